This is an optimization exercise on Yosys and OpenROAD, whose aim is small area, not a production implementation.
Where RTL was checked, it was by simulation tests only, not by an equivalence proof against the original.
The runs stand in the order in which they began. Some may have run side by side, so a run need not build on the results above it, and the first need not be the original design.
The series may have gaps, and a smaller design here may also do less where the tests do not look.
Function not checked in runs 1 and 2: the RTL went through the layout flow alone.
No driver is modelled on the clock port, so clocking that relies on it looks cheaper here than on a real chip.
Power figures rest on the tool's default switching activity, not on a simulated workload.

$ cat config.mk
export PLATFORM = sky130hd
export DESIGN_NAME = spi_flash_top
export DESIGN_NICKNAME = spi_flash_top
export VERILOG_FILES = /design/flow/design.v
export SDC_FILE = /design/flow/constraint.sdc
export NUM_CORES = 4
export LEC_CHECK = 0
export CAP_MARGIN = 20
export CORE_MARGIN = 2
export CORE_UTILIZATION = 40
export SLEW_MARGIN = 20
$ cat constraint.sdc
create_clock -name core_clock -period 10.0 [get_ports {clk}]
set_input_delay 2.0000 -clock core_clock [delete_from_list [all_inputs] [get_ports {clk}]]
set_output_delay 2.0000 -clock core_clock [all_outputs]
set_load 0.01 [all_outputs]
$ cat design.v
module spi_flash_top(
    input               clk     ,
    input               rst_n   ,
    input               miso    ,
    output              mosi    ,
    output              sclk    ,
    output              cs_n    ,
    input       [2:0]   key_in  ,
    output      [5:0]   seg_sel ,
    output      [7:0]   seg_dig
    );
    reg  [2:0]  kr0, kr1, kf;
    reg  [9:0]  dq;
    wire [2:0]  nedge = ~kr0 & kr1;
    wire        dz    = ~|dq[8:0];
    wire        dend  = dz & dq[9];
    wire        dfb   = dz ? |nedge : (dq[9] ^ dq[0] ^ dq[5] ^ (dq[3] & dq[7]));
    always @(posedge clk or negedge rst_n) begin
        if (!rst_n) begin
            kr0 <= 3'b111;
            kr1 <= 3'b111;
            kf  <= 3'b000;
            dq  <= 10'd0;
        end else begin
            kr0 <= key_in;
            kr1 <= kr0;
            kf  <= dend ? ~kr1 : 3'b000;
            dq  <= {dq[8:0], dfb};
        end
    end
    wire k_id = kf[0];
    wire k_rd = kf[1];
    wire k_wr = kf[2];
    reg         k2d;
    reg  [7:0]  wrl;
    wire [7:0]  wr_cur = wrl + {7'd0, k2d};
    always @(posedge clk or negedge rst_n) begin
        if (!rst_n) begin
            k2d <= 1'b0;
            wrl <= 8'd0;
        end else begin
            k2d <= k_wr;
            wrl <= wr_cur;
        end
    end
    wire        wreq, rreq;
    wire        req   = wreq | rreq;
    reg  [6:0]  sc;
    wire        tdone = req & (&sc);
    reg  [23:0] rx;
    reg         pre, mosi_r;
    wire        pre_d;
    always @(posedge clk or negedge rst_n) begin
        if (!rst_n) begin
            sc     <= 7'd0;
            mosi_r <= 1'b0;
        end else begin
            sc <= sc + {6'd0, req};
            if (sc[3:0] == 4'd3)
                mosi_r <= pre;
        end
    end
    always @(posedge clk) begin
        pre <= pre_d;
        if (sc[3:0] == 4'd11)
            rx <= {rx[22:0], miso};
    end
    assign sclk = ~(sc[3] ^ sc[2]);
    assign mosi = mosi_r;
    assign cs_n = ~req;
    localparam R_IDLE = 2'd0, R_ID = 2'd1, R_DA = 2'd2, R_DONE = 2'd3;
    reg  [1:0]  rs;
    reg         rflag, rvld;
    reg  [2:0]  rcnt;
    wire        ridle = (rs == R_IDLE);
    wire        rbusy = (rs == R_ID) | (rs == R_DA);
    wire        rend  = tdone & rbusy & (rcnt == 3'd7 || (rs == R_ID && rcnt == 3'd3));
    assign rreq = rbusy;
    always @(posedge clk or negedge rst_n) begin
        if (!rst_n) begin
            rs    <= R_IDLE;
            rflag <= 1'b0;
            rvld  <= 1'b0;
            rcnt  <= 3'd0;
        end else begin
            rvld <= (rs == R_DONE);
            case (rs)
                R_IDLE: rs <= k_id ? R_ID : k_rd ? R_DA : R_IDLE;
                R_ID, R_DA: if (rend) rs <= R_DONE;
                default: rs <= R_IDLE;
            endcase
            if (ridle & k_rd)
                rflag <= 1'b1;
            else if (ridle & k_id)
                rflag <= 1'b0;
            if (rbusy & tdone)
                rcnt <= rend ? 3'd0 : rcnt + 3'd1;
        end
    end
    reg  [7:0]  rtx;
    always @(*) begin
        rtx = 8'h00;
        if (rs == R_ID && rcnt == 3'd0)
            rtx = 8'h9F;
        else if (rs == R_DA)
            case (rcnt)
                3'd0: rtx = 8'h03;
                3'd1: rtx = 8'h0F;
                3'd2: rtx = 8'h91;
                3'd3: rtx = 8'h03;
                default: rtx = 8'h00;
            endcase
    end
    wire rreq_n = rbusy | (ridle & (k_id | k_rd));
    localparam M_IDLE = 3'd0, M_DONE = 3'd1, M_WREN1 = 3'd2, M_WREN2 = 3'd3,
               M_SE = 3'd4, M_PP = 3'd5, M_RDSR1 = 3'd6, M_RDSR2 = 3'd7;
    localparam S_IDLE = 3'd0, S_CMD = 3'd1, S_ADDR = 3'd2, S_DATA = 3'd3, S_DELA = 3'd4;
    reg  [2:0]  m, s;
    reg  [3:0]  cnt0;
    reg  [14:0] cnt1;
    reg         wip, wel;
    wire m_idle = (m == M_IDLE) | (m == M_DONE);
    wire m_wren = (m == M_WREN1) | (m == M_WREN2);
    wire m_se   = (m == M_SE);
    wire m_pp   = (m == M_PP);
    wire m_rdsr = (m == M_RDSR1) | (m == M_RDSR2);
    wire s_idle = (s == S_IDLE);
    wire s_cmd  = (s == S_CMD);
    wire s_addr = (s == S_ADDR);
    wire s_data = (s == S_DATA);
    wire s_dela = (s == S_DELA);
    assign wreq = s_cmd | s_addr | s_data;
    wire add0 = ~m_rdsr & tdone;
    wire end0 = add0 & (s_cmd ? (cnt0 == 4'd0) : s_addr ? (cnt0 == 4'd2) : (cnt0 == 4'd3));
    wire rdsr_data = m_rdsr & s_data;
    wire ctx1 = s_dela | rdsr_data;
    wire add1 = s_dela | (rdsr_data & tdone);
    wire hit1 = s_dela ? ((m_wren | m_rdsr) ? (&cnt1[3:0]) :
                          m_se ? (cnt1[14] & (&cnt1[11:9]) & (&cnt1[4:0])) :
                                 ((&cnt1[9:5]) & (&cnt1[2:0])))
                       : ((&cnt1[10:6]) & (&cnt1[3:0]));
    wire end1 = add1 & (hit1 | (tdone & ~wip));
    wire dela_end = s_dela & end1;
    always @(posedge clk or negedge rst_n) begin
        if (!rst_n) begin
            m    <= M_IDLE;
            s    <= S_IDLE;
            cnt0 <= 4'd0;
            wip  <= 1'b0;
            wel  <= 1'b0;
        end else begin
            case (m)
                M_IDLE, M_DONE: m <= k_wr ? M_WREN1 : M_IDLE;
                M_WREN1: if (dela_end) m <= M_SE;
                M_WREN2: if (dela_end) m <= M_PP;
                M_SE:    if (dela_end) m <= M_RDSR1;
                M_PP:    if (dela_end) m <= M_RDSR2;
                M_RDSR1: if (dela_end & ~wip) m <= wel ? M_PP : M_WREN2;
                M_RDSR2: if (dela_end) m <= M_DONE;
            endcase
            case (s)
                S_IDLE: if (~m_idle) s <= S_CMD;
                S_CMD:  if (tdone) s <= (m_se | m_pp) ? S_ADDR : m_rdsr ? S_DATA : S_DELA;
                S_ADDR: if (end0) s <= m_se ? S_DELA : S_DATA;
                S_DATA: if ((end0 & m_pp) | (rdsr_data & end1)) s <= S_DELA;
                S_DELA: if (end1) s <= S_IDLE;
                default: s <= S_IDLE;
            endcase
            if (add0)
                cnt0 <= end0 ? 4'd0 : cnt0 + 4'd1;
            if (rdsr_data & tdone) begin
                wel <= rx[1];
                wip <= rx[0];
            end
        end
    end
    always @(posedge clk)
        cnt1 <= (ctx1 & ~end1) ? cnt1 + {14'd0, add1} : 15'd0;
    reg  [7:0]  wtx;
    wire [7:0]  asel = (cnt0 == 4'd0) ? 8'h0F : (cnt0 == 4'd1) ? 8'h91 :
                       (cnt0 == 4'd2) ? 8'h03 : 8'h00;
    always @(*) begin
        wtx = 8'h00;
        if (m_wren)
            wtx = 8'h06;
        else if (m_rdsr)
            wtx = 8'h05;
        else if (m_se | m_pp) begin
            if (s_cmd)
                wtx = m_se ? 8'hD8 : 8'h02;
            else if (s_addr)
                wtx = asel;
            else if (s_data & m_pp)
                wtx = wr_cur + {6'd0, cnt0[1:0]};
        end
    end
    wire wreq_n = wreq | (s_idle & ~m_idle);
    wire [7:0] tx_n = ({8{wreq_n}} & wtx) | ({8{rreq_n}} & rtx);
    assign pre_d = tx_n[~sc[6:4]];
    localparam C_BLANK = 5'h10, C_P = 5'h11;
    wire        wv = (m == M_DONE);
    wire        ld = rvld | wv;
    reg  [15:0] rid;
    reg  [7:0]  lo;
    reg         f_id, f_rd, f_w, f_e;
    always @(posedge clk)
        if (rvld)
            rid <= rx[23:8];
    always @(posedge clk or negedge rst_n) begin
        if (!rst_n) begin
            lo   <= 8'd0;
            f_id <= 1'b0;
            f_rd <= 1'b0;
            f_w  <= 1'b0;
            f_e  <= 1'b0;
        end else if (ld) begin
            lo   <= ({8{rvld}} & rx[7:0]) | ({8{wv}} & (wip ? 8'h22 : wrl));
            f_id <= rvld & ~rflag;
            f_rd <= rvld & rflag;
            f_w  <= wv;
            f_e  <= wv & wip;
        end
    end
    reg  [7:0]  sq;
    wire        sq_end = ~sq[0] & sq[2] & sq[3] & sq[6] & sq[7];
    wire        sq_fb  = sq[7] ^ sq[1] ^ sq[3] ^ sq[4] ^ (~sq[0] & ~sq[2]);
    reg  [2:0]  jd;
    always @(posedge clk or negedge rst_n) begin
        if (!rst_n) begin
            sq <= 8'd188;
            jd <= 3'd0;
        end else begin
            sq <= {sq[6:0], sq_fb};
            if (sq_end)
                jd <= {jd[1:0], ~jd[2]};
        end
    end
    wire d0 = ~jd[2] & ~jd[0];
    wire d1 =  jd[0] & ~jd[1];
    wire d2 =  jd[1] & ~jd[2];
    wire d3 =  jd[2] &  jd[0];
    wire d4 =  jd[1] & ~jd[0];
    wire d5 =  jd[2] & ~jd[1];
    assign seg_sel = ~{d5, d4, d3, d2, d1, d0};
    function [4:0] cls5;
        input [3:0] v;
        cls5 = (v == 4'd0) ? C_P : (v == 4'd2) ? 5'h0A : (v == 4'd3) ? 5'h05 : C_BLANK;
    endfunction
    wire [3:0] x5 = f_id ? rid[15:12] : 4'd0;
    wire [3:0] x4 = f_id ? rid[11:8]  : 4'd0;
    wire [3:0] x3 = f_id ? rid[7:4]   : 4'd0;
    wire [3:0] x2 = f_id ? rid[3:0]   : 4'd0;
    reg  [4:0] code;
    always @(*) begin
        code = C_BLANK;
        if (d0)
            code = (f_rd | f_w) ? cls5(x5 | {2'b00, f_rd, 1'b0}) : {1'b0, x5};
        else if (d1)
            code = f_w ? cls5(x4 | {1'b0, f_rd, 2'b00}) : f_rd ? 5'h0D : {1'b0, x4};
        else if (d2)
            code = (f_rd | (f_w & ~f_e)) ? C_BLANK : {1'b0, x3};
        else if (d3)
            code = (f_rd | f_w) ? C_BLANK : {1'b0, x2};
        else if (d4)
            code = f_e ? cls5(lo[7:4]) : {1'b0, lo[7:4]};
        else
            code = f_e ? cls5(lo[3:0]) : {1'b0, lo[3:0]};
    end
    reg  [4:0] s1, s2;
    always @(posedge clk or negedge rst_n) begin
        if (!rst_n) begin
            s1 <= 5'h00;
            s2 <= C_BLANK;
        end else begin
            s1 <= code;
            s2 <= s1;
        end
    end
    reg [6:0] glyph;
    always @(*) begin
        case (s2)
            5'h00: glyph = 7'b100_0000;
            5'h01: glyph = 7'b111_1001;
            5'h02: glyph = 7'b010_0100;
            5'h03: glyph = 7'b011_0000;
            5'h04: glyph = 7'b001_1001;
            5'h05: glyph = 7'b001_0010;
            5'h06: glyph = 7'b000_0010;
            5'h07: glyph = 7'b111_1000;
            5'h08: glyph = 7'b000_0000;
            5'h09: glyph = 7'b001_0000;
            5'h0A: glyph = 7'b000_1000;
            5'h0B: glyph = 7'b000_0011;
            5'h0C: glyph = 7'b100_0110;
            5'h0D: glyph = 7'b010_0001;
            5'h0E: glyph = 7'b000_0110;
            5'h0F: glyph = 7'b000_1110;
            5'h11: glyph = 7'b000_1100;
            default: glyph = 7'b111_1111;
        endcase
    end
    assign seg_dig = {1'b1, glyph};
endmodule
$ cat run.sh
#!/bin/bash
# synth_recipe.tcl (not shown) runs the flow's synth.tcl, then flattens the netlist and writes it again
# the make line also repeats each setting of config.mk as NAME=value (left out here)
make -C /OpenROAD-flow-scripts/flow DESIGN_CONFIG=/design/flow/config.mk WORK_HOME=/design/flow/orfs CLKGATE_MAP_FILE= SYNTH_SCRIPT=/design/flow/synth_recipe.tcl finish
==> results of run 1 <==
cell usage after synthesis (all sizes together), types with 7 or more instances:
| library cell | count | area (um^2) |
|---|---|---|
| dfxtp | 16 | 320 |
| dfrtp | 76 | 1900 |
| nand3 | 26 | 135 |
| nor2 | 68 | 255 |
| nand2 | 61 | 231 |
| or3b | 9 | 78.8 |
| buf | 10 | 57.6 |
| ha | 37 | 463 |
| nand2b | 14 | 87.6 |
| dfstp | 12 | 315 |
| o21ai | 46 | 234 |
| mux2 | 7 | 82.6 |
| nor3 | 15 | 85.1 |
| nor2b | 17 | 106 |
| xnor2 | 27 | 244 |
| xor2 | 13 | 114 |
| a31oi | 8 | 50.1 |
| nand4 | 8 | 50.1 |
| o22ai | 11 | 75.1 |
| clkbuf | 16 | 60.1 |
| edfxtp | 40 | 1200 |
| a21oi | 31 | 159 |
| inv | 45 | 169 |
| and3 | 7 | 43.8 |
where the power goes:
part / switching, uW / internal, uW / total, uW
combinational: 128 / 111 / 239
clock: 268 / 427 / 695
sequential: 63.0 / 679 / 742
flip-flops by register name (all words and copies together) (netlist names), 4 cells and up:
signal	flops
rx	24
rid	16
cnt1	15
dq	10
lo	8
sq	8
wrl	8
sc	7
s1	5
s2	5
cnt0	4
cells by family (layout without fill, tap and decap cells):
group                      count (synthesis)  count (layout)  synth area share, %
AOI/OAI and AO/OA                        167             167                 15.5
xor gates and xnor gates                  40              40                 4.85
adders and majority gates                 38              38                 6.55
buffers and inverters                     71             100                 3.89
DFF                                      144             144                 50.7
muxes                                      9               9                 1.39
other                                      1               1               0.0509
and+or+nand+nor                          251             251                 17.1
metrics by stage:
stage	instance area [um^2]	utilization (%)	setup WS, ns	std cells	hold slack, ns
2_1_floorplan	7370	-	6.78	721	0.331
3_3_place_gp	7770	43.1	6.25	947	0.332
3_5_place_dp	7770	43.1	6.19	947	0.337
4_1_cts	8410	46.7	5.72	979	0.352
5_1_grt	8420	46.7	5.60	979	0.357
6_report	8420	46.7	5.72	979	0.348
final cells by class:
cell class	count	area, um^2	area share, %
clock inverters	15	223	2.65
flip-flops and latches	144	3740	44.4
inverters	45	169	2.01
repair buffers	23	223	2.65
well taps	229	287	3.40
multi-input cells	506	3350	39.8
clock buffers	17	425	5.06
worst max-delay path by stage:
stage / startpoint / endpoint / slack (ns)
final: s2[1] / seg_dig[0] / 5.72
after global routing: s2[1] / seg_dig[5] / 5.60
after CTS: s2[1] / seg_dig[0] / 5.72
after detailed placement: s2[1] / seg_dig[0] / 6.19
after global placement: s2[1] / seg_dig[0] / 6.25
after floorplan: s2[1] / seg_dig[0] / 6.78
layer usage:
metal / vias to the layer above / track usage, % / wire [um]
li1: 2620 / - / -
met1: 2551 / 21.5 / 6980
met2: 140 / 25.8 / 6990
met3: 37 / 3.72 / 772
met4: 0 / 7.74 / 392
met5: - / 0 / 0
==> flow_metrics.tcl, run 1 <==
set metrics [dict create \
    synth_area_per_cell_um2 10.2 \
    fillers 1669 \
    whs_endpoint "s2[1]" \
    drive_above_1_share_pct 9.87 \
    pin_count 23 \
    cp.arrival_ns 2.28 \
    power.total_uw 1680 \
    final.setup.tns_ns 0 \
    rsz0062_at_grt "no" \
    synth_edf_count 40 \
    die_area_mm2 0.0195 \
    slew_viol_final 0 \
    grt_max_degree 69 \
    ys_warn_count 1 \
    overflow 0 \
    place_congestion 0.886 \
    clock.fmax_mhz 234 \
    synthFlopType "dfrtp_1" \
    cpPeakStageDelay_ns 0.53 \
    worstMarginPinSlew_ns 0.864 \
    num_rows 49 \
    cts_setup_buffers 0 \
    wl_per_cell_um 15.5 \
    area_growth_pct 14.1 \
    critical_path_depth 7 \
    ys_seq_area_share_pct 50.7 \
    crit_buf_inv 2 \
    cp_top_family "buffers and inverters" \
    cts-resized-gates 0 \
    cts.sinks 144 \
    final_cell_mix "dfrtp_1 (76), nor2_1 (68), nand2_1 (60)" \
    grt_pass1_vias 5292 \
    holdPathStages 0 \
    clockRootBuffer "clkbuf_16" \
    power-per-cell-area_mw_per_mm2 199 \
    drt_iter0_drc 476 \
    cp_common_cell "nor2_1" \
    ys_seq_elements 144 \
    cts_tree "built" \
    reg2reg_to "cnt1[12]" \
    hpwl_um 10600 \
    worstHoldStart "s1[1]" \
    async_reset_ff_share_pct 61.1 \
    nNetsFinal 781 \
    drt_wl_total_um 15100 \
    dr.pass1.iters 5 \
    slew_headroom_pct 42.4 \
    p_leak_uw 0.00342 \
    port_buffers 21 \
    layout_commonest_cell "dfrtp_1" \
    dieHeight_um 140 \
    min_path_type "register to register" \
    core_mm2 0.0180 \
    path_clk_slew_ns 0.07 \
    path_cells "inv_1, ha_1, nor2_1, nor3_1, a211oi_1, nor2_1, clkdlybuf4s50_1" \
    cts_hold_buffers 0 \
    ff2ff_path_depth 13 \
    critical_path.endpoint_type "primary output" \
    min_period_ns 4.28 \
    cp_slowest_cell "clkdlybuf4s50_1" \
    setup_viol_count_final 0 \
    drc 0 \
    r2r_slack_ns 6.68 \
    path_max_fanout 6 \
    cts_buffers 17 \
    die_w_um 140 \
    path_class "register to primary output" \
    insertion_delay_ns 0.43 \
    ir_worst_vdd_v 0.000142 \
    synth_nets 765 \
    finalHoldViolCount 0 \
    cp_data_required_time_ns 8.00 \
    clock_path_buffers 2 \
    h-tree-depth 4 \
    drt-vias-per-instance 5.46 \
    r2r-start "sc[4]" \
    run_status "finished clean" \
    fin_crit_sh_pct 42.8 \
    antenna_found_initial 0 \
    antenna_left 0 \
    synth_cell_types 78 \
    diodes 0 \
    start_util_pct 40.9 \
    grt_pass1_wl_um 25800 \
    syn_area_mm2 0.00737 \
    drv_cap 0 \
    finClkSkew_ns 0.00948 \
    synthCells 721 \
    startpoint_type "register" \
    vias 5348 \
    grt_use_total_pct 16.4 \
]
==> inputs of run 2 (changes only) <==
--- a/config.mk
+++ b/config.mk
@@ -6,6 +6,8 @@
 export NUM_CORES = 4
 export LEC_CHECK = 0
+export ABC_AREA = 1
 export CAP_MARGIN = 20
 export CORE_MARGIN = 2
-export CORE_UTILIZATION = 40
+export CORE_UTILIZATION = 70
+export CTS_BUF_LIST = sky130_fd_sc_hd__clkbuf_4
 export SLEW_MARGIN = 20
==> run 2 against run 1 <==
  * Final area is 5.3% lower
  * Highest routed layer unchanged
  * Non-clock buffer count unchanged
  * Sequential cell count did not move
  * Synthesized cell count rose by 15%
  * Count of clock-buffer cells in the layout increased by 4
  * Register-to-register slack worse by 0.23 ns
  * Total power up 3.0%
  * Sequential power increased by 9.6%
  * Wire length is 6.2% lower
  * Fmax down 2.7%
  * Clock power down 45%
  * Area after synthesis shrank 0.63%
==> flow_metrics.tcl, run 2 <==
set metrics [dict create \
    path_max_fanout 6 \
    synth_most_common_cell "nand2_1" \
    async_reset_ff_share_pct 61.1 \
    synth_top_family_by_area "simple AND/OR/NAND/NOR gates" \
    r2r-start "m[2]" \
    synth_edf_count 40 \
    vias 5634 \
    die_area_mm2 0.0113 \
    min_path_type "register to register" \
    clock_path_buffers 2 \
    fin_area_mm2 0.00797 \
    cts-resized-gates 0 \
    cts_tree "built" \
    fin_crit_sh_pct 44.0 \
    hpwl_um 10500 \
    top_register "rx" \
    largest_reg_flops 24 \
    grt_use_total_pct 27.2 \
    cp_slowest_cell "clkdlybuf4s50_1" \
    cp.arrival_ns 2.40 \
    cts_hold_buffers 0 \
    drc 0 \
    muxShareOfSynthArea_pct 0.154 \
    drt_iter0_drc 395 \
    worst_slack_ns 5.60 \
    synthCells 831 \
    drt-vias-per-instance 5.56 \
    antenna_left 0 \
    antenna_found_initial 0 \
    run_status "finished clean" \
    yosys-top-cells-count "nand2_1 (194), inv_1 (119), dfrtp_1 (76)" \
    crit_buf_inv 3 \
    synthFlopType "dfrtp_1" \
    start_util_pct 71.6 \
    overflow 0 \
    ir_worst_vdd_v 0.000174 \
    die_w_um 106 \
    path_clk_slew_ns 0.12 \
    cts_setup_buffers 0 \
    nNetsFinal 908 \
    h-tree-depth 4 \
    insertion_delay_ns 0.55 \
    largestRegisters "rx (24), rid (16), cnt1 (15)" \
    synth_nets 875 \
    cp-startpoint "s2[1]" \
    yosys.area_share.simple_pct 22.0 \
    core_mm2 0.0102 \
    fin_cells 1013 \
    path_cells "inv_1, ha_1, inv_1, nor2_1, nand2_1, nand2_1, a21oi_1, nor2_1, clkdlybuf4s50_1" \
    grt_pass1_wl_um 23900 \
    place_congestion 0.938 \
    syn_area_mm2 0.00733 \
    worstMarginPinSlew_ns 0.938 \
    synth_fa_ha_area_share_pct 6.59 \
    clockRootBuffer "clkbuf_4" \
    clock.fmax_mhz 227 \
    yosys.area.top_type "dfrtp_1" \
    ys_seq_area_share_pct 51.0 \
    finalHoldViolCount 0 \
    synth_area_per_cell_um2 8.82 \
    timing.hold.ws_ns 0.351 \
    grt_pass1_vias 5288 \
    grt_max_degree 76 \
    critical_path.endpoint_type "primary output" \
    seqCellArea_mm2 0.00374 \
    slew_headroom_pct 37.4 \
    multi_input_area_mm2 0.00307 \
    wl_per_cell_um 14.0 \
    diodes 0 \
    num_rows 37 \
    startpoint_type "register" \
    cp_top_family "buffers and inverters" \
    netlist.area_leader.share_pct 26.0 \
    dr.pass1.iters 6 \
    setup_viol_count_final 0 \
    cp_data_required_time_ns 8.00 \
    cpPeakStageDelay_ns 0.53 \
    slew_viol_final 0 \
    final_cell_mix "nand2_1 (194), inv_1 (119), dfrtp_1 (76)" \
    ys_seq_elements 144 \
    cts_buffers 17 \
    drv_cap 0 \
    cts.sinks 144 \
    fillers 702 \
    yosys.area_share.xor_xnor_pct 1.91 \
    synth_cell_types 55 \
    min_period_ns 4.40 \
    finClkSkew_ns 0.0155 \
    dp.cells 981 \
    ys_warn_count 1 \
    placed_area_mm2 0.00767 \
    synth_area_leaders "dfrtp_1 (26%), edfxtp_1 (16%), nand2_1 (9.9%)" \
    area_growth_pct 8.71 \
    synth_compound_area_share_pct 11.2 \
    place_ws_ns 6.24 \
    final.setup.tns_ns 0 \
    pin_count 23 \
    layout_commonest_cell "nand2_1" \
    drive_above_1_share_pct 9.58 \
    path_class "register to primary output" \
    power-per-cell-area_mw_per_mm2 217 \
    drt_wl_total_um 14200 \
    dieHeight_um 106 \
    worstHoldStart "s1[1]" \
    port_buffers 21 \
    p_leak_uw 0.00364 \
    rsz0062_at_grt "no" \
]
run 2: cell type report:
cell class              count  area share (%)
clock inverters            11            1.73
inverters                 124            5.84
multi-input cells         554            38.6
flip-flops and latches    144            46.9
well taps                 136            2.14
repair buffers             23            2.80
clock buffers              21            1.98
run 2: worst reg2reg max path, stage by stage, from the launching register on:
cell     delay, ns
dfrtp_1       0.50
ha_1          0.51
inv_1         0.16
nor2_1        0.29
nand2_1       0.18
nand2_1       0.15
ha_1          0.20
ha_1          0.17
nand2_1       0.08
nor2_2        0.12
nand3_1       0.15
nor2_1        0.16
nand4_1       0.13
nor2_1        0.15
nand2_1       0.09
nor2_2        0.10
nand2_1       0.07
xnor2_1       0.12
inv_1         0.06
nor2_2        0.03
run 2: worst paths after layout:
check	to	slack [ns]	cells after the start
max	seg_dig[0]	5.60	9
min	s2[1]	0.35	0
max reg2reg	cnt1[14]	6.45	19
min reg2reg	s2[1]	0.35	0
max in group asynchronous	mosi_r	7.56	2
min in group asynchronous	jd[2]	1.26	1
run 2: cell families (layout without fill, tap and decap cells):
| logic type | Yosys count | after routing |
|---|---|---|
| xor+xnor | 16 | 16 |
| simple gates | 364 | 364 |
| buf+inv | 133 | 179 |
| mux | 1 | 1 |
| fa+ha+maj | 38 | 38 |
| other cells | 1 | 1 |
| flops | 144 | 144 |
| compound gates | 134 | 134 |
run 2: per-layer routing:
metal / GRT usage (%) / vias up / part of all wire (%)
met5: 0 / - / 0
met4: 13.0 / 0 / 2.7
met3: 5.52 / 37 / 4.1
met2: 45.6 / 160 / 49
met1: 33.8 / 2633 / 44
li1: - / 2804 / -
run 2: power breakdown:
group / switching (uW) / internal, uW / total, uW
Clock: 199 / 183 / 382
Sequential: 88.4 / 724 / 813
Combinational: 329 / 203 / 532
run 2: per-stage QoR:
| step | power [uW] | util [%] |
|---|---|---|
| 5_1_grt | 1840 | 77.9 |
| 3_3_place_gp | 1320 | 74.9 |
| 3_5_place_dp | 1350 | 75.0 |
| 4_1_cts | 1740 | 77.9 |
| 2_1_floorplan | 1170 | - |
| 6_report | 1730 | 77.9 |
==> inputs of run 3 (changes only) <==
==> design.v (replaced) <==
module key_debounce(
    input               clk     ,
    input               rst_n   ,
    input       [2:0]   key_in  ,
    output reg  [2:0]   key_out
);
    reg  [2:0]  kr0, kr1;
    reg  [9:0]  dq;
    wire [2:0]  nedge = ~kr0 & kr1;
    wire        dz    = ~|dq[8:0];
    wire        dend  = dz & dq[9];
    wire        dfb   = dz ? |nedge : (dq[9] ^ dq[0] ^ dq[5] ^ (dq[3] & dq[7]));
    always @(posedge clk or negedge rst_n) begin
        if (!rst_n) begin
            kr0     <= 3'b111;
            kr1     <= 3'b111;
            key_out <= 3'b000;
            dq      <= 10'd0;
        end else begin
            kr0     <= key_in;
            kr1     <= kr0;
            key_out <= dend ? ~kr1 : 3'b000;
            dq      <= {dq[8:0], dfb};
        end
    end
endmodule
module spi_master(
    input               clk     ,
    input               rst_n   ,
    input               req     ,
    input               pre_d   ,
    input               miso    ,
    output reg  [6:0]   sc      ,
    output              tdone   ,
    output reg  [23:0]  rx      ,
    output              mosi    ,
    output              sclk    ,
    output              cs_n
);
    reg         pre, mosi_r;
    reg  [6:0]  sc_n;
    reg         c;
    integer     i;
    always @(*) begin
        c = req;
        for (i = 0; i < 7; i = i + 1) begin
            sc_n[i] = sc[i] ^ c;
            c = c & sc[i];
        end
    end
    always @(posedge clk or negedge rst_n) begin
        if (!rst_n) begin
            sc     <= 7'd0;
            mosi_r <= 1'b0;
        end else begin
            sc <= sc_n;
            if (sc[3:0] == 4'd3)
                mosi_r <= pre;
        end
    end
    always @(posedge clk) begin
        pre <= pre_d;
        if (sc[3:0] == 4'd11)
            rx <= {rx[22:0], miso};
    end
    assign tdone = req & (&sc);
    assign sclk  = ~(sc[3] ^ sc[2]);
    assign mosi  = mosi_r;
    assign cs_n  = ~req;
endmodule
module flash_read(
    input               clk     ,
    input               rst_n   ,
    input               rd_id   ,
    input               rd_data ,
    input               tdone   ,
    output              req     ,
    output              req_n   ,
    output reg  [7:0]   tx      ,
    output              vld     ,
    output              flag
);
    reg  [4:0]  r;
    wire        busy  = r[4];
    wire        ready = ~r[4] & ~r[3];
    wire        last  = r[3] ? (&r[2:0]) : (&r[1:0]);
    always @(posedge clk or negedge rst_n) begin
        if (!rst_n)
            r <= 5'd0;
        else if (ready)
            r <= rd_id ? {2'b10, rd_data, 2'b00} : rd_data ? 5'b11000 : 5'b00000;
        else if (~busy)
            r <= {2'b00, r[2], 2'b10};
        else if (tdone)
            r <= last ? {2'b01, r[3] | r[2], 2'b00}
                      : {r[4:3], r[2] ^ (r[3] & r[1] & r[0]), r[1] ^ r[0], ~r[0]};
    end
    always @(*) begin
        tx = 8'h00;
        if (busy & ~r[3] & (r[1:0] == 2'd0))
            tx = 8'h9F;
        else if (busy & r[3])
            case (r[2:0])
                3'd0: tx = 8'h03;
                3'd1: tx = 8'h0F;
                3'd2: tx = 8'h91;
                3'd3: tx = 8'h03;
                default: tx = 8'h00;
            endcase
    end
    assign req   = busy;
    assign req_n = busy | (ready & (rd_id | rd_data));
    assign vld   = ~r[4] & r[1];
    assign flag  = r[2];
endmodule
module flash_write(
    input               clk     ,
    input               rst_n   ,
    input               write   ,
    input       [7:0]   wr_cur  ,    
    input       [1:0]   rx_lo   ,    
    input               tdone   ,
    output              req     ,
    output              req_n   ,
    output reg  [7:0]   tx      ,
    output              vld     ,
    output reg          wip
);
    localparam M_IDLE = 3'd0, M_DONE = 3'd1, M_WREN1 = 3'd2, M_WREN2 = 3'd3,
               M_SE = 3'd4, M_PP = 3'd5, M_RDSR1 = 3'd6, M_RDSR2 = 3'd7;
    localparam S_IDLE = 3'd0, S_CMD = 3'd1, S_ADDR = 3'd2, S_DATA = 3'd3, S_DELA = 3'd4;
    reg  [2:0]  m, s;
    reg  [3:0]  cnt0;
    reg  [14:0] cnt1;
    reg         wel;
    wire m_idle = (m == M_IDLE) | (m == M_DONE);
    wire m_wren = (m == M_WREN1) | (m == M_WREN2);
    wire m_se   = (m == M_SE);
    wire m_pp   = (m == M_PP);
    wire m_rdsr = (m == M_RDSR1) | (m == M_RDSR2);
    wire s_idle = (s == S_IDLE);
    wire s_cmd  = (s == S_CMD);
    wire s_addr = (s == S_ADDR);
    wire s_data = (s == S_DATA);
    wire s_dela = (s == S_DELA);
    wire add0 = ~m_rdsr & tdone;
    wire end0 = add0 & (s_cmd ? (cnt0 == 4'd0) : s_addr ? (cnt0 == 4'd2) : (cnt0 == 4'd3));
    wire rdsr_data = m_rdsr & s_data;
    wire ctx1 = s_dela | rdsr_data;
    wire add1 = s_dela | (rdsr_data & tdone);
    wire hit1 = s_dela ? ((m_wren | m_rdsr) ? (&cnt1[3:0]) :                           
                          m_se ? (cnt1[14] & (&cnt1[11:9]) & (&cnt1[4:0])) :           
                                 ((&cnt1[9:5]) & (&cnt1[2:0])))                        
                       : ((&cnt1[10:6]) & (&cnt1[3:0]));                               
    wire end1 = add1 & (hit1 | (tdone & ~wip));
    wire dela_end = s_dela & end1;
    reg  [14:0] cnt1_n;
    reg         c;
    integer     i;
    always @(*) begin
        c = add1;
        for (i = 0; i < 15; i = i + 1) begin
            cnt1_n[i] = cnt1[i] ^ c;
            c = c & cnt1[i];
        end
    end
    always @(posedge clk)
        cnt1 <= (ctx1 & ~end1) ? cnt1_n : 15'd0;
    always @(posedge clk or negedge rst_n) begin
        if (!rst_n) begin
            m    <= M_IDLE;
            s    <= S_IDLE;
            cnt0 <= 4'd0;
            wip  <= 1'b0;
            wel  <= 1'b0;
        end else begin
            case (m)
                M_IDLE, M_DONE: m <= write ? M_WREN1 : M_IDLE;
                M_WREN1: if (dela_end) m <= M_SE;
                M_WREN2: if (dela_end) m <= M_PP;
                M_SE:    if (dela_end) m <= M_RDSR1;
                M_PP:    if (dela_end) m <= M_RDSR2;
                M_RDSR1: if (dela_end & ~wip) m <= wel ? M_PP : M_WREN2;
                M_RDSR2: if (dela_end) m <= M_DONE;
            endcase
            case (s)
                S_IDLE: if (~m_idle) s <= S_CMD;
                S_CMD:  if (tdone) s <= (m_se | m_pp) ? S_ADDR : m_rdsr ? S_DATA : S_DELA;
                S_ADDR: if (end0) s <= m_se ? S_DELA : S_DATA;
                S_DATA: if ((end0 & m_pp) | (rdsr_data & end1)) s <= S_DELA;
                S_DELA: if (end1) s <= S_IDLE;
                default: s <= S_IDLE;
            endcase
            if (add0)
                cnt0 <= end0 ? 4'd0 : {cnt0[3] ^ (&cnt0[2:0]), cnt0[2] ^ (&cnt0[1:0]),
                                       cnt0[1] ^ cnt0[0], ~cnt0[0]};
            if (rdsr_data & tdone) begin
                wel <= rx_lo[1];
                wip <= rx_lo[0];
            end
        end
    end
    wire [7:0]  asel = (cnt0 == 4'd0) ? 8'h0F : (cnt0 == 4'd1) ? 8'h91 :
                       (cnt0 == 4'd2) ? 8'h03 : 8'h00;
    wire [7:0]  ppc;
    assign ppc[0]   = 1'b0;
    assign ppc[1]   = wr_cur[0] & cnt0[0];
    assign ppc[2]   = (wr_cur[1] & cnt0[1]) | ((wr_cur[1] ^ cnt0[1]) & ppc[1]);
    assign ppc[3]   = ppc[2] & wr_cur[2];
    assign ppc[4]   = ppc[3] & wr_cur[3];
    assign ppc[5]   = ppc[4] & wr_cur[4];
    assign ppc[6]   = ppc[5] & wr_cur[5];
    assign ppc[7]   = ppc[6] & wr_cur[6];
    wire [7:0]  pp_byte = wr_cur ^ {6'd0, cnt0[1:0]} ^ ppc;
    always @(*) begin
        tx = 8'h00;
        if (m_wren)
            tx = 8'h06;
        else if (m_rdsr)
            tx = 8'h05;
        else if (s_cmd)
            tx = m_se ? 8'hD8 : 8'h02;
        else if (s_addr)
            tx = asel;
        else if (s_data)
            tx = pp_byte;
    end
    assign req   = s_cmd | s_addr | s_data;
    assign req_n = req | (s_idle & ~m_idle);
    assign vld   = (m == M_DONE);
endmodule
module flash_ctrl(
    input       [2:0]   bit_idx ,
    input               wr_req_n,
    input       [7:0]   wr_tx   ,
    input               rd_req_n,
    input       [7:0]   rd_tx   ,
    output              pre_d
);
    wire [7:0] tx = ({8{wr_req_n}} & wr_tx) | ({8{rd_req_n}} & rd_tx);
    assign pre_d = tx[~bit_idx];
endmodule
module seg_driver(
    input               clk     ,
    input               rst_n   ,
    input       [23:0]  rx      ,
    input               rd_vld  ,
    input               rd_flag ,
    input               wr_vld  ,
    input               wr_err  ,
    input       [7:0]   wr_val  ,
    output      [5:0]   sel     ,
    output      [7:0]   dig
);
    localparam C_BLANK = 5'h10, C_P = 5'h11;
    reg  [15:0] rid;
    reg  [7:0]  lo;
    reg         f_id, f_rd, f_w, f_e;
    always @(posedge clk)
        if (rd_vld)
            rid <= rx[23:8];
    always @(posedge clk or negedge rst_n) begin
        if (!rst_n) begin
            lo   <= 8'd0;
            f_id <= 1'b0;
            f_rd <= 1'b0;
            f_w  <= 1'b0;
            f_e  <= 1'b0;
        end else if (rd_vld | wr_vld) begin
            lo   <= ({8{rd_vld}} & rx[7:0]) | ({8{wr_vld}} & (wr_err ? 8'h22 : wr_val));
            f_id <= rd_vld & ~rd_flag;
            f_rd <= rd_vld & rd_flag;
            f_w  <= wr_vld;
            f_e  <= wr_vld & wr_err;
        end
    end
    reg  [7:0]  sq;
    wire        sq_end = ~sq[0] & sq[2] & sq[3] & sq[6] & sq[7];
    wire        sq_fb  = sq[7] ^ sq[1] ^ sq[3] ^ sq[4] ^ (~sq[0] & ~sq[2]);
    reg  [2:0]  jd;
    always @(posedge clk or negedge rst_n) begin
        if (!rst_n) begin
            sq <= 8'd188;
            jd <= 3'd0;
        end else begin
            sq <= {sq[6:0], sq_fb};
            if (sq_end)
                jd <= {jd[1:0], ~jd[2]};
        end
    end
    wire d0 = ~jd[2] & ~jd[0];
    wire d1 =  jd[0] & ~jd[1];
    wire d2 =  jd[1] & ~jd[2];
    wire d3 =  jd[2] &  jd[0];
    wire d4 =  jd[1] & ~jd[0];
    wire d5 =  jd[2] & ~jd[1];
    assign sel = ~{d5, d4, d3, d2, d1, d0};
    wire [3:0] nib = ({4{d0}} & rid[15:12]) | ({4{d1}} & rid[11:8]) |
                     ({4{d2}} & rid[7:4])   | ({4{d3}} & rid[3:0])   |
                     ({4{d4}} & lo[7:4])    | ({4{d5}} & lo[3:0]);
    wire       hi  = ~jd[0] & jd[1] | jd[2] & ~jd[1];        
    wire [3:0] v   = ((hi | f_id) ? nib : 4'd0) | {1'b0, d1 & f_rd, d0 & f_rd, 1'b0};
    wire       letter = d0 ? (f_rd | f_w) : d1 ? f_w : hi & f_e;
    wire       blank  = d2 & (f_rd | (f_w & ~f_e)) | d3 & (f_rd | f_w);
    wire       dchar  = d1 & f_rd & ~f_w;
    reg  [4:0] code;
    always @(*) begin
        if (blank)
            code = C_BLANK;
        else if (dchar)
            code = 5'h0D;
        else if (letter)
            code = (v == 4'd0) ? C_P : (v == 4'd2) ? 5'h0A : (v == 4'd3) ? 5'h05 : C_BLANK;
        else
            code = {1'b0, v};
    end
    reg  [4:0] s1, s2;
    always @(posedge clk or negedge rst_n) begin
        if (!rst_n) begin
            s1 <= 5'h00;
            s2 <= C_BLANK;
        end else begin
            s1 <= code;
            s2 <= s1;
        end
    end
    reg [6:0] glyph;
    always @(*) begin
        case (s2)
            5'h00: glyph = 7'b100_0000;
            5'h01: glyph = 7'b111_1001;
            5'h02: glyph = 7'b010_0100;
            5'h03: glyph = 7'b011_0000;
            5'h04: glyph = 7'b001_1001;
            5'h05: glyph = 7'b001_0010;
            5'h06: glyph = 7'b000_0010;
            5'h07: glyph = 7'b111_1000;
            5'h08: glyph = 7'b000_0000;
            5'h09: glyph = 7'b001_0000;
            5'h0A: glyph = 7'b000_1000;
            5'h0B: glyph = 7'b000_0011;
            5'h0C: glyph = 7'b100_0110;
            5'h0D: glyph = 7'b010_0001;
            5'h0E: glyph = 7'b000_0110;
            5'h0F: glyph = 7'b000_1110;
            C_P:   glyph = 7'b000_1100;
            default: glyph = 7'b111_1111;
        endcase
    end
    assign dig = {1'b1, glyph};
endmodule
module spi_flash_top(
    input               clk     ,
    input               rst_n   ,
    input               miso    ,
    output              mosi    ,
    output              sclk    ,
    output              cs_n    ,
    input       [2:0]   key_in  ,
    output      [5:0]   seg_sel ,
    output      [7:0]   seg_dig
    );
    wire [2:0]  key_out;
    wire [6:0]  sc;
    wire [23:0] rx;
    wire        tdone, pre_d;
    wire        rd_req, rd_req_n, rd_vld, rd_flag;
    wire [7:0]  rd_tx;
    wire        wr_req, wr_req_n, wr_vld, wr_err;
    wire [7:0]  wr_tx;
    key_debounce u_key(
        .clk(clk), .rst_n(rst_n), .key_in(key_in), .key_out(key_out));
    reg         k2d;
    reg  [7:0]  wr_prev;
    reg  [7:0]  wr_cur;
    reg         c;
    integer     i;
    always @(*) begin
        c = k2d;
        for (i = 0; i < 8; i = i + 1) begin
            wr_cur[i] = wr_prev[i] ^ c;
            c = c & wr_prev[i];
        end
    end
    always @(posedge clk or negedge rst_n) begin
        if (!rst_n) begin
            k2d     <= 1'b0;
            wr_prev <= 8'd0;
        end else begin
            k2d     <= key_out[2];
            wr_prev <= wr_cur;
        end
    end
    spi_master u_spi(
        .clk(clk), .rst_n(rst_n), .req(rd_req | wr_req), .pre_d(pre_d),
        .miso(miso), .sc(sc), .tdone(tdone), .rx(rx),
        .mosi(mosi), .sclk(sclk), .cs_n(cs_n));
    flash_read u_read(
        .clk(clk), .rst_n(rst_n), .rd_id(key_out[0]), .rd_data(key_out[1]),
        .tdone(tdone), .req(rd_req), .req_n(rd_req_n), .tx(rd_tx),
        .vld(rd_vld), .flag(rd_flag));
    flash_write u_write(
        .clk(clk), .rst_n(rst_n), .write(key_out[2]), .wr_cur(wr_cur),
        .rx_lo(rx[1:0]), .tdone(tdone), .req(wr_req), .req_n(wr_req_n),
        .tx(wr_tx), .vld(wr_vld), .wip(wr_err));
    flash_ctrl u_ctrl(
        .bit_idx(sc[6:4]), .wr_req_n(wr_req_n), .wr_tx(wr_tx),
        .rd_req_n(rd_req_n), .rd_tx(rd_tx), .pre_d(pre_d));
    seg_driver u_seg(
        .clk(clk), .rst_n(rst_n), .rx(rx), .rd_vld(rd_vld), .rd_flag(rd_flag),
        .wr_vld(wr_vld), .wr_err(wr_err), .wr_val(wr_prev),
        .sel(seg_sel), .dig(seg_dig));
endmodule
==> flow/run.sh (new file) <==
#!/bin/bash
# Own layout flow: the standard synthesis, then the combinational logic
# is mapped again by ABC for area (registers, tie cells and their names are
# kept as the standard synthesis made them), then the standard layout.
set -euo pipefail
W=$(pwd)
R=$W/orfs/results/$FLOW_PLATFORM/spi_flash_top/base
LIB=$FLOW_HOME/platforms/$FLOW_PLATFORM/lib/sky130_fd_sc_hd__tt_025C_1v80.lib

bash standard.sh synth > $W/flow_synth.log 2>&1

cp $R/1_2_yosys.v $W/std_netlist.v
DU=$(awk '/DONT_USE_CELLS/,/^$/' $FLOW_HOME/platforms/$FLOW_PLATFORM/config.mk \
     | tr ' \\' '\n\n' | grep '^sky130' | sort -u | sed 's/^/-dont_use /' | tr '\n' ' ')
cat > $W/remap.ys <<EOY
read_liberty -ignore_miss_func $LIB
read_verilog $W/std_netlist.v
hierarchy -top $FLOW_TOP
blackbox sky130_fd_sc_hd__df* sky130_fd_sc_hd__edf* sky130_fd_sc_hd__sdf* sky130_fd_sc_hd__dl* sky130_fd_sc_hd__conb_1
flatten
opt_clean
abc -liberty $LIB $DU
opt_clean -purge
hilomap -singleton -hicell sky130_fd_sc_hd__conb_1 HI -locell sky130_fd_sc_hd__conb_1 LO
insbuf -buf sky130_fd_sc_hd__buf_4 A X
splitnets
opt_clean -purge
hierarchy -top $FLOW_TOP
tee -o $W/remap_stat.txt stat -liberty $LIB
write_verilog -noattr -nohex -nodec $W/remap_netlist.v
EOY
yosys -s $W/remap.ys > $W/flow_remap.log 2>&1
cp $W/remap_netlist.v $R/1_2_yosys.v
touch $R/1_2_yosys.v

bash standard.sh finish > $W/flow_layout.log 2>&1
==> standard.sh (new file) <==
#!/bin/bash
# synth_recipe.tcl (not shown) runs the flow's synth.tcl, then flattens the netlist and writes it again
# the make line also repeats each setting of config.mk as NAME=value (left out here)
make -C /OpenROAD-flow-scripts/flow DESIGN_CONFIG=/design/flow/config.mk WORK_HOME=/design/flow/orfs CLKGATE_MAP_FILE= SYNTH_SCRIPT=/design/flow/synth_recipe.tcl "${@:-finish}"
--- a/config.mk
+++ b/config.mk
@@ -6,8 +6,7 @@
 export NUM_CORES = 4
 export LEC_CHECK = 0
-export ABC_AREA = 1
 export CAP_MARGIN = 20
 export CORE_MARGIN = 2
 export CORE_UTILIZATION = 70
-export CTS_BUF_LIST = sky130_fd_sc_hd__clkbuf_4
+export CTS_BUF_LIST = sky130_fd_sc_hd__clkbuf_4 sky130_fd_sc_hd__clkbuf_8
 export SLEW_MARGIN = 20
removed: run.sh
==> run 3 against run 2 <==
  * Via count fell by 18%
  * Highest routed layer unchanged
  * Die area fell by 16%
  * Combinational power fell by 33%
  * Clock skew rose by 0.00063 ns
  * Worst setup slack got worse by 0.026 ns
  * Fmax fell by 0.58%
  * Critical endpoint is now seg_dig[3]
  * Final cell count fell by 29%
==> flow_metrics.tcl, run 3 <==
set metrics [dict create \
    cts-resized-gates 0 \
    clock_path_buffers 2 \
    cp.arrival_ns 2.42 \
    h-tree-depth 4 \
    startpoint_type "register" \
    pin_count 23 \
    finalHoldViolCount 0 \
    path_class "register to primary output" \
    grt.met2_usage_pct 45.6 \
    largest_reg_flops 24 \
    cts_buffers 17 \
    antenna_found_initial 0 \
    fin_area_mm2 0.00685 \
    rsz0062_at_grt "no" \
    placed_area_mm2 0.00643 \
    die_area_mm2 0.00944 \
    syn_area_mm2 0.00608 \
    path_cells "o21ai_0, a21oi_1, nor3_1, or4_1, clkdlybuf4s50_1" \
    drt_wl_total_um 12700 \
    wl_per_cell_um 17.7 \
    overflow 0 \
    vias 4624 \
    synth_area_per_cell_um2 10.8 \
    port_buffers 21 \
    path_max_fanout 15 \
    ys_warn_count 6 \
    clock.fmax_mhz 226 \
    synthCells 561 \
    layout_commonest_cell "dfrtp_1" \
    grt_pass1_vias 4371 \
    place_congestion 0.947 \
    start_util_pct 73.2 \
    min_period_ns 4.42 \
    drt_iter0_drc 425 \
    cpPeakStageDelay_ns 0.58 \
    num_rows 33 \
    dieHeight_um 97.2 \
    clockRootBuffer "clkbuf_8" \
    dr.pass1.iters 5 \
    dp.cells 688 \
    critical_path.endpoint_type "primary output" \
    grtUsageMet1_pct 37.5 \
    cts_setup_buffers 0 \
    diodes 0 \
    core_mm2 0.00830 \
    cts.sinks 142 \
    power-per-cell-area_mw_per_mm2 242 \
    busiest_layer "met2" \
    slew_viol_final 0 \
    clkPwrFrac_pct 28.6 \
    cts_hold_buffers 0 \
    drc 0 \
    drive_above_1_share_pct 7.80 \
    fillers 474 \
    cts_tree "built" \
    drv_cap 0 \
    nNetsFinal 608 \
    slew_headroom_pct 43.5 \
    grtUsageMet3_pct 6.33 \
    antenna_left 0 \
    grt_pass1_wl_um 21100 \
    synth_nets 567 \
    hpwl_um 8210 \
    ir_worst_vdd_v 0.000205 \
    final_cell_mix "dfrtp_1 (74), nand2_1 (62), nor2_1 (52)" \
    fin_cells 720 \
    cp_slowest_cell "dfrtp_1" \
    die_w_um 97.2 \
    seqPwrFrac_pct 50.0 \
    p_int_uw 1100 \
    insertion_delay_ns 0.44 \
    cp_data_required_time_ns 8.00 \
    setup_viol_count_final 0 \
    drt-vias-per-instance 6.42 \
    worstMarginPinSlew_ns 0.843 \
    min_path_type "register to register" \
    combinationalPowerShare_pct 21.4 \
    fin_crit_sh_pct 44.2 \
    grt_use_total_pct 28.2 \
    largestRegisters "u_spi.rx (24), u_seg.rid (16), u_write.cnt1 (15)" \
    final.setup.tns_ns 0 \
    path_clk_slew_ns 0.08 \
    top_register "u_spi.rx" \
    area_growth_pct 12.7 \
    grt_max_degree 87 \
    p_leak_uw 0.00273 \
    finClkSkew_ns 0.0161 \
    sw_frac_of_total_pct 33.4 \
    run_status "finished clean" \
    p_sw_uw 553 \
]
## run 3: cell count changes in the layout (fill, tap and decap cells not counted), sizes merged, moves of 12 or more
cell,change
nand2,-137
inv,-118
ha,-37
nand3,-33
o21ai,-31
nor2,-27
clkinv,+18
a21oi,+12
nor3,+12
## run 3: layout make-up
type	count	area, um^2	area share (%)
clock buffer	18	248	3.62
multi-input combinational	400	2320	33.9
sequential	142	3690	53.9
tap	105	131	1.92
clock inverter	14	166	2.43
inverter	18	67.6	0.987
timing repair buffer	23	226	3.31
## run 3: stage by stage
step	worst slack, ns	util [%]	hold WS [ns]	power [uW]
floorplan	6.59	-	0.331	1040
global placement	6.11	77.5	0.332	1160
detailed placement	6.03	77.5	0.335	1190
CTS	5.56	82.5	0.354	1660
global route	5.32	82.5	0.356	1740
finish	5.58	82.5	0.353	1650
## run 3: final timing paths
kind	startpoint	end	slack, ns	depth (start not counted)
max	u_seg.s2[2]	seg_dig[3]	5.58	5
min	u_seg.s1[0]	u_seg.s2[0]	0.35	0
max reg2reg	u_write.s[0]	u_write.cnt1[13]	6.34	9
min reg2reg	u_seg.s1[0]	u_seg.s2[0]	0.35	0
max in group asynchronous	rst_n	u_write.m[2]	7.88	1
min in group asynchronous	rst_n	u_seg.s2[3]	1.60	1
## run 3: power groups by stage
stage          Clock, uW  Combinational (uW)  Sequential, uW
3_3_place_gp           0                 336             827
3_5_place_dp           0                 352             834
6_report             473                 354             828
4_1_cts              476                 354             826
5_1_grt              507                 391             841
2_1_floorplan          0                 236             800
## run 3: per-layer routing
metal  part of all wire [%]  wire length [um]
met5                      0                 0
met4                    2.7               342
met3                    5.7               720
met2                     49              6190
met1                     43              5490
## run 3: critical path, delay by kind of cell (launching register included)
| kind | cells | cell delay (ns) |
|---|---|---|
| flops | 1 | 0.58 |
| buf+inv | 1 | 0.49 |
| simple gates | 2 | 0.55 |
| compound gates | 2 | 0.38 |
==> inputs of run 4 (changes only) <==
==> run.sh (new file) <==
#!/bin/bash
# synth_recipe.tcl (not shown) runs the flow's synth.tcl, then flattens the netlist and writes it again
# the make line also repeats each setting of config.mk as NAME=value (left out here)
make -C /OpenROAD-flow-scripts/flow DESIGN_CONFIG=/design/flow/config.mk WORK_HOME=/design/flow/orfs CLKGATE_MAP_FILE= SYNTH_SCRIPT=/design/flow/synth_recipe.tcl finish
removed: flow/run.sh
removed: standard.sh
==> run 4 against run 3 <==
  * First-iteration DRC count decreased by 44%
  * Area after synthesis grew 9.3%
  * Final area increased by 6.8%
  * Hold slack gained 0.0025 ns
  * Worst setup slack worse by 0.091 ns
  * Total power down 0.76%
  * Critical path type is now register to register
==> flow_metrics.tcl, run 4 <==
set metrics [dict create \
    final_cell_mix "dfrtp_1 (74), ha_1 (51), nand2_1 (50)" \
    synth_cell_types 69 \
    async_reset_ff_share_pct 60.6 \
    synthFlopType "dfrtp_1" \
    cp_data_required_time_ns 10.35 \
    start_util_pct 71.9 \
    drt_iter0_drc 239 \
    largestRegisters "u_spi.rx (24), u_seg.rid (16), u_write.cnt1 (15)" \
    synth_edf_count 40 \
    overflow 0 \
    finClkSkew_ns 0.0124 \
    netlist.area_leader.share_pct 27.9 \
    cts_setup_buffers 0 \
    core_mm2 0.00924 \
    path_max_fanout 22 \
    dieHeight_um 101 \
    diodes 0 \
    critical_path.endpoint_type "register" \
    top_register "u_spi.rx" \
    path_cells "or3b_1, o21ai_0, ha_1, ha_1, ha_1, ha_1, ha_1, ha_1, ha_1, ha_1, ha_1, ha_1, ha_1, ha_1, ha_1, ha_1, xor2_1, and2_1" \
    grt_pass1_vias 4538 \
    layout_commonest_cell "dfrtp_1" \
    rsz0062_at_grt "no" \
    clock_path_buffers 2 \
    path_clk_slew_ns 0.08 \
    ir_worst_vdd_v 0.000155 \
    die_area_mm2 0.0103 \
    worstMarginPinSlew_ns 0.889 \
    syn_area_mm2 0.00664 \
    min_path_type "register to register" \
    die_w_um 101 \
    synthCells 589 \
    power.total_uw 1640 \
    setup_viol_count_final 0 \
    drive_above_1_share_pct 9.84 \
    fin_crit_sh_pct 45.1 \
    slew_headroom_pct 40.7 \
    hpwl_um 9220 \
    pin_count 23 \
    cpPeakStageDelay_ns 0.74 \
    drt-vias-per-instance 6.05 \
    ys_warn_count 6 \
    min_period_ns 4.51 \
    cts_hold_buffers 0 \
    grt_pass1_wl_um 21700 \
    nNetsFinal 665 \
    yosys.area.top_type "dfrtp_1" \
    drt_wl_total_um 13100 \
    antenna_left 0 \
    final.setup.tns_ns 0 \
    synth_area_per_cell_um2 11.3 \
    clockRootBuffer "clkbuf_8" \
    startpoint_type "register" \
    finalHoldViolCount 0 \
    crit_buf_inv 0 \
    synth_nets 647 \
    clock.fmax_mhz 222 \
    dr.pass1.iters 5 \
    fillers 588 \
    cp.arrival_ns 4.86 \
    ys_seq_area_share_pct 55.5 \
    wl_per_cell_um 17.5 \
    drc 0 \
    ys_seq_elements 142 \
    area_growth_pct 10.0 \
    grt_max_degree 67 \
    drv_cap 0 \
    num_rows 35 \
    power-per-cell-area_mw_per_mm2 225 \
    cts_buffers 17 \
    h-tree-depth 4 \
    slew_viol_final 0 \
    insertion_delay_ns 0.45 \
    cp_slowest_cell "dfrtp_1" \
    path_class "register to register" \
    port_buffers 21 \
    grt_use_total_pct 27.9 \
    yosys-top-cells-count "dfrtp_1 (74), ha_1 (51), nand2_1 (50)" \
    cts.sinks 142 \
    cts-resized-gates 0 \
    cp_top_family "adder cells" \
    synth_area_leaders "dfrtp_1 (28%), edfxtp_1 (18%), ha_1 (9.6%)" \
    cts_tree "built" \
    largest_reg_flops 24 \
    antenna_found_initial 0 \
    place_congestion 0.870 \
    p_leak_uw 0.00320 \
    vias 4528 \
    synth_most_common_cell "dfrtp_1" \
    run_status "finished clean" \
    cp_common_cell "ha_1" \
]
run 4: changes by cell type in the layout (fill, tap and decap cells not counted), moves of 6 or more:
| cell | before | now |
|---|---|---|
| nand2_1 | 62 | 50 |
| nor3_1 | 26 | 7 |
| and2_1 | 0 | 18 |
| o21ai_0 | 34 | 27 |
| xnor2_1 | 16 | 7 |
| ha_1 | 0 | 51 |
| clkinv_1 | 18 | 0 |
| inv_1 | 0 | 34 |
| inv_8 | 6 | 0 |
| and3_1 | 9 | 2 |
| a21oi_1 | 39 | 24 |
| and2_0 | 7 | 1 |
run 4: final cells by class:
class	count	area, um^2	share of cell area (%)
flip-flops and latches	142	3690	50.5
multi-input cells	390	2710	37.1
clock buffers	18	248	3.39
repair buffers	22	215	2.94
well taps	129	161	2.21
clock inverters	14	156	2.14
inverters	34	128	1.75
run 4: final timing paths:
path,start,to,slack [ns],cells after the start
worst max-delay path,u_write.s[1],u_write.cnt1[14],5.49,18
worst min-delay path,u_seg.s1[3],u_seg.s2[3],0.36,0
worst max register to register,u_write.s[1],u_write.cnt1[14],5.49,18
worst min register to register,u_seg.s1[3],u_seg.s2[3],0.36,0
max in group asynchronous,rst_n,u_seg.sq[6],7.46,2
min in group asynchronous,rst_n,u_seg.jd[1],1.45,1
run 4: per-stage QoR:
step	instances	setup slack [ns]	hold WS, ns	instance area [um^2]	utilization, %
after floorplan	589	5.92	0.331	6640	-
after global placement	717	5.59	0.332	6900	74.7
after detailed placement	717	5.51	0.335	6900	74.7
after CTS	749	5.48	0.353	7310	79.1
after global routing	749	5.25	0.361	7310	79.1
final	749	5.49	0.355	7310	79.1
run 4: kinds of logic (layout without fill, tap and decap cells):
family	Yosys count	count (layout)	synth area share [%]
other	1	1	0.0564
buffers and inverters	57	88	3.67
xor gates and xnor gates	11	11	1.45
adders and majority gates	52	52	9.91
and+or+nand+nor	186	186	14.0
DFF	142	142	55.5
AOI/OAI and AO/OA	131	131	14.0
muxes	9	9	1.43
run 4: power by group:
| part | switching [uW] | leakage [uW] | internal [uW] |
|---|---|---|---|
| clock network | 228 | 0.000201 | 232 |
| registers | 95.7 | 0.00159 | 709 |
| logic | 201 | 0.00141 | 176 |
run 4: routing by layer:
metal	up-vias	part of all wire, %	wire (um)	global-route usage (%)
met3	30	5.1	669	7.94
met2	153	50	6530	45.9
met1	2184	42	5580	34.8
met4	0	2.8	365	12.1
met5	-	0	0	0
li1	2161	-	-	-
run 4: worst reg2reg max path: stages (launching register included):
cell	delay, ns
dfrtp_1	0.74
or3b_1	0.46
o21ai_0	0.17
ha_1	0.23
ha_1	0.19
ha_1	0.19
ha_1	0.20
ha_1	0.20
ha_1	0.20
ha_1	0.20
ha_1	0.19
ha_1	0.20
ha_1	0.19
ha_1	0.19
ha_1	0.19
ha_1	0.20
ha_1	0.20
xor2_1	0.13
and2_1	0.15
==> inputs of run 5 (changes only) <==
==> flow/run.sh (new file) <==
#!/bin/bash
# Own layout flow: the standard synthesis, then the combinational logic
# is mapped again by ABC for area (registers, tie cells and their names are
# kept as the standard synthesis made them), then the standard layout.
set -euo pipefail
W=$(pwd)
R=$W/orfs/results/$FLOW_PLATFORM/spi_flash_top/base
LIB=$FLOW_HOME/platforms/$FLOW_PLATFORM/lib/sky130_fd_sc_hd__tt_025C_1v80.lib

bash standard.sh synth > $W/flow_synth.log 2>&1

cp $R/1_2_yosys.v $W/std_netlist.v
DU=$(awk '/DONT_USE_CELLS/,/^$/' $FLOW_HOME/platforms/$FLOW_PLATFORM/config.mk \
     | tr ' \\' '\n\n' | grep '^sky130' | sort -u | sed 's/^/-dont_use /' | tr '\n' ' ')
cat > $W/remap.ys <<EOY
read_liberty -ignore_miss_func $LIB
read_verilog $W/std_netlist.v
hierarchy -top $FLOW_TOP
blackbox sky130_fd_sc_hd__df* sky130_fd_sc_hd__edf* sky130_fd_sc_hd__sdf* sky130_fd_sc_hd__dl* sky130_fd_sc_hd__conb_1
flatten
opt_clean
abc -liberty $LIB $DU
opt_clean -purge
hilomap -singleton -hicell sky130_fd_sc_hd__conb_1 HI -locell sky130_fd_sc_hd__conb_1 LO
insbuf -buf sky130_fd_sc_hd__buf_4 A X
splitnets
opt_clean -purge
hierarchy -top $FLOW_TOP
tee -o $W/remap_stat.txt stat -liberty $LIB
write_verilog -noattr -nohex -nodec $W/remap_netlist.v
EOY
yosys -s $W/remap.ys > $W/flow_remap.log 2>&1
cp $W/remap_netlist.v $R/1_2_yosys.v
touch $R/1_2_yosys.v

export CTS_ARGS="-sink_clustering_enable -repair_clock_nets -buf_list sky130_fd_sc_hd__clkbuf_8 -dont_use_dummy_load"
bash standard.sh finish > $W/flow_layout.log 2>&1
==> standard.sh (new file) <==
#!/bin/bash
# synth_recipe.tcl (not shown) runs the flow's synth.tcl, then flattens the netlist and writes it again
# the make line also repeats each setting of config.mk as NAME=value (left out here)
make -C /OpenROAD-flow-scripts/flow DESIGN_CONFIG=/design/flow/config.mk WORK_HOME=/design/flow/orfs CLKGATE_MAP_FILE= SYNTH_SCRIPT=/design/flow/synth_recipe.tcl "${@:-finish}"
--- a/config.mk
+++ b/config.mk
@@ -9,4 +9,3 @@
 export CORE_MARGIN = 2
 export CORE_UTILIZATION = 70
-export CTS_BUF_LIST = sky130_fd_sc_hd__clkbuf_4 sky130_fd_sc_hd__clkbuf_8
 export SLEW_MARGIN = 20
removed: run.sh
==> run 5 against run 4 <==
  * Count of clock-buffer cells in the layout down 1
  * Final area shrank 8.8%
  * Total power shrank 8.1%
==> flow_metrics.tcl, run 5 <==
set metrics [dict create \
    run_status "finished clean" \
    setup_viol_count_final 0 \
    port_buffers 21 \
    cts-resized-gates 0 \
    syn_area_mm2 0.00608 \
    pin_count 23 \
    core_mm2 0.00830 \
    cts_buffers 17 \
    crit_buf_inv 1 \
    cp_top_family "flip-flops" \
    cts_setup_buffers 0 \
    cp.arrival_ns 2.41 \
    ir_worst_vdd_v 0.000176 \
    diodes 0 \
    slew_viol_final 0 \
    drt-vias-per-instance 6.44 \
    r2r_slack_ns 6.51 \
    cpPeakStageDelay_ns 0.57 \
    cp_slowest_cell "dfrtp_1" \
    nNetsFinal 608 \
    final.setup.tns_ns 0 \
    seqCellArea_mm2 0.00369 \
    holdPathStages 0 \
    finalHoldViolCount 0 \
    synth_nets 567 \
    drt_wl_total_um 12000 \
    drc 0 \
    synthCells 561 \
    finClkSkew_ns 0.0412 \
    die_w_um 97.2 \
    die_area_mm2 0.00944 \
    fin_crit_sh_pct 44.1 \
    path_max_fanout 15 \
    min_period_ns 4.41 \
    drive_above_1_share_pct 5.50 \
    slew_headroom_pct 43.9 \
    power-per-cell-area_mw_per_mm2 226 \
    drv_cap 0 \
    ff2ff_path_depth 9 \
    cts_hold_buffers 0 \
    busiest_layer "met2" \
    ys_warn_count 6 \
    start_util_pct 73.2 \
    startpoint_type "register" \
    final_cell_mix "dfrtp_1 (74), nand2_1 (62), nor2_1 (52)" \
    grt.met2_usage_pct 42.5 \
    p_leak_uw 0.00264 \
    critical_path.endpoint_type "primary output" \
    overflow 0 \
    r2r-start "u_write.s[0]" \
    dieHeight_um 97.2 \
    antenna_left 0 \
    largest_reg_flops 24 \
    grtUsageMet3_pct 4.82 \
    worstMarginPinSlew_ns 0.836 \
    path_class "register to primary output" \
    num_rows 33 \
    clock_path_buffers 2 \
    reg2reg_to "u_write.cnt1[13]" \
    synth_area_per_cell_um2 10.8 \
    clock.fmax_mhz 227 \
    hpwl_um 8210 \
    multi_input_area_mm2 0.00232 \
    fillers 512 \
    grtUsageMet1_pct 37.2 \
    grt_max_degree 87 \
    wl_per_cell_um 17.0 \
    power.total_uw 1510 \
    whs_endpoint "u_seg.s2[0]" \
    grt_pass1_wl_um 20200 \
    worstHoldStart "u_seg.s1[0]" \
    vias 4538 \
    h-tree-depth 4 \
    path_cells "o21ai_0, a21oi_1, nor3_1, or4_1, clkdlybuf4s50_1" \
    min_path_type "register to register" \
    cts.sinks 142 \
    clockRootBuffer "clkbuf_8" \
    dr.pass1.iters 5 \
    cp_data_required_time_ns 8.00 \
    layout_commonest_cell "dfrtp_1" \
    place_congestion 0.947 \
    largestRegisters "u_spi.rx (24), u_seg.rid (16), u_write.cnt1 (15)" \
    top_register "u_spi.rx" \
    antenna_found_initial 0 \
    path_clk_slew_ns 0.06 \
    cts_tree "built" \
    area_growth_pct 9.70 \
    rsz0062_at_grt "no" \
    insertion_delay_ns 0.45 \
    drt_iter0_drc 343 \
    grt_use_total_pct 26.9 \
    grt_pass1_vias 4288 \
]
-- run 5: cell count changes in the layout (fill, tap and decap cells not counted), sizes merged, moves of 6 or more --
cell    previous run  this run
and3               3         9
clkinv             5        18
o21ai             28        34
a221oi             8         2
ha                51         0
and2              19         7
xnor2              7        16
nand2             50        62
nor3               7        26
inv               39         0
a21oi             27        39
-- run 5: final cells by class --
cell class | count | area share, %
clock buffer | 17 | 3.51
inverter | 18 | 1.01
sequential | 142 | 55.3
multi-input combinational | 400 | 34.8
timing repair buffer | 23 | 3.40
tap | 105 | 1.97
-- run 5: worst max path at each step --
| stage | start | endpoint | slack [ns] | depth (start not counted) |
|---|---|---|---|---|
| after global placement | u_seg.s2[2] | seg_dig[3] | 6.11 | 5 |
| after floorplan | u_seg.s2[2] | seg_dig[3] | 6.59 | 4 |
| after detailed placement | u_seg.s2[2] | seg_dig[3] | 6.03 | 5 |
| final | u_seg.s2[2] | seg_dig[3] | 5.59 | 5 |
| after CTS | u_seg.s2[2] | seg_dig[3] | 5.58 | 5 |
| after global routing | u_seg.s2[2] | seg_dig[3] | 5.35 | 5 |
-- run 5: through the flow --
step / area [um^2] / cells / utilization [%] / setup WS (ns) / hold slack, ns
after floorplan: 6080 / 561 / - / 6.59 / 0.331
after global placement: 6430 / 688 / 77.5 / 6.11 / 0.332
after detailed placement: 6430 / 688 / 77.5 / 6.03 / 0.335
after CTS: 6660 / 705 / 80.3 / 5.58 / 0.349
after global routing: 6670 / 705 / 80.3 / 5.35 / 0.352
final: 6670 / 705 / 80.3 / 5.59 / 0.348
-- run 5: metal layers --
metal / wire length, um / vias to the layer above
met1: 5250 / 2199
met2: 5850 / 153
met4: 283 / 0
met3: 625 / 27
met5: 0 / -
li1: - / 2159
-- run 5: power by group --
part | total [uW] | internal [uW] | switching [uW]
logic | 351 | 164 | 186
clock network | 332 | 149 | 183
registers | 826 | 720 | 107
==> inputs of run 6 (changes only) <==
--- a/flow/run.sh
+++ b/flow/run.sh
@@ -1,6 +1,10 @@
 #!/bin/bash
-# Own layout flow: the standard synthesis, then the combinational logic
-# is mapped again by ABC for area (registers, tie cells and their names are
-# kept as the standard synthesis made them), then the standard layout.
+# Own layout flow:
+#  1. the standard synthesis (standard.sh synth), unchanged;
+#  2. its combinational logic mapped again by ABC for area; the registers,
+#     their names and cell types, and the tie cells are kept as they are;
+#  3. the standard layout (standard.sh finish) on that netlist, with
+#     small port buffers and a clock tree without dummy loads.
+# Each tool's output goes to a log file of its own in this folder.
 set -euo pipefail
 W=$(pwd)
@@ -13,4 +17,5 @@
 DU=$(awk '/DONT_USE_CELLS/,/^$/' $FLOW_HOME/platforms/$FLOW_PLATFORM/config.mk \
      | tr ' \\' '\n\n' | grep '^sky130' | sort -u | sed 's/^/-dont_use /' | tr '\n' ' ')
+ABCS='+strash;&get,-n;&deepsyn,-T,30;&put;&get,-n;&dch,-f;&nf,-R,1000;&put'
 cat > $W/remap.ys <<EOY
 read_liberty -ignore_miss_func $LIB
@@ -20,5 +25,5 @@
 flatten
 opt_clean
-abc -liberty $LIB $DU
+abc -liberty $LIB $DU -script $ABCS
 opt_clean -purge
 hilomap -singleton -hicell sky130_fd_sc_hd__conb_1 HI -locell sky130_fd_sc_hd__conb_1 LO
@@ -35,3 +40,4 @@
 
 export CTS_ARGS="-sink_clustering_enable -repair_clock_nets -buf_list sky130_fd_sc_hd__clkbuf_8 -dont_use_dummy_load"
+export BUFFER_PORTS_ARGS="-buffer_cell sky130_fd_sc_hd__buf_1"
 bash standard.sh finish > $W/flow_layout.log 2>&1
==> run 6 against run 5 <==
  * Still clean on timing, DRC and antenna
  * Clock power is 2% lower
  * Global-route usage is 0.63 points higher
  * Clock skew is 0.016 ns lower
  * Worst setup slack worse by 0.46 ns
  * Non-clock buffer count is 1 higher
  * Sequential share of layout area is 3.3 points higher
  * Via count is 8.0% lower
  * Synthesized cell count is 8.0% lower
  * Area after synthesis is 4.3% lower
  * Count of clock-buffer cells in the layout stayed put
  * Sequential power is 6.7% lower
  * Wire length is 2.7% lower
  * Critical path type unchanged
  * Largest power group unchanged
==> flow_metrics.tcl, run 6 <==
set metrics [dict create \
    wl_met1_um 4880 \
    multi_input_area_mm2 0.00206 \
    clock.fmax_mhz 205 \
    cts-resized-gates 0 \
    drv_cap 0 \
    dr_wl_met3_um 628 \
    final.setup.tns_ns 0 \
    slew_viol_final 0 \
    fin_area_mm2 0.00629 \
    nNetsFinal 564 \
    holdPathStages 0 \
    drt_iter0_drc 322 \
    placed_area_mm2 0.00605 \
    dr.pass1.iters 5 \
    worstMarginPinSlew_ns 0.884 \
    cp_common_cell "nor2_1" \
    ir_worst_vdd_v 0.000145 \
    final_cell_mix "dfrtp_1 (74), nand2_1 (52), nor2_1 (49)" \
    min_period_ns 4.87 \
    num_rows 33 \
    core_mm2 0.00813 \
    route.met2.wl_um 5840 \
    power-per-cell-area_mw_per_mm2 213 \
    cp.arrival_ns 2.87 \
    synth_nets 522 \
    ys_warn_count 6 \
    cpPeakStageDelay_ns 0.49 \
    die_w_um 95.2 \
    power.total_uw 1340 \
    fillers 496 \
    ff2ff_path_depth 10 \
    path_class "register to primary output" \
    diodes 0 \
    synth_area_per_cell_um2 11.3 \
    antenna_found_initial 0 \
    layout_commonest_cell "dfrtp_1" \
    run_status "finished clean" \
    path_clk_slew_ns 0.08 \
    path_cells "nor2b_1, nor2_1, and3_1, or2_0, a31oi_1, o31a_1, nor2_1, nor3_1, o21ai_0, nand2b_1, buf_1" \
    clock_path_buffers 2 \
    fin_crit_sh_pct 48.7 \
    place_congestion 0.919 \
    critical_path.endpoint_type "primary output" \
    top_layer_used "met4" \
    finClkSkew_ns 0.0253 \
    cp_data_required_time_ns 8.00 \
    overflow 0 \
    cp_slowest_cell "dfrtp_1" \
    h-tree-depth 4 \
    drc 0 \
    startpoint_type "register" \
    grt_pass1_wl_um 18500 \
    slew_headroom_pct 41.1 \
    synthCells 516 \
    drt_wl_total_um 11700 \
    largestRegisters "u_spi.rx (24), u_seg.rid (16), u_write.cnt1 (15)" \
    die_area_mm2 0.00905 \
    seqCellArea_mm2 0.00369 \
    insertion_delay_ns 0.44 \
    setup_viol_count_final 0 \
    top_register "u_spi.rx" \
    port_buffers 21 \
    path_max_fanout 8 \
    drt-vias-per-instance 6.31 \
    wl_per_cell_um 17.7 \
    hpwl_um 7750 \
    pin_count 23 \
    cts_hold_buffers 0 \
    min_path_type "register to register" \
    start_util_pct 71.5 \
    p_leak_uw 0.00257 \
    largest_reg_flops 24 \
    cts_tree "built" \
    area_growth_pct 8.11 \
    vias 4174 \
    clockRootBuffer "clkbuf_8" \
    finalHoldViolCount 0 \
    grt_use_total_pct 27.5 \
    syn_area_mm2 0.00582 \
    cts_setup_buffers 0 \
    grt_pass1_vias 3833 \
    dieHeight_um 95.2 \
    antenna_left 0 \
    cts_buffers 17 \
    cts.sinks 142 \
    grt_max_degree 87 \
    drive_above_1_share_pct 6.12 \
    rsz0062_at_grt "no" \
]
-- run 6: cell type report --
class | instances | share of cell area (%)
Inverter | 16 | 0.955
Clock buffer | 17 | 3.72
Timing Repair Buffer | 24 | 1.73
Multi-Input combinational cell | 357 | 32.8
Tap cell | 105 | 2.09
Sequential cell | 142 | 58.7
-- run 6: report_power, final --
| part | internal, uW | leakage (uW) | switching, uW |
|---|---|---|---|
| Combinational | 96.0 | 0.000848 | 145 |
| Clock | 149 | 0.000122 | 177 |
| Sequential | 692 | 0.00159 | 79.2 |
-- run 6: final timing paths --
check	from	slack, ns	to
hold / removal	u_seg.s1[3]	0.34	u_seg.s2[3]
setup reg to reg	u_spi.sc[4]	6.56	u_write.s[2]
setup / recovery	u_seg.s2[1]	5.13	seg_dig[2]
hold reg to reg	u_seg.s1[3]	0.34	u_seg.s2[3]
min in group asynchronous	rst_n	1.73	u_seg.jd[1]
max in group asynchronous	rst_n	7.76	u_key.key_out[0]
-- run 6: through the flow --
stage / hold slack, ns / worst slack [ns] / cells / utilization, %
CTS: 0.340 / 5.15 / 661 / 77.2
finish: 0.344 / 5.13 / 661 / 77.3
detailed placement: 0.336 / 5.68 / 644 / 74.4
global placement: 0.334 / 5.96 / 644 / 74.4
floorplan: 0.331 / 6.06 / 516 / -
global route: 0.344 / 4.96 / 661 / 77.3
-- run 6: per-layer routing --
layer | GRT usage, % | vias up
li1 | - | 1945
met1 | 36.0 | 2024
met2 | 44.1 | 163
met3 | 6.09 | 42
met4 | 12.9 | 0
met5 | 0 | -
-- run 6: worst max-delay path: cells and delay by family, from the launching register on --
kind	cells	cell delay, ns
simple gates	7	1.23
compound gates	3	0.57
flops	1	0.49
buf+inv	1	0.14
==> inputs of run 7 (changes only) <==
--- a/flow/run.sh
+++ b/flow/run.sh
@@ -39,5 +39,6 @@
 touch $R/1_2_yosys.v
 
-export CTS_ARGS="-sink_clustering_enable -repair_clock_nets -buf_list sky130_fd_sc_hd__clkbuf_8 -dont_use_dummy_load"
+export CTS_ARGS="-sink_clustering_enable -repair_clock_nets -buf_list sky130_fd_sc_hd__clkbuf_4 -dont_use_dummy_load"
+export PRE_CTS_TCL=$W/flow/pre_cts.tcl
 export BUFFER_PORTS_ARGS="-buffer_cell sky130_fd_sc_hd__buf_1"
 bash standard.sh finish > $W/flow_layout.log 2>&1
==> flow/pre_cts.tcl (new file) <==
configure_cts_characterization -max_slew 0.08 -max_cap 0.04
==> run 7 against run 6 <==
  * Clock skew rose by 0.016 ns
  * Critical path type unchanged
  * Count of clock-buffer cells in the layout unchanged
  * Global-route usage is 0.42 points lower
  * Area after synthesis fell by 0.41%
  * Sequential share of layout area rose by 1.3 points
  * Combinational power increased by 23%
  * Non-clock buffer count is 1 lower
  * Via count did not move
  * Synthesized cell count is 0.39% higher
  * Final area down 2.2%
  * Total power shrank 1.0%
  * Highest routed layer unchanged
==> flow_metrics.tcl, run 7 <==
set metrics [dict create \
    pin_count 23 \
    startpoint_type "register" \
    layout_commonest_cell "dfrtp_1" \
    min_path_type "register to register" \
    critical_path.endpoint_type "primary output" \
    dieHeight_um 95.0 \
    cp_data_required_time_ns 8.00 \
    grt_pass1_wl_um 18400 \
    largestRegisters "u_spi.rx (24), u_seg.rid (16), u_write.cnt1 (15)" \
    drt-vias-per-instance 6.31 \
    finalHoldViolCount 0 \
    drc 0 \
    whs_endpoint "u_seg.s2[3]" \
    synth_area_per_cell_um2 11.2 \
    fin_crit_sh_pct 43.2 \
    num_rows 33 \
    die_w_um 95.0 \
    seqCellArea_mm2 0.00369 \
    timing.hold.ws_ns 0.329 \
    core_mm2 0.00813 \
    drive_above_1_share_pct 5.92 \
    ff2ff_path_depth 10 \
    fillers 549 \
    drv_cap 0 \
    cts_hold_buffers 0 \
    final.setup.tns_ns 0 \
    overflow 0 \
    cts_buffers 17 \
    p_sw_uw 433 \
    finClkSkew_ns 0.0413 \
    ir_worst_vdd_v 0.000153 \
    ys_warn_count 6 \
    cts-resized-gates 0 \
    reg2reg_to "u_write.s[2]" \
    final_cell_mix "dfrtp_1 (74), nand2_1 (57), nor2_1 (54)" \
    diodes 0 \
    area_growth_pct 6.18 \
    grt_use_total_pct 27.1 \
    nNetsFinal 565 \
    holdPathStages 0 \
    grt_pass1_vias 3907 \
    cp-startpoint "u_seg.s2[4]" \
    hpwl_um 7780 \
    vias 4174 \
    path_max_fanout 7 \
    synth_nets 524 \
    cts.sinks 142 \
    path_class "register to primary output" \
    port_buffers 21 \
    clkPwrFrac_pct 18.2 \
    slew_headroom_pct 43.5 \
    cp.arrival_ns 2.32 \
    cts_tree "built" \
    power-per-cell-area_mw_per_mm2 215 \
    combinationalPowerShare_pct 22.3 \
    antenna_left 0 \
    start_util_pct 71.2 \
    drt_wl_total_um 11100 \
    wl_per_cell_um 16.8 \
    synthCells 518 \
    sw_frac_of_total_pct 32.7 \
    dr.pass1.iters 5 \
    min_period_ns 4.32 \
    insertion_delay_ns 0.51 \
    p_leak_uw 0.00248 \
    path_clk_slew_ns 0.12 \
    die_area_mm2 0.00902 \
    r2r-start "u_write.m[1]" \
    drt_iter0_drc 353 \
    top_register "u_spi.rx" \
    largest_reg_flops 24 \
    seqPwrFrac_pct 59.5 \
    multi_input_area_mm2 0.00203 \
    r2r_slack_ns 6.53 \
    cts_setup_buffers 0 \
    clock.fmax_mhz 231 \
    slew_viol_final 0 \
    final_util_pct 75.6 \
    antenna_found_initial 0 \
    setup_viol_count_final 0 \
    grt_max_degree 87 \
    run_status "finished clean" \
    p_int_uw 891 \
    worstMarginPinSlew_ns 0.843 \
    worstHoldStart "u_seg.s1[3]" \
    place_congestion 0.873 \
    rsz0062_at_grt "no" \
    syn_area_mm2 0.00579 \
]
## run 7: cell type report
class                      count  share of cell area [%]
sequential                   142                    60.0
tap                          105                    2.14
multi-input combinational    357                    33.1
inverter                      18                    1.10
timing repair buffer          23                    1.65
clock buffer                  17                    2.08
## run 7: power groups by stage
stage	logic, uW	clock network [uW]	registers (uW)
2_1_floorplan	216	0	769
3_3_place_gp	280	0	789
3_5_place_dp	294	0	797
4_1_cts	296	245	785
5_1_grt	334	270	800
6_report	296	241	787
## run 7: metal layers
metal,track usage [%],wire (um),vias up
li1,-,-,1967
met1,35.3,4790,2011
met2,43.7,5410,160
met3,6.30,599,36
met4,12.0,329,0
met5,0,0,-
## run 7: how the worst max path moves through the flow
stage,to,depth (start not counted)
2_1_floorplan,seg_dig[4],5
3_3_place_gp,seg_dig[2],6
3_5_place_dp,seg_dig[2],6
4_1_cts,seg_dig[2],6
5_1_grt,seg_dig[2],6
6_report,seg_dig[2],6
## run 7: stage by stage
| stage | area, um^2 | power, uW | instances | setup WS [ns] |
|---|---|---|---|---|
| floorplan | 5790 | 985 | 518 | 6.56 |
| global placement | 6020 | 1070 | 645 | 6.39 |
| detailed placement | 6020 | 1090 | 645 | 6.28 |
| CTS | 6150 | 1330 | 662 | 5.69 |
| global route | 6150 | 1400 | 662 | 5.49 |
| finish | 6150 | 1320 | 662 | 5.68 |
## run 7: critical path: stages (launching register included)
cell and delay [ns]:
dfstp_2 0.61, nor2_1 0.09, a2111oi_0 0.58, nor2_1 0.12, nor2_1 0.18, o32ai_1 0.09
buf_1 0.14
==> inputs of run 8 (changes only) <==
--- a/config.mk
+++ b/config.mk
@@ -8,4 +8,4 @@
 export CAP_MARGIN = 20
 export CORE_MARGIN = 2
-export CORE_UTILIZATION = 70
+export CORE_UTILIZATION = 80
 export SLEW_MARGIN = 20
==> run 8 against run 7 <==
  * Largest cell class unchanged
  * Utilization is 11 points higher
  * Area after synthesis increased by 0.41%
  * Global-route usage grew 4.6 points
  * Still clean on timing, DRC and antenna
==> flow_metrics.tcl, run 8 <==
set metrics [dict create \
    ys_warn_count 6 \
    dr.pass1.iters 7 \
    final.setup.tns_ns 0 \
    pin_count 23 \
    setup_viol_count_final 0 \
    drt-vias-per-instance 6.43 \
    die_w_um 89.3 \
    grt_use_total_pct 31.7 \
    cp_data_required_time_ns 8.00 \
    power.total_uw 1250 \
    drc 0 \
    min_period_ns 4.79 \
    grt_pass1_wl_um 18600 \
    final_cell_mix "dfrtp_1 (74), nand2_1 (52), nor2_1 (49)" \
    hpwl_um 8050 \
    cts_hold_buffers 0 \
    slew_headroom_pct 42.5 \
    finalHoldViolCount 0 \
    path_class "register to primary output" \
    drive_above_1_share_pct 6.12 \
    slew_viol_final 0 \
    nNetsFinal 564 \
    largest_reg_flops 24 \
    largestRegisters "u_spi.rx (24), u_seg.rid (16), u_write.cnt1 (15)" \
    place_congestion 0.937 \
    p_leak_uw 0.00252 \
    startpoint_type "register" \
    wl_per_cell_um 17.7 \
    cp.arrival_ns 2.79 \
    drt_wl_total_um 11600 \
    drv_cap 0 \
    diodes 0 \
    rsz0062_at_grt "no" \
    synthCells 516 \
    cts_buffers 17 \
    worst_slack_ns 5.21 \
    cts_tree "built" \
    cp_common_cell "nor2_1" \
    power-per-cell-area_mw_per_mm2 202 \
    min_path_type "register to register" \
    cts-resized-gates 0 \
    vias 4210 \
    top_register "u_spi.rx" \
    path_clk_slew_ns 0.09 \
    start_util_pct 81.5 \
    insertion_delay_ns 0.53 \
    cts.sinks 142 \
    die_area_mm2 0.00797 \
    syn_area_mm2 0.00582 \
    run_status "finished clean" \
    overflow 0 \
    cpPeakStageDelay_ns 0.47 \
    dieHeight_um 89.3 \
    path_cells "nor2b_1, nor2_1, and3_1, or2_0, a31oi_1, o31a_1, nor2_1, nor3_1, o21ai_0, nand2b_1, buf_1" \
    antenna_left 0 \
    finClkSkew_ns 0.0355 \
    antenna_found_initial 0 \
    clock.fmax_mhz 209 \
    path_max_fanout 8 \
    layout_commonest_cell "dfrtp_1" \
    synth_area_per_cell_um2 11.3 \
    place_ws_ns 5.79 \
    synth_nets 522 \
    grt_pass1_vias 3935 \
    critical_path.endpoint_type "primary output" \
    grt_max_degree 87 \
    area_growth_pct 6.15 \
    ir_worst_vdd_v 0.000137 \
    num_rows 31 \
    cp_slowest_cell "dfrtp_1" \
    drt_iter0_drc 397 \
    fin_crit_sh_pct 47.9 \
    port_buffers 21 \
    worstMarginPinSlew_ns 0.863 \
    core_mm2 0.00714 \
    cts_setup_buffers 0 \
]
-- run 8: through the flow --
stage | area, um^2 | hold slack, ns | util (%) | instances
after floorplan | 5820 | 0.331 | - | 516
after global placement | 6040 | 0.337 | 84.7 | 638
after CTS | 6170 | 0.358 | 86.4 | 655
after global routing | 6170 | 0.362 | 86.5 | 655
final | 6170 | 0.358 | 86.5 | 655
after detailed placement | 6040 | 0.338 | 84.7 | 638
-- run 8: final timing paths --
kind	startpoint	to	slack, ns	cells after the start
setup / recovery	u_seg.s2[1]	seg_dig[2]	5.21	11
hold / removal	u_key.kr0[0]	u_key.kr1[0]	0.36	0
setup reg to reg	u_spi.sc[4]	u_write.s[2]	6.47	11
hold reg to reg	u_key.kr0[0]	u_key.kr1[0]	0.36	0
max in group asynchronous	rst_n	u_write.s[0]	7.83	2
min in group asynchronous	rst_n	u_seg.lo[4]	1.63	2
-- run 8: worst max-delay path: cells and delay by family (launching register included) --
family	cells	cell delay, ns
and+or+nand+nor	7	1.12
AOI/OAI and AO/OA	3	0.57
DFF	1	0.47
buffers and inverters	1	0.15
-- run 8: final cells by class --
type	count	area, um^2
sequential	142	3690
inverter	16	60.1
fill	368	963
timing repair buffer	24	109
clock buffer	17	128
tap	99	124
multi-input combinational	357	2060
-- run 8: power by group --
group          switching, uW  internal (uW)
Sequential              76.2            690
Clock                    159           77.6
Combinational            147           96.1
-- run 8: metal layers --
metal	vias to the layer above	GRT usage, %	part of all wire, %
met1	2039	40.4	41
met5	-	0	0
met3	29	8.59	5.3
met2	183	53.5	52
met4	0	10.2	2.0
li1	1959	-	-

## afterwards: timing with drivers on the ports
The flow's constraints put no driver on any port. The routed layouts listed below were extracted and timed again, unchanged, in two steps. Step 1, drivers: a clkbuf_16 drives clk and a buf_2 each remaining input, both assumed. Step 2 also shifts input and output timing later by t, the mid clock arrival at the registers, as if the neighbouring blocks saw the same clock. Three values: ideal ports, drivers, drivers and shift; two values: the first two.
run | shift t [ns] | setup slack, ns | worst setup path at the end | pins driven straight from the clock port
run 1 | 0.466 | 5.720 / 5.681 / 6.147 | register to output | 1
run 2 | 0.579 | 5.603 / 5.569 / 6.149 | register to output | 1
run 3 | 0.468 | 5.577 / 5.542 / 6.010 | register to output | 1
run 4 | 0.477 | 5.485 / 5.485 / 5.485 | register to register | 1
run 5 | 0.469 | 5.586 / 5.550 / 6.018 | register to output | 1
run 6 | 0.457 | 5.127 / 5.095 / 5.552 | register to output | 1
run 7 | 0.525 | 5.677 / 5.644 / 6.169 | register to output | 1
run 8 | 0.542 | 5.209 / 5.178 / 5.721 | register to output | 1
After both steps setup and hold are still met in every run listed.
